From an optimization exercise on the open Yosys and OpenROAD flow, aimed at small area, a short achievable clock period and few clock cycles; shortcuts taken in it are not production practice. The RTL was checked by simulation tests, not by an equivalence proof against the original design. The runs stand in the order in which they began. Some may have run side by side, so a run need not build on the results above it, and the first need not be the original design. Not every run is shown, and edits may drop behaviour that the tests do not exercise. Power figures rest on the tool's default switching activity, not on a simulated workload.

`design/flow/run.sh`:
```
#!/bin/bash
# synth_recipe.tcl (not shown) runs the flow's synth.tcl, then flattens the netlist and writes it again
# the make line also repeats each setting of config.mk as NAME=value (left out here)
make -C /OpenROAD-flow-scripts/flow DESIGN_CONFIG=/design/flow/config.mk WORK_HOME=/design/flow/orfs CLKGATE_MAP_FILE= SYNTH_SCRIPT=/design/flow/synth_recipe.tcl finish
```
`design/flow/config.mk`:
```
export PLATFORM = sky130hd
export DESIGN_NAME = core
export DESIGN_NICKNAME = core
export VERILOG_FILES = /design/flow/design.v
export SDC_FILE = /design/flow/constraint.sdc
export NUM_CORES = 8
export LEC_CHECK = 0
export CAP_MARGIN = 20
export CORE_MARGIN = 2
export CORE_UTILIZATION = 35
export SLEW_MARGIN = 20
```
`design/flow/constraint.sdc`:
```
create_clock -name core_clock -period 10.0 [get_ports {i_clk}]
set_input_delay 2.0000 -clock core_clock [delete_from_list [all_inputs] [get_ports {i_clk}]]
set_output_delay 2.0000 -clock core_clock [all_outputs]
set_load 0.01 [all_outputs]
```
`design/flow/design.v`:
```
module inst_decoder #(
    parameter INST_W = 32
)(
    input  [INST_W-1:0] i_i_inst,
    output reg inst_type,
    output isBranch,
    output [4:0] s1,
    output [4:0] s2,
    output [4:0] s3,
    output signed [15:0] im,
    output [5:0] opcode
);
assign s1 = (inst_type) ? s3 : i_i_inst[15:11];
assign s2 = i_i_inst[25:21];
assign s3 = i_i_inst[20:16];
assign im = i_i_inst[15:0];
assign opcode = i_i_inst[31:26];
assign isBranch = (opcode[5:4] == 2'b01 || opcode[3:0] == 4'd10 || opcode[3:0] == 4'd11 || opcode[3:0] == 4'd15);
always @(*) begin
    case(opcode)
        6'd0, 6'd1, 6'd2, 6'd3, 6'd7, 6'd8, 6'd9, 6'd12, 6'd13, 6'd14: inst_type = 1'b0;  
        default: inst_type = 1'b1;
    endcase
end
endmodule
module registerFile #(
    parameter DATA_W = 32,
    parameter DEPTH  = 32
)(
    input i_clk,
	input i_rst_n,
    input we,  
    input [DATA_W-1:0] writeData_i,
    input [log2(DATA_W)-1:0] addr0,
    input [log2(DATA_W)-1:0] addr1,
    output [DATA_W-1:0] dataOut0,
    output [DATA_W-1:0] dataOut1
);
integer i;
reg [DATA_W-1:0] writeData;
reg [DATA_W-1:0] memory[0:DEPTH-1];
assign dataOut0 = (~we) ? memory[addr0] : 32'd0;
assign dataOut1 = (~we) ? memory[addr1] : 32'd0;
always @(*) begin
    if(we) begin  
        writeData = writeData_i;
    end else begin
        writeData = memory[addr0];
    end
end
always @(posedge i_clk or negedge i_rst_n) begin
    if(!i_rst_n) begin
        for(i = 0; i < DEPTH; i = i + 1) begin
            memory[i] <= 32'd0;
        end
    end else begin
        memory[addr0] <= writeData;
    end
end
function integer log2;
   input integer value;
   begin
     value = value-1;
     for (log2=0; value>0; log2=log2+1)
       value = value>>1;
   end
 endfunction
endmodule
module core #(                              
	parameter ADDR_W = 32,
	parameter INST_W = 32,
	parameter DATA_W = 32
)(
	input                   i_clk,
	input                   i_rst_n,
	output [ ADDR_W-1 : 0 ] o_i_addr,
	input  [ INST_W-1 : 0 ] i_i_inst,
	output                  o_d_we,
	output [ ADDR_W-1 : 0 ] o_d_addr,
	output [ DATA_W-1 : 0 ] o_d_wdata,
	input  [ DATA_W-1 : 0 ] i_d_rdata,
	output [        1 : 0 ] o_status,
	output                  o_status_valid
);
localparam IDLE     = 3'd0;
localparam FETCH    = 3'd1;
localparam EXEC     = 3'd2;
localparam DATA_MEM = 3'd3;
localparam PC_GEN   = 3'd4;
localparam NOP      = 3'd5;
localparam OP_ADD  = 6'd0;
localparam OP_SUB  = 6'd1;
localparam OP_ADDU = 6'd2;
localparam OP_SUBU = 6'd3;
localparam OP_ADDI = 6'd4;
localparam OP_LW   = 6'd5;
localparam OP_SW   = 6'd6;
localparam OP_AND  = 6'd7;
localparam OP_OR   = 6'd8;
localparam OP_XOR  = 6'd9;
localparam OP_BEQ  = 6'd10;
localparam OP_BNE  = 6'd11;
localparam OP_SLT  = 6'd12;
localparam OP_SLL  = 6'd13;
localparam OP_SRL  = 6'd14;
localparam OP_BLT  = 6'd15;
localparam OP_BGE  = 6'd16;
localparam OP_BLTU = 6'd17;
localparam OP_BGEU = 6'd18;
localparam OP_EOF  = 6'd19;
localparam R_TYPE_SUCCESS = 0;
localparam I_TYPE_SUCCESS = 1;
localparam MIPS_OVERFLOW  = 2;
localparam MIPS_END       = 3;
reg [2:0] ns, ps;
reg [1:0] cnt_r, cnt_w;
reg [ADDR_W-1:0] pc_w, pc_r;
wire inst_type;
wire isBranch;
wire [5:0] opcode;
wire [4:0] s1, s2, s3;
wire signed [15:0] im;
wire we;
wire [log2(DATA_W)-1:0] rf_addr0, rf_addr1;
wire [DATA_W-1:0] rf_writeData;
wire [DATA_W-1:0] rf_dataOut0, rf_dataOut1;
reg  we_w;
reg  [log2(DATA_W)-1:0] rf_addr0_w, rf_addr1_w;
reg  [DATA_W-1:0] rf_writeData_w;
reg  we_r;
reg  [log2(DATA_W)-1:0] rf_addr0_r, rf_addr1_r;
reg  [DATA_W-1:0] rf_writeData_r;
wire fetch_done;
wire exec_done;
wire jump_DM_state;
wire pc_gen_done;
wire eof_state;
wire branchJump;
wire [DATA_W-1:0] neg_add_in1;
wire signed [DATA_W:0] add_out;
reg  signed [DATA_W:0] add_in0_w, add_in1_w;
reg  signed [DATA_W:0] add_in0_r, add_in1_r;
wire compare_out;
wire equal;
reg  [DATA_W-1:0] compare_in0, compare_in1;
reg o_d_we_w;
reg [ADDR_W-1:0] o_d_addr_w;
reg [DATA_W-1:0] o_d_wdata_w;
reg [1:0] o_status_w;
reg o_status_valid_w;
wire overflow;
wire overflow_DM, overflow_IM;
reg  overflow_w, overflow_r;
inst_decoder #(
	.INST_W(INST_W)
)decoder (
	.i_i_inst(i_i_inst),
	.inst_type(inst_type),
	.s1(s1),
	.s2(s2),
	.s3(s3),
	.im(im),
	.opcode(opcode),
	.isBranch(isBranch)
);
registerFile #(
    .DATA_W(DATA_W),
    .DEPTH(32)
)RF(
	.i_clk(i_clk),
	.i_rst_n(i_rst_n),
	.we(we),  
	.addr0(rf_addr0),
	.addr1(rf_addr1),
	.writeData_i(rf_writeData),
	.dataOut0(rf_dataOut0),
	.dataOut1(rf_dataOut1)
);
assign we = we_r;
assign rf_addr0 = rf_addr0_r;
assign rf_addr1 = rf_addr1_r;
assign rf_writeData = rf_writeData_r;
assign fetch_done  = (cnt_r == 2'd1);
assign exec_done   = fetch_done;
assign pc_gen_done = fetch_done;
assign branchJump  = isBranch & fetch_done;
assign jump_DM_state = ((opcode == 6'd5 || opcode == 6'd6) && exec_done);
assign equal = (rf_dataOut0 == rf_dataOut1);
assign eof_state = (opcode == 6'd19);
assign o_d_addr  = o_d_addr_w;
assign o_d_wdata = o_d_wdata_w;
assign o_d_we    = o_d_we_w;
assign o_status  = o_status_w;
assign o_status_valid = o_status_valid_w;
assign overflow_DM = (|add_out[11:8])  | overflow_IM;
assign overflow_IM = |add_out[32:12];
assign overflow    = overflow_w | overflow_r;
always @(*) begin
	case(ps)
		IDLE: ns = FETCH;
		FETCH: begin
			case(1'b1)
				eof_state:  ns = NOP;
				branchJump: ns = PC_GEN;
				fetch_done: ns = EXEC;
				default:    ns = FETCH;
			endcase
		end
		EXEC: begin
			case(1'b1)
				jump_DM_state: ns = DATA_MEM;
				exec_done:     ns = PC_GEN;
				default:       ns = EXEC;
			endcase
		end
		DATA_MEM: ns = PC_GEN;
		PC_GEN:   begin
			case(1'b1)
				overflow:    ns = NOP;
				pc_gen_done: ns =FETCH;
				default:     ns = PC_GEN;
			endcase
		end
		NOP:      ns = NOP;
		default:  ns = IDLE;			
	endcase
end
always @(*) begin
	case(ps)
		FETCH, EXEC, PC_GEN:   cnt_w = (fetch_done) ? 2'd0 : cnt_r + 2'd1;
		default: cnt_w = 2'd0;
	endcase
end
assign o_i_addr = pc_r;
always @(*) begin
	if(ps == PC_GEN && pc_gen_done) begin
		pc_w = $unsigned(add_out[DATA_W-1:0]);
	end else begin
		pc_w = pc_r;
	end
end
always @(*) begin
	case(ps)
		FETCH: begin
			we_w = we_r;
			rf_writeData_w = rf_writeData_r;
			if(fetch_done) begin
				if(inst_type == 1'b1) begin  
					rf_addr0_w = s1;
					rf_addr1_w = s2;
				end else begin		    
						rf_addr0_w = s2;
						rf_addr1_w = s3;
				end
			end else begin
				rf_addr0_w = rf_addr0_r;
				rf_addr1_w = rf_addr0_r;
			end
		end
		EXEC: begin
			case(opcode)
				OP_ADD, OP_SUB, 
				OP_ADDU, OP_SUBU, OP_ADDI: rf_writeData_w = add_out[DATA_W-1:0];
				OP_AND:  rf_writeData_w = rf_dataOut0 & rf_dataOut1;
				OP_OR:   rf_writeData_w = rf_dataOut0 | rf_dataOut1;
				OP_XOR:  rf_writeData_w = rf_dataOut0 ^ rf_dataOut1;
				OP_SLL:  rf_writeData_w = rf_dataOut0 << rf_dataOut1;
				OP_SRL:  rf_writeData_w = rf_dataOut0 >> rf_dataOut1;
				OP_SLT:  rf_writeData_w = (compare_out) ? 32'd1 : 32'd0;
				default: rf_writeData_w = 32'd0;
			endcase
			rf_addr0_w = (exec_done) ? s1 : s2;
			rf_addr1_w = rf_addr1_r;
			if(exec_done && opcode != OP_SW && opcode != OP_LW && ~isBranch) begin
				we_w = 1'b1;
			end else begin
				we_w = 1'b0;
			end			
		end
		DATA_MEM: begin
			we_w = opcode[0];
			rf_addr0_w = s1;
			rf_addr1_w = rf_addr1_r;
			rf_writeData_w = i_d_rdata;
		end
		default: begin
			we_w = 1'b0;
			rf_addr0_w = rf_addr0_r;
			rf_addr1_w = rf_addr1_r;
			rf_writeData_w = rf_writeData_r;
		end
	endcase
end
assign neg_add_in1 = ~rf_dataOut1 + 1'b1;
assign add_out = $signed(add_in0_r) + $signed(add_in1_r);
always @(*) begin
	if(ps != PC_GEN) begin
		case(opcode)
			OP_ADD: begin
				add_in0_w = $signed(rf_dataOut0);
				add_in1_w = $signed(rf_dataOut1);
			end
			OP_SUB: begin
				add_in0_w = $signed(rf_dataOut0);
				add_in1_w = $signed(neg_add_in1);
			end
			OP_ADDU: begin
				add_in0_w = $signed({1'b0,rf_dataOut0});
				add_in1_w = $signed({1'b0,rf_dataOut1});
			end
			OP_SUBU: begin
				add_in0_w = $signed({1'b0,rf_dataOut0});
				add_in1_w = $signed({1'b0,neg_add_in1});
			end
			OP_ADDI, OP_LW, OP_SW: begin  
				add_in0_w = $signed(rf_dataOut1);
				add_in1_w = im;
			end
			default: begin
				add_in0_w = 32'd0;
				add_in1_w = 32'd0;
			end
		endcase
	end else begin
		case(opcode)
			OP_BEQ: begin
				add_in0_w = $signed({1'b0, pc_r});
				if(equal) begin
					add_in1_w = $signed({1'b0, im});
				end else begin
					add_in1_w = 32'sd4;
				end
			end
			OP_BNE: begin
				add_in0_w = $signed({1'b0, pc_r});
				if(equal) begin
					add_in1_w = 32'sd4;
				end else begin
					add_in1_w = $signed({1'b0, im});
				end
			end
			OP_BLT: begin
				add_in0_w = $signed(pc_r);
				if(compare_out) begin
					add_in1_w = $signed(im);
				end else begin
					add_in1_w = 32'sd4;
				end				
			end
			OP_BLTU: begin
				add_in0_w = $signed({1'b0, pc_r});
				if(compare_out) begin
					add_in1_w = $signed({1'b0, im});
				end else begin
					add_in1_w = 32'sd4;
				end		
			end
			OP_BGE: begin
				add_in0_w = $signed(pc_r);
				if(compare_out) begin
					add_in1_w = 32'sd4;
				end else begin
					add_in1_w = $signed(im);
				end							
			end
			OP_BGEU: begin
				add_in0_w = $signed({1'b0, pc_r});
				if(compare_out) begin
					add_in1_w = 32'sd4;
				end else begin
					add_in1_w = $signed({1'b0, im});
				end		
			end
			default: begin
				add_in0_w = $signed(pc_r);
				add_in1_w = 32'sd4;
			end
		endcase
	end
end
assign compare_out = ($signed(compare_in0) > $signed(compare_in1));
always @(*) begin
	compare_in0 = rf_dataOut1;
	compare_in1 = rf_dataOut0;
end
always @(*) begin
	o_d_we_w    = (ps == DATA_MEM && opcode == OP_SW) ? 1'b1 : 1'b0;
	o_d_addr_w  = add_out[DATA_W-1:0];
	o_d_wdata_w = rf_dataOut0;
end
always @(*) begin
	case(ps)
		PC_GEN: begin
			if(pc_gen_done) begin
				o_status_w = {1'b0, inst_type};
				o_status_valid_w = 1'b1;
			end else begin
				o_status_w = 2'd0;
				o_status_valid_w = 1'b0;
			end
		end
		NOP: begin
			o_status_valid_w = 1'b1;
			o_status_w = (overflow_r) ? 2'b10 : 2'b11;
		end
		default: begin
			o_status_w = 2'd0;
			o_status_valid_w = 1'b0;
		end
	endcase
end
always @(*) begin
	overflow_w = overflow_r;
	if(exec_done && ps == EXEC) begin
		case(opcode)
			OP_LW, OP_SW: overflow_w = overflow_DM;
			OP_ADD, OP_ADDI, OP_SUB: overflow_w = add_out[DATA_W] ^ add_out[DATA_W-1];
			OP_ADDU: overflow_w = add_out[DATA_W];
			OP_SUBU: overflow_w = ~add_out[DATA_W];
			default: overflow_w = overflow_r;
		endcase
	end else if(isBranch && ps == PC_GEN && pc_gen_done) begin
		overflow_w = overflow_IM;
	end 
end
always @(posedge i_clk or negedge i_rst_n) begin
	if(!i_rst_n) begin
		ps <= IDLE;
	end else begin
		ps <= ns;
	end
end
always @(posedge i_clk or negedge i_rst_n) begin
	if(!i_rst_n) begin
		cnt_r <= 2'd0;
	end else begin
		cnt_r <= cnt_w;
	end
end
always @(posedge i_clk or negedge i_rst_n) begin
	if(!i_rst_n) begin
		pc_r <= 32'd0;
	end else begin
		pc_r <= pc_w;
	end
end
always @(posedge i_clk or negedge i_rst_n) begin
	if(!i_rst_n) begin
		add_in0_r <= 33'd0;
		add_in1_r <= 33'd0;
	end else begin
		add_in0_r <= add_in0_w;
		add_in1_r <= add_in1_w;
	end
end
always @(posedge i_clk or negedge i_rst_n) begin
	if(!i_rst_n) begin
		we_r <= 1'b0;
		rf_addr0_r <= {log2(DATA_W){1'b0}};
		rf_addr1_r <= {log2(DATA_W){1'b0}};
		rf_writeData_r <= 32'd0;
	end else begin
		we_r <= we_w;
		rf_addr0_r <= rf_addr0_w;
		rf_addr1_r <= rf_addr1_w;
		rf_writeData_r <= rf_writeData_w;
	end
end
always @(posedge i_clk or negedge i_rst_n) begin
	if(!i_rst_n) begin
		overflow_r <= 1'b0;
	end else begin
		overflow_r <= overflow_w;
	end
end
function integer log2;
   input integer value;
   begin
     value = value-1;
     for (log2=0; value>0; log2=log2+1)
       value = value>>1;
   end
 endfunction
endmodule
```
==> results of run 1 <==
## path summary, 6_finish.rpt
path                                            from  depth (start not counted)                             to
max                        rf_addr0_r[4]$_DFFE_PN0P_                          9                  o_d_wdata[16]
min                               cnt_r[0]$_DFF_PN0_                          1             cnt_r[0]$_DFF_PN0_
max reg2reg                rf_addr1_r[0]$_DFFE_PN0P_                         19        add_in1_r[21]$_DFF_PN0_
min reg2reg                       cnt_r[0]$_DFF_PN0_                          1             cnt_r[0]$_DFF_PN0_
max in group asynchronous                    i_rst_n                          3    RF.memory[2][8]$_DFFE_PN0N_
min in group asynchronous                    i_rst_n                          1  RF.memory[23][15]$_DFFE_PN0N_
## routing by layer
layer,GRT usage (%),up-vias
met2,60.9,6585
met5,0,-
met3,16.4,1871
li1,-,29000
met1,53.4,35800
met4,31.5,32
## cell usage in the layout, fill, tap and decap left out, types with 29 or more instances in the layout
| cell type | count |
|---|---|
| mux2i_1 | 60 |
| a21o_1 | 29 |
| and4_1 | 39 |
| inv_1 | 104 |
| a22o_1 | 49 |
| a221oi_1 | 78 |
| and3_1 | 540 |
| buf_4 | 294 |
| a2111oi_0 | 158 |
| nor2_2 | 35 |
| o22ai_1 | 39 |
| nand2_1 | 915 |
| a22oi_1 | 399 |
| nor2_4 | 37 |
| a211oi_1 | 47 |
| clkdlybuf4s50_1 | 163 |
| o21ai_0 | 746 |
| nor2_1 | 714 |
| a31oi_1 | 33 |
| nand3_1 | 334 |
| a21oi_1 | 642 |
| nor4_1 | 41 |
| xnor2_1 | 52 |
| ha_1 | 127 |
| dfrtp_1 | 1160 |
| nor3_1 | 49 |
| clkbuf_16 | 142 |
| nand4_1 | 170 |
## metrics by stage
stage / instances / setup slack [ns] / utilization, %
6_report: 10500 / 1.36 / 40.3
5_1_grt: 10500 / 1.48 / 40.3
4_1_cts: 10500 / 1.82 / 40.3
3_5_place_dp: 10200 / 1.89 / 37.7
3_3_place_gp: 10200 / 2.16 / 37.7
2_1_floorplan: 8003 / 4.62 / -
## worst reg2reg max path: cells and delay by family, from the launching register on
family | cells | cell delay [ns]
mux | 1 | 0.44
flops | 1 | 1.02
simple gates | 9 | 3.72
buf+inv | 1 | 0.41
compound gates | 7 | 2.02
fa+ha+maj | 1 | 0.62
## sequential cells by signal, summed over array words and instances, names as in the netlist
signal / flops
RF.memory: 1024
add_in0_r: 33
add_in1_r: 33
cnt_r: 2
overflow_r: 1
pc_r: 32
ps: 3
rf_addr0_r: 5
rf_addr1_r: 5
rf_writeData_r: 32
we_r: 1
## area by class of cell
cell class / instances / area, µm² / share of cell area [%]
multi-input combinational: 5949 / 35300 / 45.7
sequential: 1171 / 29300 / 37.9
timing repair buffer: 473 / 4120 / 5.32
clock buffer: 187 / 3960 / 5.12
tap: 2526 / 3160 / 4.09
clock inverter: 69 / 975 / 1.26
inverter: 113 / 424 / 0.548
antenna: 24 / 60.1 / 0.0776
## logic make-up after synthesis
group | count (synthesis) | synth area share (%)
buffers and inverters | 883 | 5.37
xor gates and xnor gates | 59 | 0.766
AOI/OAI and AO/OA | 2607 | 24.9
and+or+nand+nor | 3078 | 22.0
muxes | 77 | 1.17
DFF | 1171 | 43.4
adders and majority gates | 128 | 2.39
==> flow_summary.ini, run 1 <==
[run_status]
status = no timing/DRC/antenna violations

[yosys]
synthTopCellsByCount = dfrtp_1, nand2_1, nor2_1
yosysMostFrequentCell = dfrtp_1
netlist-cell-type-count = 113
yosysTopAreaCell = dfrtp_1
syn_area_um2 = 67500
yosysWarningCount = 4
synthArstFlopShare_pct = 100
ys_seq_elements = 1171
syn_avg_cell_area_um2 = 8.43
ys_seq_area_share_pct = 43.4
synth_top_area_share_pct = 43.4
synth_area_leaders = dfrtp_1, o21ai_0, nand2_1
synthCells = 8003
ys.flop_type = dfrtp_1
synth-edff-count = 0

[global_routing]
grt_max_degree = 150
grt_pass1_wl_um = 590000
antenna_found_initial = 38
grt_overflow = 0
grtUsageTotal_pct = 43.1
grt_pass1_vias = 67400

[cts]
cts_htree_levels = 4
cts.repair.resized = 0
cts_buffer_depth = 3
cts_sinks = 1171
ctsHoldBuffers = 0
cts.clk_slew.worst_paths_ns = 0.06
tritoncts = yes
postCtsSetupRepairBufs = 0
cts_root_buffer = clkbuf_16
cts_buffers = 142
clock_latency_ns = 0.88

[detailed_routing]
drc = 0
m1WireLength_um = 159000
routedWlPerCell_um = 41.5
vias_per_cell = 6.98
vias = 73300
dr.pass1.iters = 10
first_iter_violations = 13400
met2_length_um = 176000
ant_nets = 0
wl_met3_um = 61000
wirelength_um = 436000
highest_layer = met5

[worst_setup_path]
cp_slowest_cell = o31ai_4
reg2reg_slack_ns = 1.53
slowest_delay_ns = 1.05
crit_top_cell = buf_4
crit_family = buffers and inverters
path_buf_inv = 4
crit_arrival_ns = 6.64
end_kind = output port
critPathMaxFanout = 61
crit_type = flop to output port
critPathLaunchType = flop
crit_required_ns = 8.00
critical_path.cell_chain = buf_4 -> nor2b_4 -> buf_4 -> and3_1 -> a2111oi_0 -> nand4_1 -> o31ai_4 -> inv_1 -> clkdlybuf4s50_1

[finish]
postLayoutCellArea_um2 = 77400
area_growth_pct = 14.7
final.fill_count = 19300
nets = 8044
layout-drive-gt1-share_pct = 10.3

[timing]
fin_tns_setup_ns = 0
setup_violations = 0
fmax_ghz = 0.116
timing.slew.headroom_pct = 8.28
min_period_over_period_pct = 86.4
worst_slew_pin_slew_ns = 1.37
finClkSkew_ns = 0.0679
fin_crit_ns = 8.64
rsz0062_at_grt = false
finalMaxSlewViolations = 0
final_hold_viol_count = 0
hold_ws_ns = 0.470

[floorplanning]
die_y_um = 443
io_pins = 166
die_w_um = 443
rows = 161
core_area_um2 = 192000
die_area_um2 = 196000
initial_core_util_pct = 35.1

[placement]
hpwlAfterDp_um = 296000
gp_congestion = 1.06
place_area_um2 = 72300
portBuffers = 165

[job]
max-cap-violations = 0

[min_path]
hp-class = flop to flop
Testbench counts, summed over its fixed seeds: cycles 849,074.
Power of run 1 is not shown: the default activity estimate is doubtful for this run.
==> run 2: changes to the inputs <==
==> design/flow/design.v (replaced) <==
module inst_decoder (
    input  [31:0] inst,
    output        is_r,       
    output        wr_reg,     
    output        use_imm,    
    output        sub,        
    output        ovf_s,      
    output        ovf_u,      
    output        ovf_su,     
    output        ovf_sub,    
    output        lw,
    output        sw,
    output [7:0]  res_sel,    
    output        br_eq,      
    output        br_ne,      
    output        br_gt,      
    output        br_le,      
    output        br_sext,    
    output        eof,
    output        use_rt      
);
wire [5:0] op = inst[31:26];
wire o_add  = (op == 6'd0);
wire o_sub  = (op == 6'd1);
wire o_addu = (op == 6'd2);
wire o_subu = (op == 6'd3);
wire o_addi = (op == 6'd4);
wire o_lw   = (op == 6'd5);
wire o_sw   = (op == 6'd6);
wire o_and  = (op == 6'd7);
wire o_or   = (op == 6'd8);
wire o_xor  = (op == 6'd9);
wire o_beq  = (op == 6'd10);
wire o_bne  = (op == 6'd11);
wire o_slt  = (op == 6'd12);
wire o_sll  = (op == 6'd13);
wire o_srl  = (op == 6'd14);
wire o_blt  = (op == 6'd15);
wire o_bge  = (op == 6'd16);
wire o_bltu = (op == 6'd17);
wire o_bgeu = (op == 6'd18);
wire o_eof  = (op == 6'd19);
assign is_r    = o_add | o_sub | o_addu | o_subu | o_and | o_or | o_xor | o_slt | o_sll | o_srl;
assign wr_reg  = is_r | o_addi;
assign use_imm = o_addi | o_lw | o_sw;
assign sub     = o_sub | o_subu | o_slt | o_blt | o_bge | o_bltu | o_bgeu;
assign ovf_s   = o_add | o_sub | o_addi;
assign ovf_u   = o_addu;
assign ovf_su  = o_subu;
assign ovf_sub = o_sub;
assign lw      = o_lw;
assign sw      = o_sw;
assign res_sel = {o_sw, o_srl, o_sll, o_slt, o_xor, o_or, o_and,
                  (o_add | o_sub | o_addu | o_subu | o_addi | o_lw)};
assign br_eq   = o_beq;
assign br_ne   = o_bne;
assign br_gt   = o_blt | o_bltu;
assign br_le   = o_bge | o_bgeu;
assign br_sext = o_blt | o_bge;
assign eof     = o_eof;
assign use_rt  = is_r | o_sw | o_beq | o_bne | o_blt | o_bge | o_bltu | o_bgeu;
endmodule
module registerFile (
    input             i_clk,
    input             i_rst_n,
    input             we,
    input      [4:0]  waddr,
    input      [31:0] wdata,
    input      [4:0]  raddr0,
    input             rden0,
    input      [4:0]  raddr1,
    input             rden1,
    output     [31:0] rdata0,
    output     [31:0] rdata1
);
reg  [31:0] vld;
wire [31:0] sel0, sel1;
wire [31:0] q [0:31];
genvar i;
generate
    for (i = 0; i < 32; i = i + 1) begin : g_reg
        reg [31:0] r;
        always @(posedge i_clk) begin
            if (we && waddr == i) r <= wdata;
        end
        assign q[i]    = r;
        assign sel0[i] = vld[i] & rden0 & (raddr0 == i);
        assign sel1[i] = vld[i] & rden1 & (raddr1 == i);
    end
endgenerate
always @(posedge i_clk or negedge i_rst_n) begin
    if (!i_rst_n)   vld <= 32'd0;
    else if (we)    vld[waddr] <= 1'b1;
end
reg [31:0] o0, o1;
integer k;
always @(*) begin
    o0 = 32'd0;
    o1 = 32'd0;
    for (k = 0; k < 32; k = k + 1) begin
        o0 = o0 | ({32{sel0[k]}} & q[k]);
        o1 = o1 | ({32{sel1[k]}} & q[k]);
    end
end
assign rdata0 = o0;
assign rdata1 = o1;
endmodule
module core #(
    parameter ADDR_W = 32,
    parameter INST_W = 32,
    parameter DATA_W = 32
)(
    input                   i_clk,
    input                   i_rst_n,
    output [ ADDR_W-1 : 0 ] o_i_addr,
    input  [ INST_W-1 : 0 ] i_i_inst,
    output                  o_d_we,
    output [ ADDR_W-1 : 0 ] o_d_addr,
    output [ DATA_W-1 : 0 ] o_d_wdata,
    input  [ DATA_W-1 : 0 ] i_d_rdata,
    output [        1 : 0 ] o_status,
    output                  o_status_valid
);
reg  [11:0] fa;          
reg  [11:0] pc_d;        
reg         vd;          
reg         ve;
reg  [31:0] a_d, b_d;    
reg  [15:0] imm_e;
reg  [4:0]  rd_e;
reg         is_r_e, wr_e, use_imm_e, sub_e, ovf_s_e, ovf_u_e, ovf_su_e, ovf_sub_e;
reg         lw_e, sw_e, eof_e;
reg  [7:0]  sel_e;
reg         br_eq_e, br_ne_e, br_gt_e, br_le_e;
reg  [11:0] tgt_e;
reg         ovf_t_e, ovf_nt_e;
reg         pref_e;      
reg         vm;          
reg         m_stop;      
reg         m_eof, m_ovf, m_is_r;
reg         m_we, m_ld;
reg  [4:0]  rd_m;
reg  [31:0] res_m;       
reg         d_we;
reg  [7:0]  d_addr;
reg         w_we, w_ld;
reg  [4:0]  rd_w;
reg  [31:0] res_w;
reg         halted;
reg         sv;
reg  [1:0]  st;
reg  [1:0]  fin_st;
wire [31:0] inst = i_i_inst;
wire [4:0]  rs = inst[25:21];
wire [4:0]  rt = inst[20:16];
wire [4:0]  rd = inst[15:11];
wire [15:0] im = inst[15:0];
wire d_is_r, d_wr, d_use_imm, d_sub, d_ovf_s, d_ovf_u, d_ovf_su, d_ovf_sub;
wire d_lw, d_sw, d_br_eq, d_br_ne, d_br_gt, d_br_le, d_br_sext, d_eof, d_use_rt;
wire [7:0] d_sel;
inst_decoder dec (
    .inst    (inst),
    .is_r    (d_is_r),
    .wr_reg  (d_wr),
    .use_imm (d_use_imm),
    .sub     (d_sub),
    .ovf_s   (d_ovf_s),
    .ovf_u   (d_ovf_u),
    .ovf_su  (d_ovf_su),
    .ovf_sub (d_ovf_sub),
    .lw      (d_lw),
    .sw      (d_sw),
    .res_sel (d_sel),
    .br_eq   (d_br_eq),
    .br_ne   (d_br_ne),
    .br_gt   (d_br_gt),
    .br_le   (d_br_le),
    .br_sext (d_br_sext),
    .eof     (d_eof),
    .use_rt  (d_use_rt)
);
wire [4:0] d_dst = d_is_r ? rd : rt;
wire        rf_we = w_we | w_ld;
wire [31:0] rf_wdata = w_ld ? i_d_rdata : res_w;
wire [31:0] rf_a, rf_b;
registerFile RF (
    .i_clk  (i_clk),
    .i_rst_n(i_rst_n),
    .we     (rf_we),
    .waddr  (rd_w),
    .wdata  (rf_wdata),
    .raddr0 (rs),
    .rden0  (1'b1),
    .raddr1 (rt),
    .rden1  (1'b1),
    .rdata0 (rf_a),
    .rdata1 (rf_b)
);
wire [31:0] alu_e;
wire        dae = ve & wr_e & (rd_e == rs);
wire        dbe = ve & wr_e & (rd_e == rt);
wire        dam = m_we & (rd_m == rs);
wire        dbm = m_we & (rd_m == rt);
wire        daw = rf_we & (rd_w == rs);
wire        dbw = rf_we & (rd_w == rt);
wire [31:0] a_mw = dam ? res_m : (daw ? rf_wdata : rf_a);
wire [31:0] b_mw = dbm ? res_m : (dbw ? rf_wdata : rf_b);
wire [31:0] a_rd = dae ? alu_e : a_mw;
wire [31:0] b_rd = dbe ? alu_e : b_mw;
wire hz_e = ve & lw_e & ((rd_e == rs) | (d_use_rt & (rd_e == rt)));
wire hz_m = m_ld & ((rd_m == rs) | (d_use_rt & (rd_m == rt)));
wire hz   = vd & (hz_e | hz_m);
wire [11:0] d_tgt;
wire        d_c12;
tgt_add tadd (.pc(pc_d), .off(im[11:0]), .tgt(d_tgt), .c12(d_c12));
wire        d_ovf_t = (d_br_sext & im[15]) ? ~(&im[15:12] & d_c12) : ((|im[15:12]) | d_c12);
wire        d_ovf_nt = &pc_d[11:2];
wire [31:0] a_e = a_d;
wire [31:0] b_e = b_d;
wire [31:0] imm_x = {{16{imm_e[15]}}, imm_e};
wire [31:0] y = use_imm_e ? imm_x : (sub_e ? ~b_e : b_e);
wire [31:0] s;
wire [31:0] cv;          
wire        c32;
ks_add #(.W(32)) adder (.a(a_e), .b(y), .cin(sub_e), .s(s), .c(cv), .cout(c32));
wire        b_zero = (b_e == 32'd0);
wire        b_min  = (b_e == 32'h80000000);
wire        ov_s = cv[31] ^ c32;
wire        ov_sub = b_min ? a_e[31] : ov_s;
wire [23:0] hx = a_e[31:8];
wire [23:0] hy = imm_x[31:8];
wire [23:0] hcin = {hx[22:0] | hy[22:0], cv[8]};
wire        mem_ovf = ~&((hx ^ hy) ~^ hcin);
wire        eq = (a_e == b_e);
wire        lt = s[31] ^ ov_s;
wire        gt = ~lt & ~eq;
wire        sh_big = |b_e[31:5];
reg  [31:0] a_rev, sh_rev;
integer j;
always @(*) begin
    for (j = 0; j < 32; j = j + 1) a_rev[j] = a_e[31-j];
end
wire [31:0] sh_in = sel_e[5] ? a_rev : a_e;
wire [31:0] sh    = sh_in >> b_e[4:0];
always @(*) begin
    for (j = 0; j < 32; j = j + 1) sh_rev[j] = sh[31-j];
end
wire [31:0] sll_r = sh_big ? 32'd0 : sh_rev;
wire [31:0] srl_r = sh_big ? 32'd0 : sh;
assign      alu_e = ({32{sel_e[0]}} & s)
                  | ({32{sel_e[1]}} & (a_e & b_e))
                  | ({32{sel_e[2]}} & (a_e | b_e))
                  | ({32{sel_e[3]}} & (a_e ^ b_e))
                  | ({32{sel_e[4]}} & {31'd0, lt})
                  | ({32{sel_e[5]}} & sll_r)
                  | ({32{sel_e[6]}} & srl_r)
                  | ({32{sel_e[7]}} & b_e);
wire ovf_e = (ovf_s_e & ~ovf_sub_e & ov_s)
           | (ovf_sub_e & ov_sub)
           | (ovf_u_e & c32)
           | (ovf_su_e & (~c32 | b_zero))
           | ((lw_e | sw_e) & mem_ovf);
wire is_br    = br_eq_e | br_ne_e | br_gt_e | br_le_e;
wire taken    = (br_eq_e & eq) | (br_ne_e & ~eq) | (br_gt_e & gt) | (br_le_e & ~gt);
wire br_ovf   = is_br & (taken ? ovf_t_e : ovf_nt_e);
wire e_br     = ve & is_br;
wire e_tk     = e_br & taken;
wire kill_e   = halted | (vm & m_stop);   
wire e_next   = vd & ~hz & ~e_tk;        
wire d_br     = d_br_eq | d_br_ne | d_br_gt | d_br_le;
wire d_pref   = vd & d_br & ~e_br;       
reg  [11:0] fa_n;
reg         vd_n;
always @(*) begin
    if (e_br & pref_e) begin
        if (taken) begin
            fa_n = fa + 12'd4;
            vd_n = 1'b1;
        end else begin
            fa_n = hz ? pc_d : pc_d + 12'd4;
            vd_n = 1'b0;
        end
    end else if (e_tk) begin
        fa_n = tgt_e;
        vd_n = 1'b0;
    end else if (hz) begin
        fa_n = pc_d;
        vd_n = 1'b0;
    end else if (d_pref) begin
        fa_n = d_tgt;
        vd_n = 1'b1;
    end else begin
        fa_n = fa + 12'd4;
        vd_n = 1'b1;
    end
end
assign o_i_addr  = {20'd0, fa};
assign o_d_we    = d_we;
assign o_d_addr  = {24'd0, d_addr};
assign o_d_wdata = res_m;
assign o_status  = st;
assign o_status_valid = sv;
always @(posedge i_clk or negedge i_rst_n) begin
    if (!i_rst_n) begin
        fa     <= 12'd0;
        vd     <= 1'b0;
        ve     <= 1'b0;
        vm     <= 1'b0;
        m_we   <= 1'b0;
        m_ld   <= 1'b0;
        w_we   <= 1'b0;
        w_ld   <= 1'b0;
        d_we   <= 1'b0;
        halted <= 1'b0;
        sv     <= 1'b0;
        st     <= 2'd0;
        fin_st <= 2'd0;
    end else begin
        fa   <= fa_n;
        vd   <= vd_n;
        ve   <= e_next;
        vm   <= ve & ~kill_e;
        m_we <= ve & wr_e;
        m_ld <= ve & lw_e;
        w_we <= m_we;
        w_ld <= m_ld;
        d_we <= ve & ~kill_e & sw_e & ~mem_ovf;
        halted <= kill_e;
        if (!halted) begin
            sv     <= vm;
            st     <= m_eof ? 2'd3 : (m_ovf ? 2'd2 : {1'b0, ~m_is_r});
            fin_st <= m_eof ? 2'd3 : 2'd2;
        end else begin
            sv     <= 1'b1;
            st     <= fin_st;
        end
    end
end
always @(posedge i_clk) begin
    pc_d      <= fa;
    a_d       <= a_rd;
    b_d       <= b_rd;
    imm_e     <= im;
    rd_e      <= d_dst;
    is_r_e    <= d_is_r;
    wr_e      <= d_wr;
    use_imm_e <= d_use_imm;
    sub_e     <= d_sub;
    ovf_s_e   <= d_ovf_s;
    ovf_u_e   <= d_ovf_u;
    ovf_su_e  <= d_ovf_su;
    ovf_sub_e <= d_ovf_sub;
    lw_e      <= d_lw;
    sw_e      <= d_sw;
    eof_e     <= d_eof;
    sel_e     <= d_sel;
    br_eq_e   <= d_br_eq;
    br_ne_e   <= d_br_ne;
    br_gt_e   <= d_br_gt;
    br_le_e   <= d_br_le;
    tgt_e     <= d_tgt;
    ovf_t_e   <= d_ovf_t;
    ovf_nt_e  <= d_ovf_nt;
    pref_e    <= d_pref;
    rd_m      <= rd_e;
    m_stop    <= eof_e | ovf_e | br_ovf;
    m_eof     <= eof_e;
    m_ovf     <= ovf_e;
    m_is_r    <= is_r_e;
    res_m     <= alu_e;
    d_addr    <= s[7:0];
    rd_w      <= rd_m;
    res_w     <= res_m;
end
endmodule
module ks_add #(
    parameter W = 32
)(
    input  [W-1:0] a,
    input  [W-1:0] b,
    input          cin,
    output [W-1:0] s,
    output [W-1:0] c,
    output         cout
);
wire [W-1:0] p0 = a ^ b;
wire [W-1:0] g0 = a & b;
reg  [W-1:0] g, p;
integer i, d;
always @(*) begin
    g = g0;
    p = p0;
    g[0] = g0[0] | (p0[0] & cin);
    for (d = 1; d < W; d = d * 2) begin
        for (i = W - 1; i >= d; i = i - 1) begin
            g[i] = g[i] | (p[i] & g[i - d]);
            p[i] = p[i] & p[i - d];
        end
    end
end
assign c    = {g[W-2:0], cin};
assign s    = p0 ^ c;
assign cout = g[W-1];
endmodule
module tgt_add (
    input  [11:0] pc,
    input  [11:0] off,
    output [11:0] tgt,
    output        c12
);
ks_add #(.W(12)) add (.a(pc), .b(off), .cin(1'b0), .s(tgt), .c(), .cout(c12));
endmodule
==> design/flow/flow/run.sh (new file) <==
#!/bin/bash
# Layout: the standard flow (standard.sh) with these changes:
#  - repair_timing aims at a setup slack of 7 ns on the 10 ns clock (a 3 ns
#    period), working on the worst path only (TNS_END_PERCENT 0), so the
#    achieved period is pushed down without upsizing every path;
#  - synthesis leaves adders to abc instead of mapping them to full/half
#    adder cells (ADDER_MAP_FILE empty);
#  - the branch-target adder module tgt_add is kept as its own module through
#    abc (then flattened as usual), so abc maps it for its own critical path
#    (it sits on a path from the i_i_inst input).
# Registers, their names and types are those of the standard synthesis.
cd "$(dirname "$0")/.."
export SETUP_SLACK_MARGIN=7
export TNS_END_PERCENT=0
export ADDER_MAP_FILE=
export SYNTH_KEEP_MODULES=tgt_add
bash standard.sh > standard.log 2>&1
==> design/flow/standard.sh (new file) <==
#!/bin/bash
# synth_recipe.tcl (not shown) runs the flow's synth.tcl, then flattens the netlist and writes it again
# the make line also repeats each setting of config.mk as NAME=value (left out here)
make -C /OpenROAD-flow-scripts/flow DESIGN_CONFIG=/design/flow/config.mk WORK_HOME=/design/flow/orfs CLKGATE_MAP_FILE= SYNTH_SCRIPT=/design/flow/synth_recipe.tcl "${@:-finish}"
removed: design/flow/run.sh
==> run 2 against run 1 <==
  * Synthesized cell count decreased by 39%
  * Critical path depth increased by 2
  * Critical path type is now input port to flop
  * Still clean
  * Final area decreased by 4.4%
  * Count of clock-buffer cells in the layout decreased by 9
==> flow_summary.ini, run 2 <==
[yosys]
synth_top_family_by_area = compound AO/OA/AOI/OAI gates
yosys.area_share.simple_pct = 8.84
yosysWarningCount = 4
yosysMostFrequentCell = edfxtp_1
synth-edff-count = 1024
ys_seq_area_share_pct = 60.4
synth_compound_area_share_pct = 20.2
synthCells = 4916
netlist-cell-type-count = 89
ys.flop_type = edfxtp_1
synth_xor_xnor_area_share_pct = 2.92
synthMuxAreaShare_pct = 3.35
yosysTopAreaCell = edfxtp_1
syn_avg_cell_area_um2 = 12.3
synthTopCellsByCount = edfxtp_1, clkbuf_1, a221oi_1
synthArstFlopShare_pct = 4.45
synthAdderAreaFrac_pct = 0.359
synth_top_area_share_pct = 50.8
ys_seq_elements = 1302
syn_area_um2 = 60600
synth_area_leaders = edfxtp_1, dfxtp_1, a221oi_1

[floorplanning]
die_w_um = 420
die_area_um2 = 176000
rows = 152
die_y_um = 420
io_pins = 166
initial_core_util_pct = 35.3
core_area_um2 = 172000

[placement]
portBuffers = 121
dp.cells = 7093
hpwlAfterDp_um = 175000
gp_congestion = 1.01
pre_cts_slack_ns = 3.61

[timing]
worst_slew_pin_slew_ns = 1.26
finClkSkew_ns = 0.0663
finalMaxSlewViolations = 0
fin_crit_ns = 4.17
setup_violations = 0
rsz0062_at_grt = true
fin_tns_setup_ns = 0
timing.slew.headroom_pct = 16.3
min_period_over_period_pct = 41.7
timing.final.ws_setup_ns = 5.83
final_hold_viol_count = 0
hold_ws_ns = 0.365
fmax_ghz = 0.240

[global_routing]
grt_max_degree = 64
antenna_found_initial = 21
grt_overflow = 0
grt_pass1_wl_um = 412000
grtUsageTotal_pct = 33.8
grt_pass1_vias = 49900

[worst_setup_path]
critPathMaxFanout = 22
crit_required_ns = 10.73
cp_slowest_cell = and3_4
slowest_delay_ns = 0.51
worstRegToRegCells = 14
critPathLaunchType = input port
crit_arrival_ns = 4.90
end_kind = flop
critical_path.cell_chain = buf_6 -> nor3_1 -> and3_4 -> buf_6 -> a22o_1 -> a221oi_1 -> nand4_1 -> nor4_2 -> a211oi_1 -> a211oi_1 -> a21oi_1
crit_type = input port to flop
timing.rr.start = sub_e$_DFF_P_
reg2reg_slack_ns = 6.04
regToRegEndpoint = a_d[25]$_DFF_P_

[pwr]
p_sw_share_pct = 29.7
clockPowerShare_pct = 36.6
seq_power_share_pct = 45.6
p_leak_nw = 25.6
combinationalPowerShare_pct = 17.9
p_sw_mw = 4.29
p_int_mw = 10.2
ir_drop_mv = 0.185
power.density_nw_per_um2 = 196

[detailed_routing]
vias = 54600
dr.pass1.iters = 14
vias_per_cell = 7.23
drc = 0
wirelength_um = 313000
first_iter_violations = 11800
ant_nets = 0
routedWlPerCell_um = 41.4

[finish]
layout-drive-gt1-share_pct = 21.3
largest_reg_flops = 1024
area_growth_pct = 22.0
nets = 5181
layout_common_cells = edfxtp_1, a22o_1, a22oi_1, nand2_1, buf_4
instances_no_fill = 7552
largest-register = RF.g.r
layout_commonest_cell = edfxtp_1
final_util_pct = 43.0

[cts]
clock_latency_ns = 0.83
tritoncts = yes
cts_htree_levels = 4
cts.clk_slew.worst_paths_ns = 0.07
cts_buffer_depth = 3
cts_root_buffer = clkbuf_16
cts_buffers = 139
cts_sinks = 1302

[min_path]
hp-class = flop to flop
hold_start = eof_e$_DFF_P_
hold_depth = 0
hold_end = m_eof$_DFF_P_

[job]
max-cap-violations = 0

[run_status]
status = no timing/DRC/antenna violations
run 2: cell count changes after synthesis, moves of 474 or more:
cell      change
o21ai_0     -672
nor2_1      -605
dfrtp_1    -1113
a21oi_1     -474
nand2_1     -656
edfxtp_1   +1024
run 2: stage by stage:
stage	total power [mW]	cell area [µm²]
6_report	14.5	73900
4_1_cts	14.2	72100
3_3_place_gp	8.88	64800
2_1_floorplan	7.96	61700
3_5_place_dp	8.91	64900
5_1_grt	14.8	73900
run 2: Yosys stat by module (local to each module, per instance):
module,flops+latches,copies in the design,cell area [µm²],cells inside
core,1302,1,60100,4847
tgt_add,0,1,483,69
run 2: repair_timing:
action | in CTS | in global routing
setup endpoints to repair | 1578 | 1622
gates cloned | 12 | 11
setup buffers | 76 | 91
pin swaps | 48 | 81
resized for setup | 439 | 165
hold buffers | 0 | 0
run 2: layer usage:
layer	GRT usage (%)	wire length, µm	up-vias
li1	-	-	20100
met1	40.0	101000	25900
met2	47.6	122000	6262
met3	16.4	55200	2236
met4	24.1	34800	18
met5	0	274	-
run 2: how the worst max path moves through the flow:
stage / start / endpoint / slack, ns / cells after the start
CTS: sub_e$_DFF_P_ / fa[11]$_DFF_PN0_ / 6.06 / 17
detailed placement: i_i_inst[25] / fa[2]$_DFF_PN0_ / 3.61 / 10
global placement: i_i_inst[25] / fa[1]$_DFFE_PN0P_ / 3.72 / 11
floorplan: i_i_inst[4] / fa[8]$_DFF_PN0_ / 5.93 / 11
global route: i_i_inst[21] / a_d[23]$_DFF_P_ / 5.89 / 13
finish: i_i_inst[18] / b_d[17]$_DFF_P_ / 5.83 / 11
run 2: layout make-up:
cell class | count | area [µm²]
clock inverters | 72 | 805
repair buffers | 491 | 5390
clock buffers | 178 | 3760
inverters | 85 | 332
multi-input cells | 3096 | 24100
fillers | 15400 | 97800
diodes | 18 | 45.0
well taps | 2310 | 2890
flip-flops and latches | 1302 | 36600
run 2: logic make-up (layout without fill, tap and decap cells):
family,after synthesis,count (layout)
buffers and inverters,565,826
adder cells (fa/ha/maj),21,21
multiplexers,176,176
flip-flops,1302,1302
AND/OR/NAND/NOR,1071,1075
XOR/XNOR,194,194
AO/OA/AOI/OAI,1586,1586
other,1,62
run 2: power groups by stage:
| stage | registers, mW | logic [mW] | clock network [mW] |
|---|---|---|---|
| detailed placement | 6.65 | 2.25 | 0 |
| floorplan | 6.46 | 1.49 | 0 |
| global route | 6.61 | 2.72 | 5.48 |
| finish | 6.59 | 2.58 | 5.29 |
| CTS | 6.56 | 2.40 | 5.26 |
| global placement | 6.65 | 2.23 | 0 |
run 2: critical path, delay by kind of cell:
family,cells,cell delay [ns]
buffers and inverters,2,0.64
AND/OR/NAND/NOR,4,1.17
AO/OA/AOI/OAI,5,1.03
Testbench counts for the RTL of run 2, summed over its fixed seeds: cycles 164,830.
==> run 3: changes to the inputs <==
--- a/design/flow/design.v
+++ b/design/flow/design.v
@@ -43,7 +43,7 @@
 assign is_r    = o_add | o_sub | o_addu | o_subu | o_and | o_or | o_xor | o_slt | o_sll | o_srl;
 assign wr_reg  = is_r | o_addi;
 assign use_imm = o_addi | o_lw | o_sw;
-assign sub     = o_sub | o_subu | o_slt | o_blt | o_bge | o_bltu | o_bgeu;
+assign sub     = o_sub | o_subu;
 assign ovf_s   = o_add | o_sub | o_addi;
 assign ovf_u   = o_addu;
 assign ovf_su  = o_subu;
@@ -232,21 +232,13 @@
 wire [23:0] hcin = {hx[22:0] | hy[22:0], cv[8]};
 wire        mem_ovf = ~&((hx ^ hy) ~^ hcin);
 wire        eq = (a_e == b_e);
-wire        lt = s[31] ^ ov_s;
-wire        gt = ~lt & ~eq;
+wire        gt;
+ks_add #(.W(32)) cmp (.a({~a_e[31], a_e[30:0]}), .b({b_e[31], ~b_e[30:0]}), .cin(1'b0),
+                      .s(), .c(), .cout(gt));
+wire        lt = ~gt & ~eq;
 wire        sh_big = |b_e[31:5];
-reg  [31:0] a_rev, sh_rev;
-integer j;
-always @(*) begin
-    for (j = 0; j < 32; j = j + 1) a_rev[j] = a_e[31-j];
-end
-wire [31:0] sh_in = sel_e[5] ? a_rev : a_e;
-wire [31:0] sh    = sh_in >> b_e[4:0];
-always @(*) begin
-    for (j = 0; j < 32; j = j + 1) sh_rev[j] = sh[31-j];
-end
-wire [31:0] sll_r = sh_big ? 32'd0 : sh_rev;
-wire [31:0] srl_r = sh_big ? 32'd0 : sh;
+wire [31:0] sll_r = sh_big ? 32'd0 : (a_e << b_e[4:0]);
+wire [31:0] srl_r = sh_big ? 32'd0 : (a_e >> b_e[4:0]);
 assign      alu_e = ({32{sel_e[0]}} & s)
                   | ({32{sel_e[1]}} & (a_e & b_e))
                   | ({32{sel_e[2]}} & (a_e | b_e))
--- a/design/flow/flow/run.sh
+++ b/design/flow/flow/run.sh
@@ -7,11 +7,14 @@
 #    adder cells (ADDER_MAP_FILE empty);
 #  - the branch-target adder module tgt_add is kept as its own module through
 #    abc (then flattened as usual), so abc maps it for its own critical path
-#    (it sits on a path from the i_i_inst input).
+#    (it sits on a path from the i_i_inst input);
+#  - every port still gets its buffer, but a buf_4 instead of the delay cell
+#    buffer_ports picks by default.
 # Registers, their names and types are those of the standard synthesis.
 cd "$(dirname "$0")/.."
 export SETUP_SLACK_MARGIN=7
 export TNS_END_PERCENT=0
 export ADDER_MAP_FILE=
 export SYNTH_KEEP_MODULES=tgt_add
+export BUFFER_PORTS_ARGS="-buffer_cell sky130_fd_sc_hd__buf_4"
 bash standard.sh > standard.log 2>&1
--- a/design/flow/config.mk
+++ b/design/flow/config.mk
@@ -7,5 +7,5 @@
 export LEC_CHECK = 0
 export CAP_MARGIN = 20
 export CORE_MARGIN = 2
-export CORE_UTILIZATION = 35
+export CORE_UTILIZATION = 40
 export SLEW_MARGIN = 20
==> run 3 against run 2 <==
  * First-iteration DRC count up 3.9%
  * Flip-flop and latch count unchanged
  * Global-route usage rose by 6.2 points
  * Critical endpoint is now b_d[25]$_DFF_P_
  * Core utilization is 6.1 points higher
  * Count of clock-buffer cells in the layout is 3 lower
  * Final cell count decreased by 2.8%
  * Synthesized area rose by 1.2%
==> flow_summary.ini, run 3 <==
[run_status]
status = no timing/DRC/antenna violations

[placement]
gp_congestion = 1.04
place_area_um2 = 64500
pre_cts_slack_ns = 4.50
hpwlAfterDp_um = 178000
portBuffers = 121
dp.cells = 6832

[detailed_routing]
routedWlPerCell_um = 44.7
first_iter_violations = 12300
drc = 0
ant_nets = 0
vias_per_cell = 7.67
wirelength_um = 328000
vias = 56300
dr.pass1.iters = 15

[finish]
layout-drive-gt1-share_pct = 24.1
postLayoutCellArea_um2 = 74800
layout_common_cells = edfxtp_1, a22o_1, a221oi_1, buf_4, a21oi_1
final.fill_count = 13000
layout_commonest_cell = edfxtp_1
largest_reg_flops = 1024
largest-register = RF.g.r
instances_no_fill = 7344
area_growth_pct = 22.0
nets = 5248

[timing]
timing.final.ws_setup_ns = 6.22
fin_tns_setup_ns = 0
rsz0062_at_grt = true
timing.slew.headroom_pct = 16.6
fmax_ghz = 0.264
worst_slew_pin_slew_ns = 1.22
fin_crit_ns = 3.78
finalMaxSlewViolations = 0
finClkSkew_ns = 0.0474
setup_violations = 0
final_hold_viol_count = 0
min_period_over_period_pct = 37.8

[worst_setup_path]
worstRegToRegCells = 11
end_kind = flop
cp_slowest_cell = and3_4
critPathLaunchType = input port
crit_type = input port to flop
reg2reg_slack_ns = 6.22
critical_path.cell_chain = buf_8 -> nor3b_4 -> and3_4 -> buf_6 -> a22o_1 -> a221oi_1 -> nand4_1 -> nor3_2 -> a211oi_2 -> a211oi_1 -> a21oi_1
crit_arrival_ns = 4.53
crit_required_ns = 10.74
slowest_delay_ns = 0.45
critPathMaxFanout = 20

[min_path]
hold_depth = 0
hp-class = flop to flop

[global_routing]
grtUsageTotal_pct = 40.0
grt_pass1_vias = 51200
antenna_found_initial = 16
grt_pass1_wl_um = 431000
grt_overflow = 0
grt_max_degree = 65

[floorplanning]
initial_core_util_pct = 40.3
io_pins = 166
rows = 143
core_area_um2 = 152000
die_area_um2 = 156000
die_w_um = 395
die_y_um = 395

[yosys]
ys_seq_elements = 1302
netlist-cell-type-count = 92
synth-edff-count = 1024
yosysWarningCount = 4
ys.flop_type = edfxtp_1
synthCells = 4981
ys_seq_area_share_pct = 59.7
synthArstFlopShare_pct = 4.45
yosysTopAreaCell = edfxtp_1
syn_area_um2 = 61300
synth_area_leaders = edfxtp_1, a221oi_1, a22o_1
synthTopCellsByCount = edfxtp_1, a221oi_1, a22o_1
synth_top_area_share_pct = 50.2
yosysMostFrequentCell = edfxtp_1
syn_avg_cell_area_um2 = 12.3

[cts]
cts.clk_slew.worst_paths_ns = 0.06
cts_htree_levels = 4
cts_root_buffer = clkbuf_16
cts_sinks = 1302
clock_latency_ns = 0.85
cts_buffer_depth = 3
tritoncts = yes
cts_buffers = 138

[pwr]
ir_drop_mv = 0.211
p_leak_nw = 26.0
power.density_nw_per_um2 = 195

[job]
max-cap-violations = 0
run 3: cell types whose count changed after synthesis, moves of 28 or more:
cell,delta
o21ai_0,+54
a221oi_1,+203
nand2_1,-86
nor2_1,+43
xnor2_1,+28
a222oi_1,-63
nor4_1,-31
nand3_1,-92
nand4_1,+28
clkbuf_1,+35
a21oi_1,+32
a22o_1,+200
a22oi_1,-271
run 3: layout make-up:
class | count | area, µm² | share of cell area, %
inverter | 94 | 363 | 0.485
tap | 2030 | 2540 | 3.40
multi-input combinational | 3123 | 24800 | 33.2
sequential | 1302 | 36700 | 49.0
clock buffer | 175 | 3740 | 5.00
clock inverter | 79 | 840 | 1.12
antenna | 18 | 45.0 | 0.0603
timing repair buffer | 523 | 5740 | 7.68
run 3: worst paths after layout:
kind,start,end
hold / removal,is_r_e$_DFF_P_,m_is_r$_DFF_P_
setup reg to reg,a_d[21]$_DFF_P_,b_d[0]$_DFF_P_
min in group asynchronous,i_rst_n,fa[3]$_DFF_PN0_
max in group asynchronous,i_rst_n,w_ld$_DFF_PN0_
hold reg to reg,is_r_e$_DFF_P_,m_is_r$_DFF_P_
setup / recovery,i_i_inst[16],b_d[25]$_DFF_P_
run 3: metrics by stage:
step           total power [mW]  utilization [%]  hold WS [ns]
3_3_place_gp               9.01             42.4         0.318
5_1_grt                    14.9             49.1         0.341
3_5_place_dp               9.02             42.4         0.317
4_1_cts                    14.3             47.9         0.332
2_1_floorplan              8.02                -         0.310
6_report                   14.6             49.2         0.332
run 3: power by group:
group          total (mW)  leakage [nW]  switching (mW)  internal (mW)
logic                2.79          11.8            1.76           1.03
clock network        5.23          2.21            2.35           2.88
registers            6.55          12.0           0.395           6.16
total                14.6          26.0            4.50           10.1
run 3: cells by family after synthesis:
group	synth area share, %
AOI/OAI and AO/OA	21.8
DFF	59.7
and+or+nand+nor	8.01
buffers and inverters	4.07
xor gates and xnor gates	2.81
muxes	2.83
adders and majority gates	0.782
other	0.00612
run 3: what timing repair did:
action / CTS / global route
gates resized for setup: 446 / 229
buffers inserted: 157 / 60
endpoints found under the setup margin: 546 / 1292
endpoints found under the hold margin: 0 / 0
hold buffers: 0 / 0
pin swaps: 114 / 114
cloned: 12 / 11
run 3: critical path, delay by kind of cell:
| kind | cells | cell delay (ns) |
|---|---|---|
| buf+inv | 2 | 0.60 |
| compound gates | 5 | 0.89 |
| simple gates | 4 | 0.97 |
run 3: layer usage:
metal	GRT usage (%)	part of all wire, %	up-vias
met5	2.00	0.38	-
met4	31.6	11	44
met3	21.0	18	2362
met2	55.2	39	6527
met1	45.9	31	26900
li1	-	-	20500
run 3: Yosys stat by module (local to each module, per instance):
module	flip-flops and latches	area, µm²
core	1302	60800
tgt_add	0	483
Testbench counts for the RTL of run 3, summed over its fixed seeds: cycles 164,830.
==> run 4: changes to the inputs <==
--- a/design/flow/flow/run.sh
+++ b/design/flow/flow/run.sh
@@ -7,14 +7,11 @@
 #    adder cells (ADDER_MAP_FILE empty);
 #  - the branch-target adder module tgt_add is kept as its own module through
 #    abc (then flattened as usual), so abc maps it for its own critical path
-#    (it sits on a path from the i_i_inst input);
-#  - every port still gets its buffer, but a buf_4 instead of the delay cell
-#    buffer_ports picks by default.
+#    (it sits on a path from the i_i_inst input).
 # Registers, their names and types are those of the standard synthesis.
 cd "$(dirname "$0")/.."
 export SETUP_SLACK_MARGIN=7
 export TNS_END_PERCENT=0
 export ADDER_MAP_FILE=
 export SYNTH_KEEP_MODULES=tgt_add
-export BUFFER_PORTS_ARGS="-buffer_cell sky130_fd_sc_hd__buf_4"
 bash standard.sh > standard.log 2>&1
--- a/design/flow/config.mk
+++ b/design/flow/config.mk
@@ -7,5 +7,5 @@
 export LEC_CHECK = 0
 export CAP_MARGIN = 20
 export CORE_MARGIN = 2
-export CORE_UTILIZATION = 40
+export CORE_UTILIZATION = 35
 export SLEW_MARGIN = 20
==> run 4 against run 3 <==
  * Flip-flop and latch count unchanged
  * Clock skew increased by 0.00098 ns
  * First-iteration DRC count decreased by 3.6%
  * Maximum frequency decreased by 3.4%
  * Final area decreased by 1.1%
  * Still clean
  * Final cell count increased by 3.1%
  * Total power decreased by 0.75%
  * Routed wire length decreased by 1.1%
  * Clock power increased by 1%
  * Setup slack got worse by 0.13 ns
  * Non-clock buffer count decreased by 70
  * Sequential share of layout area increased by 0.61 points
==> flow_summary.ini, run 4 <==
[run_status]
status = no timing/DRC/antenna violations

[floorplanning]
die_y_um = 422
die_w_um = 422
rows = 153
core_area_um2 = 174000
initial_core_util_pct = 35.3
io_pins = 166
die_area_um2 = 178000

[worst_setup_path]
crit_type = input port to flop
cp_slowest_cell = nor3_1
critPathLaunchType = input port
path_buf_inv = 2
slowest_delay_ns = 0.42
crit_required_ns = 10.65
crit_family = simple AND/OR/NAND/NOR gates
critical_path.cell_chain = buf_6 -> and3_2 -> and3_4 -> buf_12 -> a22o_1 -> a221oi_1 -> nand4_1 -> nor3_1 -> a211oi_1 -> a21oi_1 -> o21ai_0
critPathMaxFanout = 27
crit_arrival_ns = 4.56
end_kind = flop

[placement]
hpwlAfterDp_um = 162000
pre_cts_slack_ns = 3.79
dp.cells = 7107
portBuffers = 121
gp_congestion = 0.990
place_area_um2 = 65000

[detailed_routing]
wirelength_um = 325000
vias = 55700
ant_nets = 0
vias_per_cell = 7.36
routedWlPerCell_um = 42.9
first_iter_violations = 11900
dr.pass1.iters = 14
drc = 0

[cts]
ctsHoldBuffers = 0
tritoncts = yes
cts_htree_levels = 4
cts_buffer_depth = 3
cts.clk_slew.worst_paths_ns = 0.06
cts_root_buffer = clkbuf_16
cts_buffers = 136
clock_latency_ns = 0.84
cts_sinks = 1302

[yosys]
synthTopCellsByCount = edfxtp_1, a221oi_1, a22o_1
yosysMostFrequentCell = edfxtp_1
synth_top_area_share_pct = 50.2
syn_area_um2 = 61300
synthCells = 4981
netlist-cell-type-count = 92
ys_seq_elements = 1302
ys_seq_area_share_pct = 59.7
synth-edff-count = 1024
synth_area_leaders = edfxtp_1, a221oi_1, a22o_1
synthArstFlopShare_pct = 4.45
syn_avg_cell_area_um2 = 12.3
yosysTopAreaCell = edfxtp_1
yosysWarningCount = 4
ys.flop_type = edfxtp_1

[finish]
postLayoutCellArea_um2 = 74000
instances_no_fill = 7568
layout-drive-gt1-share_pct = 19.7
nets = 5181
area_growth_pct = 20.7
final.fill_count = 15800
layout_commonest_cell = edfxtp_1
largest-register = RF.g.r
final_util_pct = 42.6
layout_common_cells = edfxtp_1, a22o_1, a221oi_1, a21oi_1, buf_4
largest_reg_flops = 1024

[timing]
timing.final.ws_setup_ns = 6.09
fin_crit_ns = 3.91
final_hold_viol_count = 0
min_period_over_period_pct = 39.1
timing.slew.headroom_pct = 10.8
fmax_ghz = 0.256
setup_violations = 0
rsz0062_at_grt = true
finalMaxSlewViolations = 0
finClkSkew_ns = 0.0483
fin_tns_setup_ns = 0
hold_ws_ns = 0.326
worst_slew_pin_slew_ns = 1.30

[job]
max-cap-violations = 0

[global_routing]
grt_overflow = 0
grt_pass1_wl_um = 427000
grt_max_degree = 65
grtUsageTotal_pct = 34.6
grt_pass1_vias = 50300
antenna_found_initial = 23

[min_path]
hp-class = flop to flop

[pwr]
ir_drop_mv = 0.189
p_leak_nw = 25.4
finalPower_mw = 14.5
power.density_nw_per_um2 = 195
[run 4: cell counts after synthesis]
Identical to the previous run, type by type.
[run 4: logic make-up after synthesis]
family,count (synthesis),share of synthesized area [%]
compound gates,1722,21.8
xor+xnor,192,2.81
fa+ha+maj,47,0.782
buf+inv,603,4.07
flops,1302,59.7
mux,150,2.83
other cells,1,0.00612
simple gates,964,8.01
[run 4: final timing paths]
check                               endpoint  slack (ns)  cells after the start             from
min in group asynchronous  fa[1]$_DFFE_PN0P_        1.38                      2          i_rst_n
max reg2reg                   b_d[0]$_DFF_P_        6.21                     11  a_d[21]$_DFF_P_
max in group asynchronous     w_ld$_DFF_PN0_        8.01                      2          i_rst_n
min                           m_is_r$_DFF_P_        0.33                      0   is_r_e$_DFF_P_
max                          b_d[14]$_DFF_P_        6.09                     11     i_i_inst[16]
min reg2reg                   m_is_r$_DFF_P_        0.33                      0   is_r_e$_DFF_P_
[run 4: what timing repair did]
item                                     CTS  global route
endpoints found under the setup margin  1860          1982
buffers inserted                         113            54
pin swaps                                 93            86
gates cloned                              19             9
gates resized for setup                  549           136
[run 4: final cells by class]
| type | count | area, µm² | area share, % |
|---|---|---|---|
| clock inverters | 71 | 757 | 1.02 |
| inverters | 94 | 360 | 0.487 |
| multi-input cells | 3127 | 24200 | 32.7 |
| repair inverters | 1 | 5.00 | 0.00677 |
| well taps | 2325 | 2910 | 3.93 |
| clock buffers | 178 | 3800 | 5.13 |
| flip-flops and latches | 1302 | 36700 | 49.7 |
| repair buffers | 453 | 5210 | 7.05 |
| diodes | 17 | 42.5 | 0.0575 |
[run 4: Yosys stat by module, one instance, submodules excluded]
module | cell area (µm²) | flip-flops and latches | times used | cells
core | 60800 | 1302 | 1 | 4912
tgt_add | 483 | 0 | 1 | 69
[run 4: report_power, final]
group	internal (mW)	total, mW	leakage (nW)	switching, mW
Clock	3.00	5.28	2.21	2.28
Sequential	6.16	6.58	12.0	0.417
Combinational	0.970	2.60	11.2	1.63
Total	10.1	14.5	25.4	4.33
[run 4: metal layers]
metal  vias up  part of all wire, %  GRT usage (%)
li1      20300                    -              -
met4        32                   12           27.7
met5         -                 0.19           1.13
met1     26600                   32           39.7
met3      2302                   18           18.3
met2      6452                   39           47.5
==> run 5: changes to the inputs <==
--- a/design/flow/flow/run.sh
+++ b/design/flow/flow/run.sh
@@ -7,11 +7,13 @@
 #    adder cells (ADDER_MAP_FILE empty);
 #  - the branch-target adder module tgt_add is kept as its own module through
 #    abc (then flattened as usual), so abc maps it for its own critical path
-#    (it sits on a path from the i_i_inst input).
-# Registers, their names and types are those of the standard synthesis.
+#    (it sits on a path from the i_i_inst input);
+#  - every port still gets its buffer, but a buf_4 instead of the delay cell
+#    buffer_ports picks by default;
 cd "$(dirname "$0")/.."
 export SETUP_SLACK_MARGIN=7
 export TNS_END_PERCENT=0
 export ADDER_MAP_FILE=
 export SYNTH_KEEP_MODULES=tgt_add
+export BUFFER_PORTS_ARGS="-buffer_cell sky130_fd_sc_hd__buf_4"
 bash standard.sh > standard.log 2>&1
--- a/design/flow/config.mk
+++ b/design/flow/config.mk
@@ -7,5 +7,6 @@
 export LEC_CHECK = 0
 export CAP_MARGIN = 20
 export CORE_MARGIN = 2
-export CORE_UTILIZATION = 35
+export CORE_UTILIZATION = 45
+export CTS_BUF_LIST = sky130_fd_sc_hd__clkbuf_8
 export SLEW_MARGIN = 20
==> run 5 against run 4 <==
  * Still clean on timing, DRC and antenna
  * Maximum frequency up 0.89%
  * Die area down 22%
  * Total power down 2.3%
  * Clock power down 8.0%
  * Final area down 2.6%
==> flow_summary.ini, run 5 <==
[floorplanning]
die_y_um = 373
core_area_um2 = 135000
initial_core_util_pct = 45.3
die_w_um = 373
io_pins = 166
rows = 135
die_area_um2 = 139000

[worst_setup_path]
path_buf_inv = 2
crit_family = simple AND/OR/NAND/NOR gates
slowest_delay_ns = 0.54
end_kind = flop
reg2reg_slack_ns = 6.21
critPathLaunchType = input port
critPathMaxFanout = 24
crit_arrival_ns = 4.83
crit_type = input port to flop
critical_path.cell_chain = buf_4 -> nor3b_2 -> and3_2 -> buf_8 -> a22o_1 -> a221oi_1 -> nand4_1 -> nor3_2 -> a211oi_2 -> a211oi_1 -> a21oi_1
crit_required_ns = 10.95
cp_slowest_cell = and3_2

[timing]
rsz0062_at_grt = true
fin_crit_ns = 3.88
finClkSkew_ns = 0.0682
setup_violations = 0
finalMaxSlewViolations = 0
fmax_ghz = 0.258
timing.final.ws_setup_ns = 6.12
timing.slew.headroom_pct = 6.12
worst_slew_pin_slew_ns = 1.37
min_period_over_period_pct = 38.8
fin_tns_setup_ns = 0
final_hold_viol_count = 0

[detailed_routing]
dr.pass1.iters = 21
first_iter_violations = 11500
ant_nets = 0
routedWlPerCell_um = 43.8
vias_per_cell = 7.71
drc = 0
vias = 55000
wirelength_um = 312000

[cts]
tritoncts = yes
cts_htree_levels = 4
cts_buffers = 209
cts.clk_slew.worst_paths_ns = 0.07
cts_root_buffer = clkbuf_8
cts_buffer_depth = 3
cts_sinks = 1302
clock_latency_ns = 1.05

[yosys]
yosysTopAreaCell = edfxtp_1
synthCells = 4981
synthTopCellsByCount = edfxtp_1, a221oi_1, a22o_1
yosysWarningCount = 4
synth-edff-count = 1024
synth_top_area_share_pct = 50.2
syn_area_um2 = 61300
ys_seq_elements = 1302
synth_area_leaders = edfxtp_1, a221oi_1, a22o_1
netlist-cell-type-count = 92
synthArstFlopShare_pct = 4.45
yosysMostFrequentCell = edfxtp_1
ys.flop_type = edfxtp_1
ys_seq_area_share_pct = 59.7
syn_avg_cell_area_um2 = 12.3

[finish]
final_util_pct = 53.3
largest-register = RF.g.r
postLayoutCellArea_um2 = 72000
layout_common_cells = edfxtp_1, a22o_1, a221oi_1, buf_4, a21oi_1
largest_reg_flops = 1024
nets = 5223
regArea_um2 = 36700
area_growth_pct = 17.6
final.fill_count = 11300
layout_commonest_cell = edfxtp_1
multi_input_area_um2 = 24300
layout-drive-gt1-share_pct = 21.7

[placement]
pre_cts_slack_ns = 4.47
hpwlAfterDp_um = 176000
gp_congestion = 1.05
portBuffers = 121
place_area_um2 = 64000

[pwr]
p_leak_nw = 25.1
finalPower_mw = 14.1
power.density_nw_per_um2 = 196
ir_drop_mv = 0.139

[global_routing]
grtUsageTotal_pct = 42.9
antenna_found_initial = 9
grt_max_degree = 65
grt_overflow = 0
grt_pass1_vias = 50600
grt_pass1_wl_um = 415000

[min_path]
hp-class = flop to flop

[run_status]
status = no timing/DRC/antenna violations

[job]
max-cap-violations = 0
run 5: cells by family (layout without fill, tap and decap cells):
kind of cell | after synthesis | in the layout | share of synthesized area [%]
compound gates | 1722 | 1722 | 21.8
flops | 1302 | 1302 | 59.7
simple gates | 964 | 966 | 8.01
buf+inv | 603 | 915 | 4.07
xor+xnor | 192 | 192 | 2.81
mux | 150 | 150 | 2.83
fa+ha+maj | 47 | 47 | 0.782
other cells | 1 | 53 | 0.00612
run 5: repair_timing:
action / in CTS / in global routing
setup buffers: 55 / 92
pin swaps: 30 / 87
gates cloned: 3 / 8
endpoints found under the setup margin: 1528 / 1576
hold buffers: 0 / 0
resized for setup: 254 / 246
run 5: path summary, 6_finish.rpt:
check                                from                           end  cells past startpoint
min                        is_r_e$_DFF_P_                m_is_r$_DFF_P_                      0
max                          i_i_inst[23]                a_d[8]$_DFF_P_                     11
min in group asynchronous         i_rst_n        RF.vld[13]$_DFFE_PN0N_                      1
max reg2reg                w_ld$_DFF_PN0_  RF.g_reg[22].r[26]$_DFFE_PP_                      3
max in group asynchronous         i_rst_n              fa[10]$_DFF_PN0_                      2
min reg2reg                is_r_e$_DFF_P_                m_is_r$_DFF_P_                      0
run 5: per-module statistics from Yosys, one instance, submodules excluded:
| module | times used | cells inside | cell area, µm² |
|---|---|---|---|
| core | 1 | 4912 | 60800 |
| tgt_add | 1 | 69 | 483 |
run 5: where the power goes:
part,leakage [nW],total [mW],internal [mW],switching (mW)
Sequential,12.0,6.59,6.16,0.429
Clock,2.36,4.86,2.49,2.37
Combinational,10.8,2.67,0.991,1.68
Total,25.1,14.1,9.64,4.48
run 5: routing by layer:
layer	vias up	GRT usage, %	part of all wire, %
li1	20400	-	-
met1	26200	49.8	32
met2	6167	61.3	40
met3	2158	21.5	17
met4	16	30.4	11
met5	-	0.210	0.060
run 5: layout make-up:
type / instances / area share, %
multi-input cells: 3121 / 33.7
diodes: 9 / 0.0313
clock buffers: 221 / 4.22
repair buffers: 429 / 5.82
inverters: 94 / 0.509
flip-flops and latches: 1302 / 50.9
well taps: 1781 / 3.09
clock inverters: 171 / 1.75
run 5: stage by stage:
stage               cells  hold WS, ns
floorplan            5024        0.310
global placement     6568        0.314
detailed placement   6569        0.325
CTS                  7019        0.338
global route         7121        0.342
finish               7128        0.336
==> run 6: changes to the inputs <==
--- a/design/flow/config.mk
+++ b/design/flow/config.mk
@@ -7,6 +7,6 @@
 export LEC_CHECK = 0
 export CAP_MARGIN = 20
 export CORE_MARGIN = 2
-export CORE_UTILIZATION = 45
+export CORE_UTILIZATION = 40
 export CTS_BUF_LIST = sky130_fd_sc_hd__clkbuf_8
 export SLEW_MARGIN = 20
==> run 6 against run 5 <==
  * Still clean on timing, DRC and antenna
  * Via count increased by 2.3%
  * Routed wire length increased by 3.4%
  * Maximum frequency increased by 4.9%
  * Clock skew decreased by 0.0090 ns
  * Critical endpoint is now b_d[21]$_DFF_P_
  * Largest cell class unchanged
==> flow_summary.ini, run 6 <==
[placement]
portBuffers = 121
gp_congestion = 1.04
pre_cts_slack_ns = 4.50
place_area_um2 = 64500
hpwlAfterDp_um = 178000

[floorplanning]
io_pins = 166
initial_core_util_pct = 40.3
die_w_um = 395
die_y_um = 395
die_area_um2 = 156000
core_area_um2 = 152000
rows = 143

[cts]
cts_buffer_depth = 3
ctsHoldBuffers = 0
clock_latency_ns = 1.01
cts_sinks = 1302
cts_htree_levels = 4
tritoncts = yes
cts_root_buffer = clkbuf_8
cts_buffers = 206
cts.clk_slew.worst_paths_ns = 0.06

[finish]
area_growth_pct = 20.2
layout-drive-gt1-share_pct = 24.6
layout_commonest_cell = edfxtp_1
largest-register = RF.g.r
nets = 5306
postLayoutCellArea_um2 = 73600
largest_reg_flops = 1024
layout_common_cells = edfxtp_1, a22o_1, a221oi_1, buf_4, clkbuf_8

[yosys]
yosysWarningCount = 4
synth-edff-count = 1024
synth_area_leaders = edfxtp_1, a221oi_1, a22o_1
yosysMostFrequentCell = edfxtp_1
ys_seq_area_share_pct = 59.7
yosysTopAreaCell = edfxtp_1
ys_seq_elements = 1302
synthTopCellsByCount = edfxtp_1, a221oi_1, a22o_1
netlist-cell-type-count = 92
syn_area_um2 = 61300
synthCells = 4981
synthArstFlopShare_pct = 4.45
syn_avg_cell_area_um2 = 12.3
synth_top_area_share_pct = 50.2
ys.flop_type = edfxtp_1

[detailed_routing]
m1WireLength_um = 103000
vias_per_cell = 7.54
dr.pass1.iters = 17
ant_nets = 0
drc = 0
wirelength_um = 323000
highest_layer = met5
routedWlPerCell_um = 43.3
wl_met3_um = 58500
first_iter_violations = 12200
vias = 56200
met2_length_um = 126000

[worst_setup_path]
crit_arrival_ns = 4.60
reg2reg_slack_ns = 6.35
crit_type = input port to flop
critPathMaxFanout = 8
crit_required_ns = 10.91
critPathLaunchType = input port
end_kind = flop

[global_routing]
grt_pass1_vias = 51200
grt_max_degree = 65
grt_overflow = 0
grtUsageTotal_pct = 39.3
antenna_found_initial = 18
grt_pass1_wl_um = 425000

[timing]
timing.slew.headroom_pct = 15.4
hold_ws_ns = 0.332
rsz0062_at_grt = true
fin_crit_ns = 3.70
timing.final.ws_setup_ns = 6.30
finalMaxSlewViolations = 0
worst_slew_pin_slew_ns = 1.23
final_hold_viol_count = 0
setup_violations = 0
fin_tns_setup_ns = 0
finClkSkew_ns = 0.0591
min_period_over_period_pct = 37.0
fmax_ghz = 0.270

[pwr]
p_leak_nw = 25.8
power.density_nw_per_um2 = 192
ir_drop_mv = 0.159
finalPower_mw = 14.1

[run_status]
status = no timing/DRC/antenna violations

[job]
max-cap-violations = 0

[min_path]
hp-class = flop to flop
-- run 6: cell count changes in the layout (fill, tap and decap cells not counted), sizes merged --
| cell | change |
|---|---|
| clkbuf | +5 |
| buf | +81 |
| clkinvlp | -2 |
| nor2 | +1 |
| diode | +4 |
| bufinv | -3 |
| bufbuf | -1 |
| inv | +10 |
| clkinv | -14 |
-- run 6: power by group --
group / switching (mW) / total, mW / internal [mW]
registers: 0.383 / 6.55 / 6.16
clock network: 2.30 / 4.70 / 2.40
logic: 1.79 / 2.86 / 1.07
-- run 6: critical path: stages --
cell and delay (ns):
buf_6 0.15, nor2b_4 0.32, and4_4 0.48, buf_4 0.29, buf_4 0.29, a22o_1 0.21
a221oi_1 0.06, nand4_1 0.19, nor3_2 0.09, a211oi_1 0.27, a211oi_2 0.08, a21oi_1 0.16
-- run 6: final cells by class --
type                       count  area, µm²
antenna                       13       32.5
clock buffer                 221       3040
clock inverter               162       1120
fill                       13300      78400
inverter                      94        363
multi-input combinational   3122      24600
sequential                  1302      36700
tap                         2030       2540
timing repair buffer         514       5220
-- run 6: cell families (layout without fill, tap and decap cells) --
group,after synthesis,in the layout,synth area share (%)
AO/OA/AOI/OAI,1722,1722,21.8
multiplexers,150,150,2.83
XOR/XNOR,192,192,2.81
adder cells (fa/ha/maj),47,47,0.782
buffers and inverters,603,991,4.07
flip-flops,1302,1302,59.7
AND/OR/NAND/NOR,964,967,8.01
other,1,57,0.00612
-- run 6: worst paths after layout --
path / from / endpoint / depth (start not counted)
min in group asynchronous: i_rst_n / fa[3]$_DFF_PN0_ / 1
max in group asynchronous: i_rst_n / w_ld$_DFF_PN0_ / 1
worst max-delay path: i_i_inst[20] / b_d[21]$_DFF_P_ / 12
worst max register to register: b_d[2]$_DFF_P_ / b_d[0]$_DFF_P_ / 11
worst min register to register: is_r_e$_DFF_P_ / m_is_r$_DFF_P_ / 0
worst min-delay path: is_r_e$_DFF_P_ / m_is_r$_DFF_P_ / 0
-- run 6: per-stage QoR --
| step | instances | utilization, % |
|---|---|---|
| 2_1_floorplan | 5024 | - |
| 3_3_place_gp | 6832 | 42.4 |
| 3_5_place_dp | 6832 | 42.4 |
| 4_1_cts | 7299 | 46.5 |
| 5_1_grt | 7449 | 48.4 |
| 6_report | 7458 | 48.4 |
-- run 6: repair_timing --
action | 4_1_cts | 5_1_grt
setup endpoints to repair | 814 | 1469
gates cloned | 4 | 12
gates resized for setup | 317 | 346
pin swaps | 47 | 125
setup buffers | 80 | 133
-- run 6: routing by layer --
layer / global-route usage [%] / up-vias
met4: 28.7 / 35
li1: - / 20600
met2: 54.8 / 6545
met3: 20.6 / 2261
met1: 46.0 / 26800
met5: 0 / -
-- run 6: per-module statistics from Yosys, one instance, submodules excluded --
module / flops+latches / cell area, µm² / times used / cells inside
core: 1302 / 60800 / 1 / 4912
tgt_add: 0 / 483 / 1 / 69
==> run 7: changes to the inputs <==
--- a/design/flow/design.v
+++ b/design/flow/design.v
@@ -136,8 +136,9 @@
 reg         ovf_t_e, ovf_nt_e;
 reg         pref_e;      
 reg         vm;          
-reg         m_stop;      
-reg         m_eof, m_ovf, m_is_r;
+reg         m_eof, m_is_r, m_brovf;
+reg         m_fs, m_fsub, m_fu, m_fsu, m_fmem;
+reg         m_ovs, m_c32, m_bmin, m_bzero, m_a31, m_memovf;
 reg         m_we, m_ld;
 reg  [4:0]  rd_m;
 reg  [31:0] res_m;       
@@ -203,10 +204,16 @@
 wire        dbm = m_we & (rd_m == rt);
 wire        daw = rf_we & (rd_w == rs);
 wire        dbw = rf_we & (rd_w == rt);
-wire [31:0] a_mw = dam ? res_m : (daw ? rf_wdata : rf_a);
-wire [31:0] b_mw = dbm ? res_m : (dbw ? rf_wdata : rf_b);
-wire [31:0] a_rd = dae ? alu_e : a_mw;
-wire [31:0] b_rd = dbe ? alu_e : b_mw;
+wire        sa_m = ~dae & dam;
+wire        sa_w = ~dae & ~dam & daw;
+wire        sa_r = ~dae & ~dam & ~daw;
+wire        sb_m = ~dbe & dbm;
+wire        sb_w = ~dbe & ~dbm & dbw;
+wire        sb_r = ~dbe & ~dbm & ~dbw;
+wire [31:0] a_rd = ({32{dae}} & alu_e) | ({32{sa_m}} & res_m) | ({32{sa_w}} & rf_wdata)
+                 | ({32{sa_r}} & rf_a);
+wire [31:0] b_rd = ({32{dbe}} & alu_e) | ({32{sb_m}} & res_m) | ({32{sb_w}} & rf_wdata)
+                 | ({32{sb_r}} & rf_b);
 wire hz_e = ve & lw_e & ((rd_e == rs) | (d_use_rt & (rd_e == rt)));
 wire hz_m = m_ld & ((rd_m == rs) | (d_use_rt & (rd_m == rt)));
 wire hz   = vd & (hz_e | hz_m);
@@ -226,7 +233,6 @@
 wire        b_zero = (b_e == 32'd0);
 wire        b_min  = (b_e == 32'h80000000);
 wire        ov_s = cv[31] ^ c32;
-wire        ov_sub = b_min ? a_e[31] : ov_s;
 wire [23:0] hx = a_e[31:8];
 wire [23:0] hy = imm_x[31:8];
 wire [23:0] hcin = {hx[22:0] | hy[22:0], cv[8]};
@@ -247,16 +253,17 @@
                   | ({32{sel_e[5]}} & sll_r)
                   | ({32{sel_e[6]}} & srl_r)
                   | ({32{sel_e[7]}} & b_e);
-wire ovf_e = (ovf_s_e & ~ovf_sub_e & ov_s)
-           | (ovf_sub_e & ov_sub)
-           | (ovf_u_e & c32)
-           | (ovf_su_e & (~c32 | b_zero))
-           | ((lw_e | sw_e) & mem_ovf);
 wire is_br    = br_eq_e | br_ne_e | br_gt_e | br_le_e;
 wire taken    = (br_eq_e & eq) | (br_ne_e & ~eq) | (br_gt_e & gt) | (br_le_e & ~gt);
 wire br_ovf   = is_br & (taken ? ovf_t_e : ovf_nt_e);
 wire e_br     = ve & is_br;
 wire e_tk     = e_br & taken;
+wire m_ovf    = (m_fs & m_ovs)
+              | (m_fsub & (m_bmin ? m_a31 : m_ovs))
+              | (m_fu & m_c32)
+              | (m_fsu & (~m_c32 | m_bzero))
+              | (m_fmem & m_memovf);
+wire m_stop   = m_eof | m_ovf | m_brovf;
 wire kill_e   = halted | (vm & m_stop);   
 wire e_next   = vd & ~hz & ~e_tk;        
 wire d_br     = d_br_eq | d_br_ne | d_br_gt | d_br_le;
@@ -355,9 +362,19 @@
     ovf_nt_e  <= d_ovf_nt;
     pref_e    <= d_pref;
     rd_m      <= rd_e;
-    m_stop    <= eof_e | ovf_e | br_ovf;
     m_eof     <= eof_e;
-    m_ovf     <= ovf_e;
+    m_brovf   <= br_ovf;
+    m_fs      <= ovf_s_e & ~ovf_sub_e;
+    m_fsub    <= ovf_sub_e;
+    m_fu      <= ovf_u_e;
+    m_fsu     <= ovf_su_e;
+    m_fmem    <= lw_e | sw_e;
+    m_ovs     <= ov_s;
+    m_c32     <= c32;
+    m_bmin    <= b_min;
+    m_bzero   <= b_zero;
+    m_a31     <= a_e[31];
+    m_memovf  <= mem_ovf;
     m_is_r    <= is_r_e;
     res_m     <= alu_e;
     d_addr    <= s[7:0];
==> run 7 against run 6 <==
  * Final area down 2.8%
  * First-iteration DRC count down 7.6%
  * Synthesized cell count up 1.4%
  * Combinational power down 5%
  * Final cell count down 1.4%
  * Largest power group unchanged
==> flow_summary.ini, run 7 <==
[run_status]
status = no timing/DRC/antenna violations

[floorplanning]
die_area_um2 = 157000
io_pins = 166
die_w_um = 396
die_y_um = 396
rows = 143
initial_core_util_pct = 40.4
core_area_um2 = 152000

[timing]
setup_violations = 0
finalMaxSlewViolations = 0
fin_crit_ns = 3.78
rsz0062_at_grt = true
fmax_ghz = 0.265
timing.slew.headroom_pct = 20.4
worst_slew_pin_slew_ns = 1.18
fin_tns_setup_ns = 0
timing.final.ws_setup_ns = 6.22
final_hold_viol_count = 0
finClkSkew_ns = 0.0834
min_period_over_period_pct = 37.8

[global_routing]
grt_max_degree = 77
grtUsageTotal_pct = 36.4
grt_pass1_vias = 50100
grt_overflow = 0
antenna_found_initial = 13
grt_pass1_wl_um = 400000

[placement]
pre_cts_slack_ns = 4.76
hpwlAfterDp_um = 168000
gp_congestion = 1.05
portBuffers = 121

[detailed_routing]
wirelength_um = 299000
vias = 54200
first_iter_violations = 11300
dr.pass1.iters = 15
ant_nets = 0
routedWlPerCell_um = 40.6
vias_per_cell = 7.37
drc = 0

[yosys]
yosysTopAreaCell = edfxtp_1
synth-edff-count = 1024
ys_seq_area_share_pct = 59.9
syn_area_um2 = 61500
yosysWarningCount = 4
yosysMostFrequentCell = edfxtp_1
syn_avg_cell_area_um2 = 12.2
ys_seq_elements = 1312
synthArstFlopShare_pct = 4.42
synth_top_area_share_pct = 50.0
ys.flop_type = edfxtp_1
synthTopCellsByCount = edfxtp_1, a22oi_1, clkbuf_1
synth_area_leaders = edfxtp_1, dfxtp_1, a22oi_1
synthCells = 5053
netlist-cell-type-count = 91

[worst_setup_path]
critPathMaxFanout = 32
end_kind = flop
critPathLaunchType = input port
worstRegToRegCells = 12
crit_required_ns = 10.83
crit_start = i_i_inst[22]
timing.rr.start = a_d[18]$_DFF_P_
regToRegEndpoint = fa[0]$_DFFE_PN0P_
crit_arrival_ns = 4.60
crit_path_end = a_d[29]$_DFF_P_
crit_type = input port to flop
reg2reg_slack_ns = 6.41

[finish]
largest-register = RF.g.r
nets = 5211
area_growth_pct = 16.4
final.fill_count = 13500
layout_commonest_cell = edfxtp_1
largest_reg_flops = 1024
final_util_pct = 47.0
layout_common_cells = edfxtp_1, a22oi_1, a22o_1, a221oi_1, buf_4
layout-drive-gt1-share_pct = 20.5

[cts]
cts_buffers = 205
cts_buffer_depth = 3
cts.clk_slew.worst_paths_ns = 0.06
cts_root_buffer = clkbuf_8
ctsHoldBuffers = 0
clock_latency_ns = 0.97
tritoncts = yes
cts_sinks = 1312
cts_htree_levels = 4

[pwr]
power.density_nw_per_um2 = 194
ir_drop_mv = 0.148
p_leak_nw = 24.6

[min_path]
hp-class = flop to flop

[job]
max-cap-violations = 0
-- run 7: where the power goes --
group          switching (mW)  internal, mW  leakage, nW
Combinational            1.70          1.01         10.2
Clock                    2.29          2.31         2.33
Sequential              0.349          6.19         12.1
-- run 7: area by class of cell --
type	count	area (µm²)	area share, %
Sequential cell	1312	36900	51.6
Multi-Input combinational cell	3203	24200	33.9
Timing Repair Buffer	340	3400	4.76
Clock buffer	217	2990	4.17
Tap cell	2030	2540	3.55
Clock inverter	163	1120	1.56
Inverter	82	314	0.439
Antenna cell	9	22.5	0.0315
Timing Repair inverter	1	7.51	0.0105
-- run 7: worst min path at each step --
stage                          from              to  slack (ns)  cells after the start
floorplan             eof_e$_DFF_P_   m_eof$_DFF_P_        0.31                      0
global placement     is_r_e$_DFF_P_  m_is_r$_DFF_P_        0.31                      0
detailed placement   is_r_e$_DFF_P_  m_is_r$_DFF_P_        0.31                      0
CTS                  is_r_e$_DFF_P_  m_is_r$_DFF_P_        0.32                      0
global route         is_r_e$_DFF_P_  m_is_r$_DFF_P_        0.33                      0
finish              ovf_u_e$_DFF_P_    m_fu$_DFF_P_        0.33                      0
-- run 7: worst max-delay path, cell delays in order --
cell and delay, ns:
buf_4 0.17, and3b_1 0.27, and3_2 0.26, buf_12 0.20
a22o_1 0.25, a221oi_1 0.25, nand3_1 0.21, nor3_4 0.49
nor2_1 0.10, a211oi_2 0.21, o21ai_1 0.09
-- run 7: through the flow --
step | std cells | power [mW] | hold WS (ns) | area [µm²]
after floorplan | 5096 | 8.03 | 0.310 | 61700
after detailed placement | 6889 | 8.97 | 0.312 | 64500
after global placement | 6889 | 8.96 | 0.314 | 64500
after global routing | 7351 | 14.2 | 0.326 | 71500
final | 7357 | 13.8 | 0.327 | 71500
after CTS | 7309 | 13.6 | 0.317 | 70200
-- run 7: repair_timing --
action	4_1_cts	5_1_grt
gates cloned	6	4
gates resized for setup	310	201
setup buffers	34	31
endpoints found under the setup margin	1196	1220
pin swaps	30	63
hold endpoints to repair	0	0
-- run 7: metal layers --
metal / GRT usage [%] / part of all wire [%]
met5: 0.924 / 0.16
met2: 52.3 / 41
met1: 43.6 / 33
met3: 16.6 / 17
met4: 23.7 / 9.4
-- run 7: kinds of logic (layout without fill, tap and decap cells) --
logic type / Yosys count / after routing / synth area share (%)
compound gates: 1674 / 1675 / 20.5
xor+xnor: 191 / 191 / 2.72
fa+ha+maj: 38 / 38 / 0.629
buf+inv: 586 / 803 / 3.98
flops: 1312 / 1312 / 59.9
mux: 169 / 169 / 3.34
other cells: 1 / 53 / 0.00610
simple gates: 1082 / 1086 / 8.94
-- run 7: per-module statistics from Yosys (local to each module, per instance) --
| module | area (µm²) | copies in the design |
|---|---|---|
| core | 61000 | 1 |
| tgt_add | 483 | 1 |
Testbench counts for the RTL of run 7, summed over its fixed seeds: cycles 164,830.
==> run 8: changes to the inputs <==
--- a/design/flow/design.v
+++ b/design/flow/design.v
@@ -67,14 +67,11 @@
     input      [4:0]  waddr,
     input      [31:0] wdata,
     input      [4:0]  raddr0,
-    input             rden0,
     input      [4:0]  raddr1,
-    input             rden1,
     output     [31:0] rdata0,
     output     [31:0] rdata1
 );
 reg  [31:0] vld;
-wire [31:0] sel0, sel1;
 wire [31:0] q [0:31];
 genvar i;
 generate
@@ -83,27 +80,26 @@
         always @(posedge i_clk) begin
             if (we && waddr == i) r <= wdata;
         end
-        assign q[i]    = r;
-        assign sel0[i] = vld[i] & rden0 & (raddr0 == i);
-        assign sel1[i] = vld[i] & rden1 & (raddr1 == i);
+        assign q[i] = r;
     end
 endgenerate
 always @(posedge i_clk or negedge i_rst_n) begin
     if (!i_rst_n)   vld <= 32'd0;
     else if (we)    vld[waddr] <= 1'b1;
 end
-reg [31:0] o0, o1;
+reg [31:0] lo0, hi0, lo1, hi1;
 integer k;
 always @(*) begin
-    o0 = 32'd0;
-    o1 = 32'd0;
-    for (k = 0; k < 32; k = k + 1) begin
-        o0 = o0 | ({32{sel0[k]}} & q[k]);
-        o1 = o1 | ({32{sel1[k]}} & q[k]);
+    lo0 = 32'd0; hi0 = 32'd0; lo1 = 32'd0; hi1 = 32'd0;
+    for (k = 0; k < 16; k = k + 1) begin
+        lo0 = lo0 | ({32{vld[k]    & (raddr0[3:0] == k)}} & q[k]);
+        hi0 = hi0 | ({32{vld[k+16] & (raddr0[3:0] == k)}} & q[k+16]);
+        lo1 = lo1 | ({32{vld[k]    & (raddr1[3:0] == k)}} & q[k]);
+        hi1 = hi1 | ({32{vld[k+16] & (raddr1[3:0] == k)}} & q[k+16]);
     end
 end
-assign rdata0 = o0;
-assign rdata1 = o1;
+assign rdata0 = raddr0[4] ? hi0 : lo0;
+assign rdata1 = raddr1[4] ? hi1 : lo1;
 endmodule
 module core #(
     parameter ADDR_W = 32,
@@ -191,9 +187,7 @@
     .waddr  (rd_w),
     .wdata  (rf_wdata),
     .raddr0 (rs),
-    .rden0  (1'b1),
     .raddr1 (rt),
-    .rden1  (1'b1),
     .rdata0 (rf_a),
     .rdata1 (rf_b)
 );
==> run 8 against run 7 <==
  * Non-clock buffer count fell by 22
  * Maximum frequency fell by 3.6%
  * Die area fell by 0.30%
  * Routed wire length fell by 6.4%
  * Critical endpoint is now a_d[1]$_DFF_P_
  * Critical path type unchanged
  * Largest power group unchanged
  * Count of clock-buffer cells in the layout rose by 5
  * Total power fell by 1.2%
  * Combinational power fell by 11%
  * Register-to-register slack got worse by 0.32 ns
  * Worst hold slack got worse by 0.0018 ns
==> flow_summary.ini, run 8 <==
[run_status]
status = no timing/DRC/antenna violations

[floorplanning]
io_pins = 166
core_area_um2 = 152000
die_w_um = 395
die_area_um2 = 156000
rows = 143
initial_core_util_pct = 40.3
die_y_um = 395

[cts]
cts.clk_slew.worst_paths_ns = 0.06
cts_htree_levels = 4
cts_buffers = 206
ctsHoldBuffers = 0
cts_root_buffer = clkbuf_8
clock_latency_ns = 1.01
tritoncts = yes
cts_sinks = 1312
cts_buffer_depth = 3

[detailed_routing]
dr.pass1.iters = 13
ant_nets = 0
vias = 52400
drc = 0
wirelength_um = 280000
routedWlPerCell_um = 38.4
vias_per_cell = 7.19
first_iter_violations = 11100

[timing]
rsz0062_at_grt = true
finalMaxSlewViolations = 0
fin_tns_setup_ns = 0
timing.slew.headroom_pct = 23.4
finClkSkew_ns = 0.0669
min_period_over_period_pct = 39.2
setup_violations = 0
final_hold_viol_count = 0
worst_slew_pin_slew_ns = 1.15
fin_crit_ns = 3.92
fmax_ghz = 0.255

[global_routing]
grt_max_degree = 64
grtUsageTotal_pct = 34.5
grt_pass1_vias = 49000
antenna_found_initial = 27
grt_pass1_wl_um = 382000
grt_overflow = 0

[yosys]
netlist-cell-type-count = 94
yosysWarningCount = 4
yosysMostFrequentCell = edfxtp_1
ys_seq_area_share_pct = 60.0
yosysTopAreaCell = edfxtp_1
synth_top_area_share_pct = 50.2
syn_avg_cell_area_um2 = 12.3
synthAdderAreaFrac_pct = 0.825
ys_seq_elements = 1312
synth_area_leaders = edfxtp_1, dfxtp_1, a22oi_1
synthCells = 5001
synthArstFlopShare_pct = 4.42
synth_top_family_by_area = compound AO/OA/AOI/OAI gates
yosys.area_share.simple_pct = 9.18
ys.flop_type = edfxtp_1
synthTopCellsByCount = edfxtp_1, a22oi_1, clkbuf_1
synth_xor_xnor_area_share_pct = 2.95
synth_compound_area_share_pct = 19.7
syn_area_um2 = 61300
synthMuxAreaShare_pct = 3.27
synth-edff-count = 1024

[worst_setup_path]
slowest_delay_ns = 0.51
crit_required_ns = 10.85
timing.rr.start = b_d[27]$_DFF_P_
crit_top_cell = buf_4
critical_path.cell_chain = buf_4 -> nor2b_2 -> and3_4 -> buf_4 -> a22o_1 -> a221oi_1 -> and3_1 -> nand3_1 -> o21ai_0 -> o221ai_1
crit_type = input port to flop
critPathMaxFanout = 18
reg2reg_slack_ns = 6.09
critPathLaunchType = input port
end_kind = flop
regToRegEndpoint = b_d[29]$_DFF_P_
cp_slowest_cell = and3_4
crit_arrival_ns = 4.76
worstRegToRegCells = 10

[placement]
place_area_um2 = 64300
portBuffers = 121
gp_congestion = 1.01
hpwlAfterDp_um = 167000
dp.cells = 6830

[min_path]
hold_end = m_fu$_DFF_P_
hold_start = ovf_u_e$_DFF_P_
hp-class = flop to flop
hold_depth = 0

[finish]
largest-register = RF.g.r
layout_common_cells = edfxtp_1, a22oi_1, buf_4, clkbuf_8, nor2_1
regArea_um2 = 36900
multi_input_area_um2 = 23200
final.fill_count = 13600
nets = 5117
largest_reg_flops = 1024
layout-drive-gt1-share_pct = 19.0
layout_commonest_cell = edfxtp_1
area_growth_pct = 14.2
final_util_pct = 46.0
instances_no_fill = 7283
postLayoutCellArea_um2 = 70000

[pwr]
ir_drop_mv = 0.110
finalPower_mw = 13.7
power.density_nw_per_um2 = 195
p_leak_nw = 23.4

[job]
max-cap-violations = 0
## run 8: changes by cell type in the layout (fill, tap and decap cells not counted), moves of 30 or more
cell      delta
a222oi_1   +160
o211ai_1    -41
and4_1      +30
buf_12      -32
nand3_1     +43
a221oi_1    -42
nand4_1     -35
a22o_1     -203
nor3_4      -36
a22oi_1     +34
o21ai_0     +40
## run 8: metrics by stage
stage                     setup slack [ns]  hold slack [ns]
after floorplan                       6.06            0.310
after global placement                4.81            0.314
after detailed placement              4.81            0.312
after CTS                             6.34            0.327
after global routing                  6.13            0.326
final                                 6.08            0.325
## run 8: kinds of logic (layout without fill, tap and decap cells)
family	count (synthesis)	after routing
AO/OA/AOI/OAI	1582	1582
AND/OR/NAND/NOR	1095	1097
XOR/XNOR	201	201
buffers and inverters	597	783
multiplexers	164	164
other	1	65
flip-flops	1312	1312
adder cells (fa/ha/maj)	49	49
## run 8: per-layer routing
metal / global-route usage (%) / wire, µm / part of all wire, % / vias up
met5: 0.154 / 219 / 0.078 / -
met4: 19.2 / 20600 / 7.4 / 30
met3: 17.4 / 50400 / 18 / 1403
met2: 48.4 / 113000 / 40 / 5456
met1: 42.9 / 95600 / 34 / 25300
li1: - / - / - / 20200
## run 8: report_power, final
part / internal [mW] / switching (mW)
logic: 0.847 / 1.57
clock network: 2.41 / 2.30
registers: 6.21 / 0.347
## run 8: per-module statistics from Yosys (local to each module, per instance)
module / cells inside / copies in the design / area (µm²)
core: 4932 / 1 / 60800
tgt_add: 69 / 1 / 483
## run 8: what timing repair did
item	CTS	global route
pin swaps	34	4
gates resized for setup	229	24
cloned	6	1
setup endpoints to repair	669	677
buffers inserted	33	3
## run 8: layout make-up
cell class              count  area share, %
flip-flops and latches   1312           52.7
multi-input cells        3137           33.2
clock buffers             222           4.37
repair buffers            318           3.93
well taps                2030           3.63
clock inverters           167           1.66
inverters                  76          0.418
diodes                     21         0.0751
## run 8: critical path, delay by kind of cell
family,cells,cell delay (ns)
simple gates,4,1.32
compound gates,4,0.72
buf+inv,2,0.65
## run 8: worst max-delay path by stage
| stage | start | endpoint | cells past startpoint |
|---|---|---|---|
| 6_report | i_i_inst[21] | a_d[1]$_DFF_P_ | 10 |
| 5_1_grt | sub_e$_DFF_P_ | a_d[31]$_DFF_P_ | 13 |
| 4_1_cts | sub_e$_DFF_P_ | a_d[31]$_DFF_P_ | 13 |
| 3_5_place_dp | i_i_inst[23] | a_d[8]$_DFF_P_ | 11 |
| 3_3_place_gp | i_i_inst[21] | a_d[8]$_DFF_P_ | 9 |
| 2_1_floorplan | i_i_inst[4] | fa[8]$_DFF_PN0_ | 9 |
Testbench counts for the RTL of run 8, summed over its fixed seeds: cycles 164,830.
==> run 9: changes to the inputs <==
--- a/design/flow/design.v
+++ b/design/flow/design.v
@@ -67,11 +67,14 @@
     input      [4:0]  waddr,
     input      [31:0] wdata,
     input      [4:0]  raddr0,
+    input             rden0,
     input      [4:0]  raddr1,
+    input             rden1,
     output     [31:0] rdata0,
     output     [31:0] rdata1
 );
 reg  [31:0] vld;
+wire [31:0] sel0, sel1;
 wire [31:0] q [0:31];
 genvar i;
 generate
@@ -80,26 +83,27 @@
         always @(posedge i_clk) begin
             if (we && waddr == i) r <= wdata;
         end
-        assign q[i] = r;
+        assign q[i]    = r;
+        assign sel0[i] = vld[i] & rden0 & (raddr0 == i);
+        assign sel1[i] = vld[i] & rden1 & (raddr1 == i);
     end
 endgenerate
 always @(posedge i_clk or negedge i_rst_n) begin
     if (!i_rst_n)   vld <= 32'd0;
     else if (we)    vld[waddr] <= 1'b1;
 end
-reg [31:0] lo0, hi0, lo1, hi1;
+reg [31:0] o0, o1;
 integer k;
 always @(*) begin
-    lo0 = 32'd0; hi0 = 32'd0; lo1 = 32'd0; hi1 = 32'd0;
-    for (k = 0; k < 16; k = k + 1) begin
-        lo0 = lo0 | ({32{vld[k]    & (raddr0[3:0] == k)}} & q[k]);
-        hi0 = hi0 | ({32{vld[k+16] & (raddr0[3:0] == k)}} & q[k+16]);
-        lo1 = lo1 | ({32{vld[k]    & (raddr1[3:0] == k)}} & q[k]);
-        hi1 = hi1 | ({32{vld[k+16] & (raddr1[3:0] == k)}} & q[k+16]);
+    o0 = 32'd0;
+    o1 = 32'd0;
+    for (k = 0; k < 32; k = k + 1) begin
+        o0 = o0 | ({32{sel0[k]}} & q[k]);
+        o1 = o1 | ({32{sel1[k]}} & q[k]);
     end
 end
-assign rdata0 = raddr0[4] ? hi0 : lo0;
-assign rdata1 = raddr1[4] ? hi1 : lo1;
+assign rdata0 = o0;
+assign rdata1 = o1;
 endmodule
 module core #(
     parameter ADDR_W = 32,
@@ -187,7 +191,9 @@
     .waddr  (rd_w),
     .wdata  (rf_wdata),
     .raddr0 (rs),
+    .rden0  (1'b1),
     .raddr1 (rt),
+    .rden1  (1'b1),
     .rdata0 (rf_a),
     .rdata1 (rf_b)
 );
--- a/design/flow/config.mk
+++ b/design/flow/config.mk
@@ -9,4 +9,5 @@
 export CORE_MARGIN = 2
 export CORE_UTILIZATION = 40
 export CTS_BUF_LIST = sky130_fd_sc_hd__clkbuf_8
+export PLACE_DENSITY = 0.7
 export SLEW_MARGIN = 20
==> run 9 against run 8 <==
  * Still clean on timing, DRC and antenna
  * Via count up 4.4%
  * Maximum frequency up 4.8%
  * Final cell count up 0.85%
  * Sequential share of layout area down 1.1 points
  * Die area up 0.30%
  * Non-clock buffer count up 16
  * Clock power about the same
  * Routed wire length up 4.3%
  * Register-to-register slack better by 0.27 ns
  * Combinational power up 11%
  * Count of clock-buffer cells in the layout down 9
  * Highest routed layer unchanged
==> flow_summary.ini, run 9 <==
[worst_setup_path]
worstRegToRegCells = 11
crit_type = input port to flop
timing.rr.start = b_d[31]$_DFF_P_
crit_required_ns = 10.89
critical_path.cell_chain = buf_4 -> nor3b_1 -> and3_4 -> buf_4 -> a22o_1 -> a221oi_1 -> nand3_1 -> nor4_4 -> o21ai_0 -> a21o_1
crit_top_cell = buf_4
path_buf_inv = 2
regToRegEndpoint = fa[0]$_DFFE_PN0P_
reg2reg_slack_ns = 6.36
critPathLaunchType = input port
crit_arrival_ns = 4.62
end_kind = flop
cp_slowest_cell = and3_4
slowest_delay_ns = 0.64
critPathMaxFanout = 17
crit_family = simple AND/OR/NAND/NOR gates

[placement]
portBuffers = 121
pre_cts_slack_ns = 4.60
hpwlAfterDp_um = 161000
gp_congestion = 1.01

[floorplanning]
die_w_um = 396
die_area_um2 = 157000
io_pins = 166
rows = 143
core_area_um2 = 152000
die_y_um = 396
initial_core_util_pct = 40.4

[timing]
finClkSkew_ns = 0.0745
fin_tns_setup_ns = 0
setup_violations = 0
timing.slew.headroom_pct = 18.1
timing.final.ws_setup_ns = 6.26
fmax_ghz = 0.268
fin_crit_ns = 3.74
worst_slew_pin_slew_ns = 1.19
min_period_over_period_pct = 37.4
finalMaxSlewViolations = 0
final_hold_viol_count = 0
rsz0062_at_grt = true

[min_path]
hold_start = ovf_su_e$_DFF_P_
hold_end = m_fsu$_DFF_P_
hold_depth = 0
hp-class = flop to flop

[detailed_routing]
dr.pass1.iters = 15
routedWlPerCell_um = 39.7
wirelength_um = 292000
first_iter_violations = 11600
vias = 54700
ant_nets = 0
drc = 0
vias_per_cell = 7.45

[pwr]
ir_drop_mv = 0.184
power.density_nw_per_um2 = 195
seq_power_share_pct = 46.9
p_sw_mw = 4.30
p_leak_nw = 24.5
combinationalPowerShare_pct = 19.1
p_sw_share_pct = 30.9
p_int_mw = 9.63
finalPower_mw = 13.9
clockPowerShare_pct = 33.9

[finish]
area_growth_pct = 16.2
nets = 5196
largest-register = RF.g.r
layout-drive-gt1-share_pct = 20.1
layout_common_cells = edfxtp_1, a22oi_1, a22o_1, a221oi_1, buf_4
layout_commonest_cell = edfxtp_1
largest_reg_flops = 1024

[cts]
ctsHoldBuffers = 0
cts.clk_slew.worst_paths_ns = 0.07
cts_buffer_depth = 3
cts_buffers = 200
tritoncts = yes
cts_sinks = 1312
cts_htree_levels = 4
clock_latency_ns = 1.02
cts_root_buffer = clkbuf_8

[global_routing]
grt_max_degree = 61
antenna_found_initial = 19
grt_pass1_wl_um = 389000
grt_overflow = 0
grtUsageTotal_pct = 35.2
grt_pass1_vias = 49700

[yosys]
synthTopCellsByCount = edfxtp_1, a22oi_1, clkbuf_1
syn_area_um2 = 61500
syn_avg_cell_area_um2 = 12.2
synthCells = 5053
synth_area_leaders = edfxtp_1, dfxtp_1, a22oi_1
yosysMostFrequentCell = edfxtp_1
synth_top_area_share_pct = 50.0
synthArstFlopShare_pct = 4.42
ys.flop_type = edfxtp_1
yosysWarningCount = 4
ys_seq_elements = 1312
ys_seq_area_share_pct = 59.9
yosysTopAreaCell = edfxtp_1
synth-edff-count = 1024
netlist-cell-type-count = 91

[run_status]
status = no timing/DRC/antenna violations

[job]
max-cap-violations = 0
## run 9: how the worst max path moves through the flow
stage	startpoint	to	slack [ns]	cells past startpoint
after floorplan	i_i_inst[4]	fa[8]$_DFF_PN0_	5.96	12
after global placement	i_i_inst[20]	b_d[24]$_DFF_P_	4.63	11
after detailed placement	i_i_inst[20]	b_d[24]$_DFF_P_	4.60	11
after CTS	st[1]$_DFF_PN0_	o_status[1]	6.43	1
after global routing	b_d[31]$_DFF_P_	fa[0]$_DFFE_PN0P_	6.29	11
final	i_i_inst[21]	a_d[27]$_DFF_P_	6.26	10
## run 9: what timing repair did
item | in CTS | in global routing
gates resized for setup | 287 | 188
setup buffers | 25 | 34
pin swaps | 17 | 58
hold endpoints to repair | 0 | 0
setup endpoints to repair | 316 | 363
cloned | 1 | 9
## run 9: through the flow
| step | hold WS, ns | utilization, % | std cells | cell area (µm²) |
|---|---|---|---|---|
| floorplan | 0.310 | - | 5096 | 61700 |
| global placement | 0.312 | 42.3 | 6885 | 64400 |
| detailed placement | 0.312 | 42.3 | 6885 | 64400 |
| CTS | 0.318 | 45.9 | 7278 | 70000 |
| global route | 0.319 | 46.9 | 7327 | 71400 |
| finish | 0.329 | 46.9 | 7345 | 71400 |
## run 9: modules after synthesis, one instance, submodules excluded
module,flops+latches,cells inside,area (µm²)
core,1312,4984,61000
tgt_add,0,69,483
## run 9: cell families after synthesis
kind of cell | synth area share (%)
other cells | 0.00610
flops | 59.9
mux | 3.34
buf+inv | 3.98
simple gates | 8.94
compound gates | 20.5
xor+xnor | 2.72
fa+ha+maj | 0.629
## run 9: routing by layer
metal | up-vias | global-route usage, % | routed length, µm
met1 | 25900 | 41.8 | 93600
li1 | 20400 | - | -
met4 | 31 | 21.2 | 28600
met3 | 2087 | 18.7 | 53700
met5 | - | 1.02 | 484
met2 | 6340 | 49.9 | 115000
## run 9: cell type report
class	instances	area (µm²)
fillers	13300	80800
clock inverters	154	1220
multi-input cells	3200	24100
flip-flops and latches	1312	36900
well taps	2030	2540
repair buffers	334	3360
diodes	20	50.0
inverters	82	317
clock buffers	213	2930
## run 9: power by group through the flow
stage	Combinational, mW	Clock [mW]	Sequential, mW
after floorplan	1.57	0	6.46
after global placement	2.29	0	6.64
after detailed placement	2.32	0	6.64
after CTS	2.46	4.70	6.52
after global routing	2.79	4.95	6.55
final	2.67	4.73	6.54
Testbench counts for the RTL of run 9, summed over its fixed seeds: cycles 164,830.
==> run 10: changes to the inputs <==
--- a/design/flow/design.v
+++ b/design/flow/design.v
@@ -67,14 +67,11 @@
     input      [4:0]  waddr,
     input      [31:0] wdata,
     input      [4:0]  raddr0,
-    input             rden0,
     input      [4:0]  raddr1,
-    input             rden1,
     output     [31:0] rdata0,
     output     [31:0] rdata1
 );
 reg  [31:0] vld;
-wire [31:0] sel0, sel1;
 wire [31:0] q [0:31];
 genvar i;
 generate
@@ -83,27 +80,26 @@
         always @(posedge i_clk) begin
             if (we && waddr == i) r <= wdata;
         end
-        assign q[i]    = r;
-        assign sel0[i] = vld[i] & rden0 & (raddr0 == i);
-        assign sel1[i] = vld[i] & rden1 & (raddr1 == i);
+        assign q[i] = r;
     end
 endgenerate
 always @(posedge i_clk or negedge i_rst_n) begin
     if (!i_rst_n)   vld <= 32'd0;
     else if (we)    vld[waddr] <= 1'b1;
 end
-reg [31:0] o0, o1;
+reg [31:0] lo0, hi0, lo1, hi1;
 integer k;
 always @(*) begin
-    o0 = 32'd0;
-    o1 = 32'd0;
-    for (k = 0; k < 32; k = k + 1) begin
-        o0 = o0 | ({32{sel0[k]}} & q[k]);
-        o1 = o1 | ({32{sel1[k]}} & q[k]);
+    lo0 = 32'd0; hi0 = 32'd0; lo1 = 32'd0; hi1 = 32'd0;
+    for (k = 0; k < 16; k = k + 1) begin
+        lo0 = lo0 | ({32{vld[k]    & (raddr0[3:0] == k)}} & q[k]);
+        hi0 = hi0 | ({32{vld[k+16] & (raddr0[3:0] == k)}} & q[k+16]);
+        lo1 = lo1 | ({32{vld[k]    & (raddr1[3:0] == k)}} & q[k]);
+        hi1 = hi1 | ({32{vld[k+16] & (raddr1[3:0] == k)}} & q[k+16]);
     end
 end
-assign rdata0 = o0;
-assign rdata1 = o1;
+assign rdata0 = raddr0[4] ? hi0 : lo0;
+assign rdata1 = raddr1[4] ? hi1 : lo1;
 endmodule
 module core #(
     parameter ADDR_W = 32,
@@ -191,9 +187,7 @@
     .waddr  (rd_w),
     .wdata  (rf_wdata),
     .raddr0 (rs),
-    .rden0  (1'b1),
     .raddr1 (rt),
-    .rden1  (1'b1),
     .rdata0 (rf_a),
     .rdata1 (rf_b)
 );
==> run 10 against run 9 <==
  * Global-route usage decreased by 2.1 points
  * Core utilization decreased by 1.1 points
  * Count of clock-buffer cells in the layout increased by 3
  * Clock power decreased by 7.4%
  * Final area decreased by 2.4%
  * Non-clock buffer count decreased by 13
  * Sequential power about the same
  * Critical endpoint is now b_d[2]$_DFF_P_
  * Worst hold slack got worse by 0.0016 ns
  * Setup slack got worse by 0.25 ns
  * Largest power group unchanged
  * Combinational power decreased by 12%
  * First-iteration DRC count increased by 1.8%
  * Synthesized area decreased by 0.30%
==> flow_summary.ini, run 10 <==
[run_status]
status = no timing/DRC/antenna violations

[detailed_routing]
ant_nets = 0
drc = 0
vias_per_cell = 7.25
wirelength_um = 269000
routedWlPerCell_um = 37.0
first_iter_violations = 11800
vias = 52700
dr.pass1.iters = 22

[global_routing]
antenna_found_initial = 21
grt_overflow = 0
grt_max_degree = 64
grtUsageTotal_pct = 33.1
grt_pass1_wl_um = 370000
grt_pass1_vias = 49600

[pwr]
seq_power_share_pct = 49.3
p_sw_mw = 4.13
p_sw_share_pct = 31.1
combinationalPowerShare_pct = 17.7
clockPowerShare_pct = 32.9
ir_drop_mv = 0.152
p_int_mw = 9.16
p_leak_nw = 23.3
power.density_nw_per_um2 = 191

[worst_setup_path]
critPathLaunchType = flop
crit_arrival_ns = 4.76
crit_required_ns = 10.78
cp_slowest_cell = dfxtp_1
critPathMaxFanout = 12
path_buf_inv = 2
end_kind = flop
critical_path.cell_chain = nor4_1 -> nand4_1 -> nor3_1 -> and2_1 -> buf_4 -> nand2b_1 -> inv_1 -> a221o_1 -> a21oi_1 -> o221ai_1
slowest_delay_ns = 0.80
crit_type = flop to flop
crit_family = simple AND/OR/NAND/NOR gates

[floorplanning]
core_area_um2 = 152000
die_area_um2 = 156000
die_w_um = 395
io_pins = 166
die_y_um = 395
initial_core_util_pct = 40.3
rows = 143

[job]
max-cap-violations = 0

[timing]
setup_violations = 0
finalMaxSlewViolations = 0
final_hold_viol_count = 0
fin_crit_ns = 3.98
min_period_over_period_pct = 39.8
fin_tns_setup_ns = 0
timing.slew.headroom_pct = 22.4
finClkSkew_ns = 0.102
worst_slew_pin_slew_ns = 1.16
rsz0062_at_grt = true
hold_ws_ns = 0.327
fmax_ghz = 0.251

[yosys]
yosysMostFrequentCell = edfxtp_1
synth_area_leaders = edfxtp_1, dfxtp_1, a22oi_1
ys_seq_area_share_pct = 60.0
ys.flop_type = edfxtp_1
synthCells = 5001
synth-edff-count = 1024
yosysTopAreaCell = edfxtp_1
syn_avg_cell_area_um2 = 12.3
synthTopCellsByCount = edfxtp_1, a22oi_1, clkbuf_1
synth_top_area_share_pct = 50.2
yosysWarningCount = 4
netlist-cell-type-count = 94
ys_seq_elements = 1312
syn_area_um2 = 61300
synthArstFlopShare_pct = 4.42

[finish]
nets = 5111
area_growth_pct = 13.7
largest_reg_flops = 1024
final_util_pct = 45.8
layout-drive-gt1-share_pct = 18.7
largest-register = RF.g.r
layout_commonest_cell = edfxtp_1
layout_common_cells = edfxtp_1, a22oi_1, buf_4, clkbuf_8, nor2_1

[cts]
cts.clk_slew.worst_paths_ns = 0.07
cts_htree_levels = 4
clock_latency_ns = 0.99
ctsHoldBuffers = 0
cts_buffer_depth = 3
cts_sinks = 1312
cts_root_buffer = clkbuf_8
cts_buffers = 198
tritoncts = yes

[placement]
hpwlAfterDp_um = 158000
gp_congestion = 1.05
portBuffers = 121

[min_path]
hp-class = flop to flop
-- run 10: final timing paths --
| kind | start | end | slack, ns | cells past startpoint |
|---|---|---|---|---|
| worst max-delay path | b_d[30]$_DFF_P_ | b_d[2]$_DFF_P_ | 6.02 | 10 |
| worst min-delay path | eof_e$_DFF_P_ | m_eof$_DFF_P_ | 0.33 | 0 |
| worst max register to register | b_d[30]$_DFF_P_ | b_d[2]$_DFF_P_ | 6.02 | 10 |
| worst min register to register | eof_e$_DFF_P_ | m_eof$_DFF_P_ | 0.33 | 0 |
| max in group asynchronous | i_rst_n | w_ld$_DFF_PN0_ | 8.06 | 1 |
| min in group asynchronous | i_rst_n | fa[11]$_DFF_PN0_ | 1.17 | 1 |
-- run 10: timing repair --
item | in CTS | in global routing
pin swaps | 29 | 18
gates cloned | 6 | 0
setup endpoints to repair | 784 | 891
setup buffers | 34 | 9
gates resized for setup | 195 | 40
-- run 10: logic make-up (layout without fill, tap and decap cells) --
group           count (synthesis)  count (layout)  synth area share, %
other cells                     1              61              0.00612
mux                           164             164                 3.27
xor+xnor                      201             201                 2.95
simple gates                 1095            1096                 9.18
flops                        1312            1312                 60.0
buf+inv                       597             769                 4.07
fa+ha+maj                      49              49                0.825
compound gates               1582            1582                 19.7
-- run 10: area by class of cell --
class	instances	area, µm²
antenna	17	42.5
inverter	76	299
clock buffer	216	2970
tap	2030	2540
clock inverter	156	898
fill	13400	82400
multi-input combinational	3136	23200
timing repair buffer	321	2820
sequential	1312	36900
-- run 10: power groups by stage --
stage / combinational, mW / clock [mW] / sequential [mW]
floorplan: 1.40 / 0 / 6.47
global placement: 2.09 / 0 / 6.64
detailed placement: 2.12 / 0 / 6.64
CTS: 2.21 / 4.35 / 6.53
global route: 2.45 / 4.59 / 6.57
finish: 2.36 / 4.38 / 6.56
-- run 10: per-module statistics from Yosys (local to each module, per instance) --
| module | flops+latches | cell area (µm²) | cells | times used |
|---|---|---|---|---|
| core | 1312 | 60800 | 4932 | 1 |
| tgt_add | 0 | 483 | 69 | 1 |
-- run 10: per-layer routing --
layer / vias up / track usage, % / share of wire, %
met5: - / 2.31 / 0.22
met4: 26 / 21.3 / 8.6
met3: 1683 / 17.5 / 19
met2: 5842 / 45.6 / 39
met1: 24900 / 39.8 / 32
li1: 20200 / - / -
-- run 10: per-stage QoR --
step	power [mW]	setup slack, ns	area, µm²	instances
6_report	13.3	6.02	69700	7264
4_1_cts	13.1	6.34	69400	7238
3_5_place_dp	8.76	4.69	64300	6826
3_3_place_gp	8.72	4.83	64300	6826
5_1_grt	13.6	6.14	69700	7252
2_1_floorplan	7.87	6.06	61600	5044
Testbench counts for the RTL of run 10, summed over its fixed seeds: cycles 164,830.

[what the ideal ports hide]
How much do the figures lean on ideal ports? The routed layouts below were timed once more, with nothing changed but the port constraints. Step 1: set_driving_cell puts a clkbuf_16 on i_clk and a buf_2 on each other input, an assumption about the parent block. Step 2 moves the port delays by t, midway between the first and last clock arrival at a register: inputs arrive t later, outputs are due t later. That takes back most of the time a late clock gives input paths. a / b / c = ideal ports / drivers / drivers and shift; a / b = the first two.
run	t (ns)	setup slack, ns	hold slack, ns	worst register clock-pin slew, ns
run 1	0.925	1.355 / 1.268 / 1.530	0.470 / 0.470 / 0.470	0.07 / 0.07
run 2	0.881	5.828 / 5.871 / 4.990	0.365 / 0.365 / 0.365	0.07 / 0.07
run 3	0.912	6.218 / 6.223 / 5.326	0.332 / 0.332 / 0.332	0.07 / 0.07
run 4	0.897	6.087 / 6.128 / 5.231	0.326 / 0.326 / 0.326	0.08 / 0.08
run 5	1.087	6.121 / 6.172 / 5.085	0.336 / 0.336 / 0.336	0.08 / 0.08
run 6	1.067	6.303 / 6.340 / 5.283	0.332 / 0.332 / 0.332	0.08 / 0.08
run 7	1.011	6.223 / 6.242 / 5.230	0.327 / 0.327 / 0.327	0.08 / 0.08
run 8	1.058	6.084 / 6.043 / 4.986	0.325 / 0.325 / 0.325	0.08 / 0.08
run 9	1.048	6.265 / 6.281 / 5.233	0.329 / 0.329 / 0.329	0.10 / 0.10
run 10	1.010	6.019 / 5.975 / 4.966	0.327 / 0.327 / 0.327	0.08 / 0.08
After both steps setup and hold are still met in every run listed. The setup slack of run 8, which loses most, moves by -0.041 ns with the drivers and by -1.098 ns with both steps.
